Background: an optimization exercise with open tools, aiming at small area. Do not read the settings as production practice. RTL that was checked went through simulation tests only; none was proved equivalent to the original. Runs are listed by start time; runs that overlapped did not see each other's results, and the first one shown may already differ from the original design. The series may have gaps, and a smaller design here may also do less where the tests do not look. Function not checked in run 8: the RTL went through the layout flow alone. The clock cells of runs 9 to 12 come from the design's own scripts or RTL, not from TritonCTS. No driver is modelled on the clock port, so clock power and skew are understated where the tree is cut down; a real chip needs a root buffer or a tree.

--- design.v ---
module VGA_Sync_Count #(
    parameter TOTAL_COLS = 800,
    parameter TOTAL_ROWS = 525
) (
    input clk_i,
    input rst_i,
    input Hsync_i,
    input Vsync_i,
    output reg Hsync_o,
    output reg Vsync_o,
    output reg [9:0] col_count_o,
    output reg [9:0] row_count_o
);
    wire frame_start_w;
    always@(posedge clk_i)
    begin
        if (rst_i)
        begin
            Vsync_o <= 1'b0;
            Hsync_o <= 1'b0;
        end
        else
        begin
            Vsync_o <= Vsync_i;
            Hsync_o <= Hsync_i;
        end
    end
    always @(posedge clk_i) 
    begin
        if (rst_i || frame_start_w == 1'b1)
        begin
            col_count_o <= 0;
            row_count_o <= 0;
        end
        else
        begin
            if (col_count_o == TOTAL_COLS - 1)
            begin
                if (row_count_o == TOTAL_ROWS - 1)
                begin
                    row_count_o <= 0;
                end
                else
                begin
                    row_count_o <= row_count_o + 1;
                end
                col_count_o <= 0;
            end
            else
            begin
                col_count_o <= col_count_o + 1;                
            end
        end
    end
    assign frame_start_w = (~Vsync_o & Vsync_i);
endmodule
module VGA_Sync_Pulse #(
    parameter TOTAL_COLS = 800, 
    parameter TOTAL_ROWS = 525, 
    parameter ACTIVE_COLS = 640, 
    parameter ACTIVE_ROWS = 480
) (
    input clk_i,
    input rst_i,
    output Hsync_o,
    output Vsync_o,
    output reg [9:0] col_count_o,
    output reg [9:0] row_count_o
);
    always@(posedge clk_i)
    begin
        if (rst_i)
        begin
            col_count_o <= 0;
            row_count_o <= 0;
        end
        else if (col_count_o == TOTAL_COLS - 1)
        begin
            col_count_o <= 0;
            if (row_count_o == TOTAL_ROWS - 1)
                row_count_o <= 0;
            else
                row_count_o <= row_count_o + 1;
        end
        else
            col_count_o <= col_count_o + 1;
    end
    assign Hsync_o = col_count_o < ACTIVE_COLS - 1 ? 1'b1 : 1'b0;
    assign Vsync_o = row_count_o < ACTIVE_ROWS - 1 ? 1'b1 : 1'b0;
endmodule 
module VGA_Sync_Porch #(
    parameter VIDEO_WIDTH = 3,
    parameter TOTAL_COLS = 3,
    parameter TOTAL_ROWS = 3,
    parameter ACTIVE_COLS = 2,
    parameter ACTIVE_ROWS = 2
) (
    input clk_i,
    input rst_i,
    input Hsync_i,
    input Vsync_i,
    input [VIDEO_WIDTH-1:0] red_video_i,
    input [VIDEO_WIDTH-1:0] grn_video_i,
    input [VIDEO_WIDTH-1:0] blu_video_i,
    output reg Hsync_o,
    output reg Vsync_o,
    output reg [VIDEO_WIDTH-1:0] red_video_o,
    output reg [VIDEO_WIDTH-1:0] grn_video_o,
    output reg [VIDEO_WIDTH-1:0] blu_video_o
);
    parameter FRONT_PORCH_HORIZ = 18;
    parameter BACK_PORCH_HORIZ = 50;
    parameter FRONT_PORCH_VERT = 10;
    parameter BACK_PORCH_VERT = 33;
    wire Hsync_w;
    wire Vsync_w;
    wire [9:0] col_count_w;
    wire [9:0] row_count_w;
    reg [VIDEO_WIDTH-1:0] red_video_r;
    reg [VIDEO_WIDTH-1:0] grn_video_r;
    reg [VIDEO_WIDTH-1:0] blu_video_r;
    VGA_Sync_Count #(.TOTAL_COLS(TOTAL_COLS),
                  .TOTAL_ROWS(TOTAL_ROWS)) VGA_Sync_Count_Inst 
    (
        .clk_i(clk_i),
        .rst_i(rst_i),
        .Hsync_i(Hsync_i),
        .Vsync_i(Vsync_i),
        .Hsync_o(Hsync_w),
        .Vsync_o(Vsync_w),
        .col_count_o(col_count_w),
        .row_count_o(row_count_w)
    );
    always @(posedge clk_i) 
    begin
        if (rst_i)
        begin
            Hsync_o <= 1'b0;
            Vsync_o <= 1'b0;
        end
        else
        begin
        if ((col_count_w < FRONT_PORCH_HORIZ + ACTIVE_COLS) || (col_count_w > TOTAL_COLS - BACK_PORCH_HORIZ - 1))
            Hsync_o <= 1'b1;
        else
            Hsync_o <= Hsync_w;
        if ((row_count_w < FRONT_PORCH_VERT + ACTIVE_ROWS) || (row_count_w > TOTAL_ROWS - BACK_PORCH_VERT - 1))
            Vsync_o <= 1'b1;
        else
            Vsync_o <= Vsync_w;
        end
    end
    always @(posedge clk_i) 
    begin
        if (rst_i)
        begin
            red_video_r <= 0;
            grn_video_r <= 0;
            blu_video_r <= 0;
            red_video_o <= 0;
            grn_video_o <= 0;
            blu_video_o <= 0;
        end
        else
        begin
        red_video_r <= red_video_i;
        grn_video_r <= grn_video_i;
        blu_video_r <= blu_video_i;
        red_video_o <= red_video_r;
        grn_video_o <= grn_video_r;
        blu_video_o <= blu_video_r;
        end
    end
endmodule
module Debounced_Switch #(parameter DEBOUNCE_LIMIT = 250000) (
    input clk_i,
    input rst_i, 
    input sw_i, 
    output sw_o 
);
    reg state_r;
    reg [$clog2(DEBOUNCE_LIMIT)-1:0] count_r;
    always @(posedge clk_i)
    begin
        if (rst_i)
            begin
                count_r <= 0;
                state_r <= 1'b0;
            end
        else if (sw_i != state_r && count_r < DEBOUNCE_LIMIT)
            count_r <= count_r + 1;  
        else if(count_r == DEBOUNCE_LIMIT)
            begin
                count_r <= 0;
                state_r <= sw_i;
            end
        else
            count_r <= 0;
   	end
    assign sw_o = state_r;
endmodule
module UART_RX #(parameter CLKS_PER_BIT = 217) (
    input clk_i,
    input rst_i,
    input rx_serial_i,
    output rx_dv_o,
    output [7:0] rx_byte_o
);
    parameter IDLE = 3'b000;
    parameter RX_START_BIT = 3'b001;
    parameter RX_DATA_BITS = 3'b010;
    parameter RX_STOP_BITS = 3'b011;
    parameter CLEANUP = 3'b100;
    reg [7:0] clk_count_r;
    reg [2:0] bit_index_r;
    reg [7:0] rx_byte_r;
    reg rx_dv_r;
    reg [2:0] state_r;
    always @(posedge clk_i) 
    begin
        if (rst_i)
        begin
            state_r <= IDLE;
            rx_dv_r <= 1'b0;
            clk_count_r <= 0;
            bit_index_r <= 0;
        end
        else
        case (state_r)
            IDLE : 
                begin
                    rx_dv_r <= 1'b0;
                    clk_count_r <= 0;
                    bit_index_r <= 0;
                    if (rx_serial_i == 1'b0)
                        state_r <= RX_START_BIT;
                    else
                        state_r <= IDLE;
                end
            RX_START_BIT :
                begin
                    if (clk_count_r == (CLKS_PER_BIT - 1) / 2)
                    begin
                        if (rx_serial_i == 1'b0)
                        begin
                            clk_count_r <= 0;
                            state_r <= RX_DATA_BITS;
                        end
                        else
                            state_r <= IDLE;
                    end
                    else
                    begin
                        clk_count_r <= clk_count_r + 1;
                        state_r <= RX_START_BIT;
                    end
                end
            RX_DATA_BITS :
                begin
                    if (clk_count_r < CLKS_PER_BIT - 1)
                    begin
                        clk_count_r <= clk_count_r + 1;
                        state_r <= RX_DATA_BITS;
                    end
                    else
                    begin
                        clk_count_r <= 0;
                        rx_byte_r[bit_index_r] <= rx_serial_i;
                        if (bit_index_r < 7)
                        begin
                            bit_index_r <= bit_index_r + 1;
                            state_r <= RX_DATA_BITS;
                        end
                        else
                        begin
                            bit_index_r <= 0;
                            state_r <= RX_STOP_BITS;
                        end
                    end
                end
            RX_STOP_BITS :
                begin
                    if (clk_count_r < CLKS_PER_BIT - 1)
                    begin
                        clk_count_r <= clk_count_r + 1;
                        state_r <= RX_STOP_BITS;
                    end           
                    else
                    begin
                        rx_dv_r <= 1'b1;
                        clk_count_r <= 0;
                        state_r <= CLEANUP;
                    end
                end
            CLEANUP :
                begin
                    state_r <= IDLE;
                    rx_dv_r <= 1'b0;
                end
            default: 
                state_r <= IDLE;
        endcase
    end
    assign rx_dv_o = rx_dv_r;
    assign rx_byte_o = rx_byte_r;
endmodule
module Pong_Paddle_Ctl #(
    parameter PLAYER_PADDLE_X = 0,
    parameter PADDLE_HEIGHT = 6,
    parameter GAME_HEIGHT = 30 
) (
        input clk_i,
        input rst_i,
        input [5:0] col_count_div_i,
        input [5:0] row_count_div_i,
        input Paddle_Up_i,
        input Paddle_Down_i,
        output reg Draw_Paddle_o,
        output reg [5:0] Paddle_Y_o 
);
    parameter PADDLE_SPEED = 1250000;  
    reg [31:0] Paddle_Count_r;
    wire Paddle_Count_en;
    assign Paddle_Count_en = Paddle_Up_i ^ Paddle_Down_i;
    always @(posedge clk_i) 
    begin
        if (rst_i)
        begin
            Paddle_Count_r <= 0;
            Paddle_Y_o <= (GAME_HEIGHT - PADDLE_HEIGHT) / 2;
        end
        else
        begin
        if (Paddle_Count_en == 1'b1)
        begin
            if (Paddle_Count_r == PADDLE_SPEED)
                Paddle_Count_r <= 0;
            else
                Paddle_Count_r <= Paddle_Count_r + 1;
        end
        if (Paddle_Up_i == 1'b1 && Paddle_Count_r == PADDLE_SPEED && Paddle_Y_o !== 0)
            Paddle_Y_o <= Paddle_Y_o - 1;
        else if (Paddle_Down_i == 1'b1 && Paddle_Count_r == PADDLE_SPEED && Paddle_Y_o !== GAME_HEIGHT - PADDLE_HEIGHT - 1)
            Paddle_Y_o <= Paddle_Y_o + 1;
        end
    end
    always @(posedge clk_i) 
    begin
        if (rst_i)
            Draw_Paddle_o <= 1'b0;
        else if (col_count_div_i == PLAYER_PADDLE_X && row_count_div_i >= Paddle_Y_o && row_count_div_i <= Paddle_Y_o + PADDLE_HEIGHT)
            Draw_Paddle_o <= 1'b1;
        else
            Draw_Paddle_o <= 1'b0;
    end
endmodule
module Pong_Ball_Ctl #(
    parameter GAME_WIDTH = 40,
    parameter GAME_HEIGHT = 30 
) (
    input clk_i,
    input rst_i,
    input Game_Active_i,
    input [5:0] col_count_div_i,
    input [5:0] row_count_div_i,
    output reg Draw_Ball_o,
    output reg [5:0] Ball_X_o,
    output reg [5:0] Ball_Y_o 
);
    parameter BALL_SPEED = 1250000;
    reg [5:0] Ball_X_prev_r;
    reg [5:0] Ball_Y_prev_r;
    reg [31:0] Ball_Count_r;
    always @(posedge clk_i) 
    begin
        if (rst_i)
        begin
            Ball_X_o <= GAME_WIDTH / 2;
            Ball_Y_o <= GAME_HEIGHT / 2;
            Ball_X_prev_r <= (GAME_WIDTH / 2) + 1;
            Ball_Y_prev_r <= (GAME_HEIGHT / 2) + 1;
            Ball_Count_r <= 0;
        end
        else if (Game_Active_i == 1'b0)
        begin
            Ball_X_o <= GAME_WIDTH / 2;
            Ball_Y_o <= GAME_HEIGHT / 2;
            Ball_X_prev_r <= (GAME_WIDTH / 2) + 1;
            Ball_Y_prev_r <= (GAME_HEIGHT / 2) + 1;
        end
        else
        begin
            if (Ball_Count_r < BALL_SPEED)
                Ball_Count_r <= Ball_Count_r + 1;
            else
            begin
                Ball_Count_r <= 0;
                Ball_X_prev_r <= Ball_X_o;
                Ball_Y_prev_r <= Ball_Y_o;
                if ((Ball_X_prev_r < Ball_X_o && Ball_X_o == GAME_WIDTH-1) || (Ball_X_prev_r > Ball_X_o && Ball_X_o != 0))
                    Ball_X_o <= Ball_X_o - 1;  
                else 
                    Ball_X_o <= Ball_X_o + 1;  
                if ((Ball_Y_prev_r < Ball_Y_o && Ball_Y_o == GAME_HEIGHT-1) || (Ball_Y_prev_r > Ball_Y_o && Ball_Y_o != 0))
                    Ball_Y_o <= Ball_Y_o - 1;  
                else 
                    Ball_Y_o <= Ball_Y_o + 1;  
            end
        end
    end
    always @(posedge clk_i) 
    begin
        if (rst_i)
            Draw_Ball_o <= 1'b0;
        else if (col_count_div_i == Ball_X_o && row_count_div_i == Ball_Y_o)
            Draw_Ball_o <= 1'b1;
        else
            Draw_Ball_o <= 1'b0;
    end
endmodule
module Pong_Top #(
    parameter TOTAL_COLS = 800, 
    parameter TOTAL_ROWS = 525, 
    parameter ACTIVE_COLS = 640, 
    parameter ACTIVE_ROWS = 480
) (
    input clk_i,
    input rst_i,
    input Hsync_i,
    input Vsync_i,
    input Game_Start_i, 
    input Paddle_Up_P1_i,
    input Paddle_Down_P1_i,
    input Paddle_Up_P2_i,
    input Paddle_Down_P2_i,
    output reg Hsync_o,
    output reg Vsync_o,
    output [2:0] Red_Video_o,
    output [2:0] Grn_Video_o,
    output [2:0] Blu_Video_o
);
    parameter GAME_WIDTH = 40;
    parameter GAME_HEIGHT = 30;
    parameter SCORE_LIMIT = 9;
    parameter PADDLE_HEIGHT = 6;
    parameter PADDLE_COL_P1 = 0;
    parameter PADDLE_COL_P2 = GAME_WIDTH - 1;  
    parameter IDLE = 3'b000;
    parameter RUNNING = 3'b001;
    parameter P1_Wins = 3'b010;
    parameter P2_Wins = 3'b011;
    parameter CLEANUP = 3'b100;
    reg [2:0] state_r;
    wire Hsync_w, Vsync_w;
    wire [9:0] col_count_w, row_count_w;
    wire Draw_Paddle_P1_w, Draw_Paddle_P2_w; 
    wire [5:0] Paddle_Y_P1_w, Paddle_Y_P2_w;
    wire Draw_Ball_w, Draw_Any_w;
    wire [5:0] Ball_X_w, Ball_Y_w;
    reg [3:0] P1_Score_r;
    reg [3:0] P2_Score_r;
    wire [5:0] col_count_div_w, row_count_div_w;
    VGA_Sync_Count #(.TOTAL_COLS(TOTAL_COLS),
                  .TOTAL_ROWS(TOTAL_ROWS)) VGA_Sync_Count_Inst 
    (
        .clk_i(clk_i),
        .rst_i(rst_i),
        .Hsync_i(Hsync_i),
        .Vsync_i(Vsync_i),
        .Hsync_o(Hsync_w),
        .Vsync_o(Vsync_w),
        .col_count_o(col_count_w),
        .row_count_o(row_count_w)
    );
    always @(posedge clk_i) 
    begin
        if (rst_i)
        begin
            Hsync_o <= 1'b0;
            Vsync_o <= 1'b0;
        end
        else
        begin
            Hsync_o <= Hsync_w;
            Vsync_o <= Vsync_w;
        end
    end
    assign col_count_div_w = col_count_w[9:4];
    assign row_count_div_w = row_count_w[9:4];
    Pong_Paddle_Ctl #(
        .PLAYER_PADDLE_X(PADDLE_COL_P1),
        .GAME_HEIGHT(GAME_HEIGHT)
    ) P1_Inst (
        .clk_i(clk_i),
        .rst_i(rst_i),
        .col_count_div_i(col_count_div_w),
        .row_count_div_i(row_count_div_w),
        .Paddle_Up_i(Paddle_Up_P1_i),
        .Paddle_Down_i(Paddle_Down_P1_i),
        .Draw_Paddle_o(Draw_Paddle_P1_w),
        .Paddle_Y_o(Paddle_Y_P1_w) 
    );
    Pong_Paddle_Ctl #(
        .PLAYER_PADDLE_X(PADDLE_COL_P2),
        .GAME_HEIGHT(GAME_HEIGHT)
        ) P2_Inst (
        .clk_i(clk_i),
        .rst_i(rst_i),
        .col_count_div_i(col_count_div_w),
        .row_count_div_i(row_count_div_w),
        .Paddle_Up_i(Paddle_Up_P2_i),
        .Paddle_Down_i(Paddle_Down_P2_i),
        .Draw_Paddle_o(Draw_Paddle_P2_w),
        .Paddle_Y_o(Paddle_Y_P2_w) 
    );
    wire Game_Active_w;
    Pong_Ball_Ctl Ball_Inst (
        .clk_i(clk_i),
        .rst_i(rst_i),
        .Game_Active_i(Game_Active_w),
        .col_count_div_i(col_count_div_w),
        .row_count_div_i(row_count_div_w),
        .Draw_Ball_o(Draw_Ball_w),
        .Ball_X_o(Ball_X_w),
        .Ball_Y_o(Ball_Y_w) 
    );
    always @(posedge clk_i) 
    begin
        if (rst_i)
        begin
            state_r <= IDLE;
            P1_Score_r <= 0;
            P2_Score_r <= 0;
        end
        else
        case (state_r)
            IDLE : 
            begin
                if (Game_Start_i == 1'b1)
                    state_r <= RUNNING;
            end
            RUNNING : 
            begin
                if (Ball_X_w == 0 && (Ball_Y_w < Paddle_Y_P1_w || Ball_Y_w > Paddle_Y_P1_w + PADDLE_HEIGHT))
                    state_r <= P2_Wins;
                else if (Ball_X_w == GAME_WIDTH-1 && (Ball_Y_w < Paddle_Y_P2_w || Ball_Y_w > Paddle_Y_P2_w + PADDLE_HEIGHT))
                    state_r <= P1_Wins;
            end
            P1_Wins : 
            begin
                if (P1_Score_r == SCORE_LIMIT - 1)
                    P1_Score_r <= 0;
                else
                begin
                    P1_Score_r <= P1_Score_r + 1;
                    state_r <= CLEANUP;
                end
            end
            P2_Wins : 
            begin
                if (P2_Score_r == SCORE_LIMIT - 1)
                    P2_Score_r <= 0;
                else
                begin
                    P2_Score_r <= P2_Score_r + 1;
                    state_r <= CLEANUP;
                end
            end
            CLEANUP :
                state_r <= IDLE;
        endcase
    end
    assign Game_Active_w = (state_r == RUNNING) ? 1'b1 : 1'b0;
    assign Draw_Any_w = Draw_Ball_w | Draw_Paddle_P1_w | Draw_Paddle_P2_w;
    assign Red_Video_o = Draw_Any_w ? 4'b1111 : 4'b0000;
    assign Grn_Video_o = Draw_Any_w ? 4'b1111 : 4'b0000;
    assign Blu_Video_o = Draw_Any_w ? 4'b1111 : 4'b0000;
endmodule
module Classic_Pong_Top (
    input clk_i,
    input rst_i,
    input UART_RX_i,
    input sw1_i,
    input sw2_i,
    input sw3_i,
    input sw4_i,
    output VGA_Hsync_o,
    output VGA_Vsync_o,
    output VGA_Red_0_o,
    output VGA_Red_1_o,
    output VGA_Red_2_o,
    output VGA_Grn_0_o,
    output VGA_Grn_1_o,
    output VGA_Grn_2_o,
    output VGA_Blu_0_o,
    output VGA_Blu_1_o,
    output VGA_Blu_2_o
);
    parameter CLKS_PER_BIT = 217;
    parameter VIDEO_WIDTH = 3;  
    parameter TOTAL_COLS = 800;
    parameter TOTAL_ROWS = 525;
    parameter ACTIVE_COLS = 640;
    parameter ACTIVE_ROWS = 480;
    wire [VIDEO_WIDTH-1:0] Red_Video_Pong_w, Red_Video_Porch_w;
    wire [VIDEO_WIDTH-1:0] Grn_Video_Pong_w, Grn_Video_Porch_w;
    wire [VIDEO_WIDTH-1:0] Blu_Video_Pong_w, Blu_Video_Porch_w;
    wire rx_dv_w;
    UART_RX #(.CLKS_PER_BIT(CLKS_PER_BIT)) UART_RX_Inst
    (
        .clk_i(clk_i),
        .rst_i(rst_i),
        .rx_serial_i(UART_RX_i),
        .rx_dv_o(rx_dv_w),
        .rx_byte_o()
    );
    wire Hsync_w, Vsync_w;
    VGA_Sync_Pulse #( 
        .TOTAL_COLS(TOTAL_COLS),
        .TOTAL_ROWS(TOTAL_ROWS),
        .ACTIVE_COLS(ACTIVE_COLS),
        .ACTIVE_ROWS(ACTIVE_ROWS) 
    ) VGA_Sync_Inst (
        .clk_i(clk_i),
        .rst_i(rst_i),
        .Hsync_o(Hsync_w),
        .Vsync_o(Vsync_w),
        .col_count_o(),
        .row_count_o()
    );
    wire sw1_w, sw2_w, sw3_w, sw4_w;
    Debounced_Switch sw_1 (
        .clk_i(clk_i),
        .rst_i(rst_i),
        .sw_i(sw1_i),
        .sw_o(sw1_w)
    );
    Debounced_Switch sw_2 (
        .clk_i(clk_i),
        .rst_i(rst_i),
        .sw_i(sw2_i),
        .sw_o(sw2_w)
    );
    Debounced_Switch sw_3 (
        .clk_i(clk_i),
        .rst_i(rst_i),
        .sw_i(sw3_i),
        .sw_o(sw3_w)
    );
    Debounced_Switch sw_4 (
        .clk_i(clk_i),
        .rst_i(rst_i),
        .sw_i(sw4_i),
        .sw_o(sw4_w)
    );
    wire Hsync_Pong_w, Vsync_Pong_w;
    Pong_Top #( 
        .TOTAL_COLS(TOTAL_COLS),
        .TOTAL_ROWS(TOTAL_ROWS),
        .ACTIVE_COLS(ACTIVE_COLS),
        .ACTIVE_ROWS(ACTIVE_ROWS) ) 
    Pong_Top_Inst (
        .clk_i(clk_i),
        .rst_i(rst_i),
        .Hsync_i(Hsync_w),
        .Vsync_i(Vsync_w),
        .Game_Start_i(rx_dv_w),
        .Paddle_Up_P1_i(sw1_w),
        .Paddle_Down_P1_i(sw2_w),
        .Paddle_Up_P2_i(sw3_w),
        .Paddle_Down_P2_i(sw4_w),
        .Hsync_o(Hsync_Pong_w),
        .Vsync_o(Vsync_Pong_w),
        .Red_Video_o(Red_Video_Pong_w),
        .Grn_Video_o(Grn_Video_Pong_w),
        .Blu_Video_o(Blu_Video_Pong_w)
    );
    wire Hsync_porch_w, Vsync_porch_w;
    VGA_Sync_Porch #(
        .VIDEO_WIDTH(VIDEO_WIDTH),   
        .TOTAL_COLS(TOTAL_COLS),
        .TOTAL_ROWS(TOTAL_ROWS),
        .ACTIVE_COLS(ACTIVE_COLS),
        .ACTIVE_ROWS(ACTIVE_ROWS)
    ) VGA_Sync_Porch_Inst (
        .clk_i(clk_i),
        .rst_i(rst_i),
        .Hsync_i(Hsync_Pong_w),
        .Vsync_i(Vsync_Pong_w),
        .red_video_i(Red_Video_Pong_w),
        .grn_video_i(Grn_Video_Pong_w),
        .blu_video_i(Blu_Video_Pong_w),
        .Hsync_o(Hsync_porch_w),
        .Vsync_o(Vsync_porch_w),
        .red_video_o(Red_Video_Porch_w),
        .grn_video_o(Grn_Video_Porch_w),
        .blu_video_o(Blu_Video_Porch_w)
    );
    assign VGA_Hsync_o = Hsync_porch_w;
    assign VGA_Vsync_o = Vsync_porch_w;
    assign { VGA_Red_2_o, VGA_Red_1_o, VGA_Red_0_o } = Red_Video_Porch_w; 
    assign { VGA_Grn_2_o, VGA_Grn_1_o, VGA_Grn_0_o } = Grn_Video_Porch_w; 
    assign { VGA_Blu_2_o, VGA_Blu_1_o, VGA_Blu_0_o } = Blu_Video_Porch_w; 
endmodule
--- config.mk ---
export PLATFORM = sky130hd
export DESIGN_NAME = Classic_Pong_Top
export DESIGN_NICKNAME = Classic_Pong_Top
export VERILOG_FILES = /design/flow/design.v
export SDC_FILE = /design/flow/constraint.sdc
export NUM_CORES = 4
export LEC_CHECK = 0
export CAP_MARGIN = 20
export CORE_MARGIN = 2
export CORE_UTILIZATION = 40
export PLACE_DENSITY = 0.6
export SLEW_MARGIN = 20
--- run.sh ---
#!/bin/bash
# synth_recipe.tcl (not shown) runs the flow's synth.tcl, then flattens the netlist and writes it again
# the make line also repeats each setting of config.mk as NAME=value (left out here)
make -C /OpenROAD-flow-scripts/flow DESIGN_CONFIG=/design/flow/config.mk WORK_HOME=/design/flow/orfs CLKGATE_MAP_FILE= SYNTH_SCRIPT=/design/flow/synth_recipe.tcl finish
--- constraint.sdc ---
create_clock -name core_clock -period 40.0 [get_ports {clk_i}]
set_input_delay 8.0000 -clock core_clock [delete_from_list [all_inputs] [get_ports {clk_i}]]
set_output_delay 8.0000 -clock core_clock [all_outputs]
set_load 0.01 [all_outputs]
==> impl_metrics.ini, run 1 <==
[detailed_routing]
via_count = 12300
routed_wl_mm = 31.6
drt_iter0_markers = 598
via_per_inst = 5.12
route.detailed.drc = 0
drt_pass1_iterations = 5
wl_per_cell_um = 13.2
drtAntennaViolNets = 0

[global_routing]
grt_pass1_wl_mm = 54.4
grt_max_degree = 54
top_usage_layer = met2
gr-usage-met1_pct = 20.7
met3_usage_pct = 3.05
grt.met2_usage_pct = 25.7
gr-total-overflow = 0
grtUsageTotal_pct = 15.6
grt_pass1_vias = 11600
antenna_found_initial = 0

[sta]
skew_ns = 0.0222
rsz0062_at_grt = no
slew_viol_final = 0
period_share_pct = 24.3
timing.slew.headroom_pct = 30.7
hold_viol = 0
tns_ns = 0
worst_slew_pin_slew_ns = 1.04
setup_violations = 0
layout_min_cycle_time_ns = 9.73
fmax_mhz = 103

[floorplan]
core_area_mm2 = 0.0387
start_util_pct = 40.5
ioPinCount = 18
die_w_um = 202
die_height_um = 202
rows = 72
dieArea_mm2 = 0.0409

[worst_setup_path]
path_class = input port to flip-flop
reg2reg_slack_ns = 36.19
end_kind = flip-flop
worstPathRequired_ns = 40.42
critPathLaunchType = input port
path_max_fanout = 53
arrival_ns = 10.14

[synthesis]
ys_async_sr_fraction_pct = 0
synth_compound_area_share_pct = 8.58
synth_area_mm2 = 0.0157
synthFlopType = dfxtp_1
synth_top_family_by_area = simple AND/OR/NAND/NOR gates
synthAdderAreaFrac_pct = 8.62
synth_area_leaders = dfxtp_1 (39%), ha_1 (8.0%), nor2_1 (7.9%)
synth_edf_count = 0
yosys.area.top_type = dfxtp_1
ys_types = 77
ys_seq_area_share_pct = 39.1
synth_xor_area_share_pct = 13.2
yosys.area_share.simple_pct = 25.9
syn_inst = 1845
syn_avg_cell_area_um2 = 8.51
ys_ff_latch = 307
synth_fp_nets = 1957
yosysWarnings = 9
synth_top_area_share_pct = 39.1
synth_mux_area_share_pct = 1.28

[place]
hpwl_mm = 21.6
gp_congestion = 0.821
port_buffers = 17

[final_layout]
final_common_cell = nor2_1
areaGrowthSynthToFinish_pct = 11.2
finish.utilization_pct = 45.1
diodes = 0
fin_nets = 1967
drive_above_1_share_pct = 4.31
final_cell_mix = nor2_1 (332), dfxtp_1 (307), xor2_1 (141)

[run]
cap_violations = 0

[clock_network]
cts_root_buf = clkbuf_16
hold_buffers = 0
clock-sinks = 307
cts_tree = yes
cts_setup_buffers = 0
clk-insertion-delay-late_ns = 0.56
h-tree-depth = 2
cts_buffer_depth = 3
clkTransAtPathRegs_ns = 0.06
cts_buffers = 36
postCtsResizedCells = 0

[hold_path]
hold_class = flip-flop to flip-flop

[run_status]
status = finished clean
==> metal layers <==
layer / share of wire, % / vias up
li1: - / 6373
met1: 49 / 5724
met2: 45 / 134
met3: 3.3 / 47
met4: 2.1 / 0
met5: 0 / -
==> logic make-up after synthesis <==
kind of cell | count (synthesis)
AND/OR/NAND/NOR | 833
flip-flops | 307
XOR/XNOR | 236
AO/OA/AOI/OAI | 211
buffers and inverters | 132
adder cells (fa/ha/maj) | 106
multiplexers | 20
==> worst max-delay path: stages <==
cell and delay, ns:
buf_2 0.07, buf_4 0.52, inv_2 0.44, o21ai_1 0.39
nor2_1 0.15, nor2_1 0.44, nor2_1 0.10
==> worst paths after layout <==
kind / from / end / cells after the start
worst min-delay path: VGA_Sync_Inst.col_count_o[0] / VGA_Sync_Inst.col_count_o[0] / 1
worst min register to register: VGA_Sync_Inst.col_count_o[0] / VGA_Sync_Inst.col_count_o[0] / 1
worst max register to register: Pong_Top_Inst.Ball_Inst.Ball_Y_o[3] / Pong_Top_Inst.Ball_Inst.Ball_Y_o[5] / 15
worst max-delay path: rst_i / flip-flop / 7
==> state kept, by name, indices dropped and copies added, names as in the netlist, 18 cells and up <==
signal	cells
sw_4.count_r	18
Pong_Top_Inst.Ball_Inst.Ball_Count_r	32
Pong_Top_Inst.P2_Inst.Paddle_Count_r	32
Pong_Top_Inst.P1_Inst.Paddle_Count_r	32
sw_3.count_r	18
sw_2.count_r	18
sw_1.count_r	18
==> through the flow <==
step | setup slack (ns) | cells | instance area, um^2 | hold slack, ns
after global placement | 29.76 | 2335 | 16400 | 0.428
after floorplan | 30.84 | 1845 | 15700 | 0.410
after CTS | 30.28 | 2396 | 17500 | 0.466
final | 30.27 | 2396 | 17500 | 0.459
after global routing | 30.03 | 2396 | 17500 | 0.479
after detailed placement | 29.66 | 2335 | 16400 | 0.453
==> cell usage after synthesis (4+ instances only) <==
cell type / instances
nor2_1: 332
dfxtp_1: 307
xor2_1: 141
nand2_1: 128
ha_1: 101
xnor2_1: 95
nand3_1: 89
inv_1: 78
a21oi_1: 69
nand4_1: 59
o21ai_0: 41
and3_1: 38
clkbuf_1: 35
nor3_1: 32
nor2b_1: 22
nor4_1: 21
or3_1: 20
mux2i_1: 19
o211ai_1: 19
nand2b_1: 15
and4_1: 14
a21o_1: 12
a31oi_1: 12
nor4b_1: 11
o31ai_1: 11
a211oi_1: 8
and2_1: 8
buf_1: 8
buf_4: 8
nand4b_1: 7
o21bai_1: 7
or2_2: 6
or4_1: 6
fa_1: 4
nor3b_1: 4
==> cell type report <==
type / instances / area (um^2)
Clock buffer: 53 / 1020
Clock inverter: 8 / 75.1
Fill cell: 3835 / 21300
Inverter: 79 / 297
Multi-Input combinational cell: 1406 / 9050
Sequential cell: 307 / 6150
Tap cell: 518 / 648
Timing Repair Buffer: 25 / 225
Power of run 1 is not shown: the default activity estimate is doubtful for this run.
==> run 2: changes to the inputs <==
==> design.v (replaced) <==
module VGA_Sync_Count (
    input  clk_i,
    input  rst_i,
    output reg [9:0] col_o,
    output reg [9:0] row_o
);
    always @(posedge clk_i) begin
        if (rst_i) begin
            col_o <= 10'd799;
            row_o <= 10'd524;
        end else if (col_o == 10'd799) begin
            col_o <= 10'd0;
            row_o <= (row_o == 10'd524) ? 10'd0 : row_o + 10'd1;
        end else
            col_o <= col_o + 10'd1;
    end
endmodule
module Debounced_Switch (
    input  clk_i,
    input  rst_i,
    input  sw_i,
    output reg sw_o
);
    localparam [17:0] SEED = 18'h00001;
    localparam [17:0] TERM = 18'h16385;
    reg [17:0] cnt_r;
    wire term_w = (cnt_r == TERM);
    wire diff_w = sw_i ^ sw_o;
    always @(posedge clk_i) begin
        if (rst_i) begin
            cnt_r <= SEED;
            sw_o  <= 1'b0;
        end else begin
            if (diff_w && !term_w)
                cnt_r <= {cnt_r[16:0], cnt_r[17] ^ cnt_r[10]};
            else
                cnt_r <= SEED;
            if (term_w)
                sw_o <= sw_i;
        end
    end
endmodule
module UART_RX (
    input  clk_i,
    input  rst_i,
    input  rx_serial_i,
    output rx_dv_o
);
    localparam [11:0] SEED  = 12'h001;
    localparam [11:0] P109  = 12'hee0;
    localparam [11:0] CLEAN = 12'hf96;
    reg [11:0] st_r;
    assign rx_dv_o = (st_r == CLEAN);
    always @(posedge clk_i) begin
        if (rst_i || rx_dv_o || (rx_serial_i && (st_r == SEED || st_r == P109)))
            st_r <= SEED;
        else
            st_r <= {st_r[10:0], st_r[11] ^ st_r[5] ^ st_r[3] ^ st_r[0]};
    end
endmodule
module Pong_Paddle_Ctl (
    input  clk_i,
    input  rst_i,
    input  up_i,
    input  dn_i,
    output reg [4:0] y_o
);
    localparam [20:0] SEED = 21'h0996ae;
    localparam [20:0] TERM = 21'h04cb57;
    reg [20:0] cnt_r;
    wire term_w = (cnt_r == TERM);
    always @(posedge clk_i) begin
        if (rst_i) begin
            cnt_r <= SEED;
            y_o   <= 5'd12;
        end else begin
            if (up_i ^ dn_i)
                cnt_r <= {cnt_r[19:0], cnt_r[20] ^ cnt_r[1] ^ term_w};
            if (term_w && up_i && y_o != 5'd0)
                y_o <= y_o - 5'd1;
            else if (term_w && dn_i && y_o != 5'd23)
                y_o <= y_o + 5'd1;
        end
    end
endmodule
module Pong_Ball_Ctl (
    input  clk_i,
    input  rst_i,
    input  active_i,
    output reg [5:0] x_o,
    output reg [4:0] y_o
);
    localparam [20:0] SEED = 21'h0996ae;
    localparam [20:0] TERM = 21'h04cb57;
    reg [20:0] cnt_r;
    reg left_r, up_r;
    wire term_w = (cnt_r == TERM);
    wire go_left_w = left_r ? (x_o != 6'd0) : (x_o == 6'd39);
    wire go_up_w   = up_r   ? (y_o != 5'd0) : (y_o == 5'd29);
    always @(posedge clk_i) begin
        if (rst_i)
            cnt_r <= SEED;
        else if (active_i)
            cnt_r <= {cnt_r[19:0], cnt_r[20] ^ cnt_r[1] ^ term_w};
    end
    always @(posedge clk_i) begin
        if (rst_i || !active_i) begin
            x_o    <= 6'd20;
            y_o    <= 5'd15;
            left_r <= 1'b1;
            up_r   <= 1'b1;
        end else if (term_w) begin
            x_o    <= go_left_w ? x_o - 6'd1 : x_o + 6'd1;
            y_o    <= go_up_w   ? y_o - 5'd1 : y_o + 5'd1;
            left_r <= go_left_w;
            up_r   <= go_up_w;
        end
    end
endmodule
module Classic_Pong_Top (
    input clk_i,
    input rst_i,
    input UART_RX_i,
    input sw1_i,
    input sw2_i,
    input sw3_i,
    input sw4_i,
    output VGA_Hsync_o,
    output VGA_Vsync_o,
    output VGA_Red_0_o,
    output VGA_Red_1_o,
    output VGA_Red_2_o,
    output VGA_Grn_0_o,
    output VGA_Grn_1_o,
    output VGA_Grn_2_o,
    output VGA_Blu_0_o,
    output VGA_Blu_1_o,
    output VGA_Blu_2_o
);
    localparam [2:0] IDLE = 3'd0, RUNNING = 3'd1, P1_WINS = 3'd2,
                     P2_WINS = 3'd3, CLEANUP = 3'd4;
    wire rx_dv_w;
    UART_RX uart_i (.clk_i(clk_i), .rst_i(rst_i), .rx_serial_i(UART_RX_i),
                    .rx_dv_o(rx_dv_w));
    wire sw1_w, sw2_w, sw3_w, sw4_w;
    Debounced_Switch sw_1 (.clk_i(clk_i), .rst_i(rst_i), .sw_i(sw1_i), .sw_o(sw1_w));
    Debounced_Switch sw_2 (.clk_i(clk_i), .rst_i(rst_i), .sw_i(sw2_i), .sw_o(sw2_w));
    Debounced_Switch sw_3 (.clk_i(clk_i), .rst_i(rst_i), .sw_i(sw3_i), .sw_o(sw3_w));
    Debounced_Switch sw_4 (.clk_i(clk_i), .rst_i(rst_i), .sw_i(sw4_i), .sw_o(sw4_w));
    wire [4:0] p1_y_w, p2_y_w;
    Pong_Paddle_Ctl p1_i (.clk_i(clk_i), .rst_i(rst_i), .up_i(sw1_w), .dn_i(sw2_w), .y_o(p1_y_w));
    Pong_Paddle_Ctl p2_i (.clk_i(clk_i), .rst_i(rst_i), .up_i(sw3_w), .dn_i(sw4_w), .y_o(p2_y_w));
    reg [2:0] state_r;
    reg [3:0] p1_score_r, p2_score_r;
    wire [5:0] ball_x_w;
    wire [4:0] ball_y_w;
    Pong_Ball_Ctl ball_i (.clk_i(clk_i), .rst_i(rst_i), .active_i(state_r == RUNNING),
                          .x_o(ball_x_w), .y_o(ball_y_w));
    function covers(input [5:0] r, input [4:0] y);
        covers = (r >= {1'b0, y}) && (r <= {1'b0, y} + 6'd6);
    endfunction
    always @(posedge clk_i) begin
        if (rst_i) begin
            state_r    <= IDLE;
            p1_score_r <= 4'd0;
            p2_score_r <= 4'd0;
        end else
            case (state_r)
                IDLE:
                    if (rx_dv_w) state_r <= RUNNING;
                RUNNING:
                    if (ball_x_w == 6'd0 && !covers({1'b0, ball_y_w}, p1_y_w))
                        state_r <= P2_WINS;
                    else if (ball_x_w == 6'd39 && !covers({1'b0, ball_y_w}, p2_y_w))
                        state_r <= P1_WINS;
                P1_WINS:
                    if (p1_score_r == 4'd8)
                        p1_score_r <= 4'd0;
                    else begin
                        p1_score_r <= p1_score_r + 4'd1;
                        state_r    <= CLEANUP;
                    end
                P2_WINS:
                    if (p2_score_r == 4'd8)
                        p2_score_r <= 4'd0;
                    else begin
                        p2_score_r <= p2_score_r + 4'd1;
                        state_r    <= CLEANUP;
                    end
                CLEANUP:
                    state_r <= IDLE;
                default: ;
            endcase
    end
    wire [9:0] col_w, row_w;
    VGA_Sync_Count vga_i (.clk_i(clk_i), .rst_i(rst_i), .col_o(col_w), .row_o(row_w));
    wire [5:0] cell_x_w = col_w[9:4];
    wire [5:0] cell_y_w = row_w[9:4];
    wire draw_w = (cell_x_w == ball_x_w && cell_y_w == {1'b0, ball_y_w})
                | (cell_x_w == 6'd0  && covers(cell_y_w, p1_y_w))
                | (cell_x_w == 6'd39 && covers(cell_y_w, p2_y_w));
    reg [2:0] video_r;
    always @(posedge clk_i) begin
        if (rst_i)
            video_r <= 3'b000;
        else
            video_r <= {video_r[1:0], draw_w};
    end
    assign VGA_Hsync_o = !(col_w >= 10'd661 && col_w <= 10'd752);
    assign VGA_Vsync_o = !((row_w == 10'd490 && col_w >= 10'd3) || row_w == 10'd491 ||
                           (row_w == 10'd492 && col_w < 10'd3));
    assign {VGA_Red_2_o, VGA_Red_1_o, VGA_Red_0_o} = {3{video_r[2]}};
    assign {VGA_Grn_2_o, VGA_Grn_1_o, VGA_Grn_0_o} = {3{video_r[2]}};
    assign {VGA_Blu_2_o, VGA_Blu_1_o, VGA_Blu_0_o} = {3{video_r[2]}};
endmodule
==> run 2 against run 1 <==
Worst hold slack worse by 0.011 ns. Register-to-register slack better by 0.72 ns. Final area is 39% lower. Die area is 39% lower. Still clean. Via count is 44% lower. Utilization is 0.81 points higher. First-iteration DRC count is 52% lower. Setup slack worse by 0.91 ns.
==> impl_metrics.ini, run 2 <==
[detailed_routing]
wl_per_cell_um = 12.9
routed_wl_mm = 18.0
drtAntennaViolNets = 0
drt_iter0_markers = 286
drt_pass1_iterations = 5
via_count = 6916
route.detailed.drc = 0
via_per_inst = 4.96

[sta]
timing.slew.headroom_pct = 43.6
fmax_mhz = 94.0
worst_slew_pin_slew_ns = 0.839
hold_viol = 0
rsz0062_at_grt = no
period_share_pct = 26.6
skew_ns = 0.00803
layout_min_cycle_time_ns = 10.64
tns_ns = 0
slew_viol_final = 0
setup_violations = 0

[floorplan]
start_util_pct = 40.7
die_height_um = 158
ioPinCount = 18
dieArea_mm2 = 0.0251
rows = 56
die_w_um = 158
core_area_mm2 = 0.0234

[global_routing]
grt_pass1_wl_mm = 30.8
grtUsageTotal_pct = 14.7
antenna_found_initial = 0
grt_pass1_vias = 6502
gr-total-overflow = 0
grt_max_degree = 60

[clock_network]
hold_buffers = 0
postCtsResizedCells = 0
cts_buffer_depth = 3
cts_buffers = 23
h-tree-depth = 1
clk-insertion-delay-late_ns = 0.52
cts_root_buf = clkbuf_16
cts_setup_buffers = 0
cts_tree = yes
clkTransAtPathRegs_ns = 0.06
clock-sinks = 208

[final_layout]
final_common_cell = dfxtp_1
diodes = 0
areaGrowthSynthToFinish_pct = 12.8
largestRegisters = ball_i.cnt_r x21, p1_i.cnt_r x21, p2_i.cnt_r x21
final_cell_mix = dfxtp_1 (208), nand2_1 (172), and2_1 (79)
fin_nets = 1131
nFillCells = 2315
drive_above_1_share_pct = 6.70

[worst_setup_path]
path_cells = nor3_2 > nand2_1 > or4_1 > a21oi_1 > o32ai_1 > nand2_1 > clkdlybuf4s50_1
critPathLaunchType = flip-flop
end_kind = output port
crit_top_cell = nand2_1
path_class = flip-flop to output port
reg2reg_depth = 10
arrival_ns = 2.64
worstPathRequired_ns = 32.00
timing.rr.end = video_r[0]
path_max_fanout = 8
reg2reg_slack_ns = 36.91
slowest_stage = clkdlybuf4s50_1
r2r_start = p1_i.y_o[1]
cpPeakStageDelay_ns = 0.54

[synthesis]
syn_avg_cell_area_um2 = 8.98
synth_top_area_share_pct = 43.7
ys_ff_latch = 208
ys_async_sr_fraction_pct = 0
yosysWarnings = 6
synth_edf_count = 0
yosysMostFrequentCell = dfxtp_1
synthFlopType = dfxtp_1
synth_area_leaders = dfxtp_1 (44%), ha_1 (7.9%), nand2_1 (6.8%)
synth_area_mm2 = 0.00952
synth_fp_nets = 1132
yosys.area.top_type = dfxtp_1
ys_seq_area_share_pct = 43.7
syn_inst = 1061
yosys-top-cells-count = dfxtp_1 (208), nand2_1 (172), and2_1 (79)
ys_types = 73

[place]
gp_congestion = 0.803
hpwl_mm = 11.8
port_buffers = 17

[hold_path]
holdPathEnd = sw_3.cnt_r[10]
whs_path_depth = 1
hold_start = sw_3.cnt_r[9]
hold_class = flip-flop to flip-flop

[run]
cap_violations = 0

[run_status]
status = finished clean
run 2: metrics by stage:
| step | setup WS [ns] | area (um^2) | util (%) | instances | hold WS (ns) |
|---|---|---|---|---|---|
| 2_1_floorplan | 30.49 | 9520 | - | 1061 | 0.414 |
| 3_3_place_gp | 29.90 | 9940 | 42.5 | 1354 | 0.432 |
| 3_5_place_dp | 29.90 | 9940 | 42.5 | 1354 | 0.438 |
| 4_1_cts | 29.33 | 10700 | 45.9 | 1393 | 0.456 |
| 5_1_grt | 29.21 | 10700 | 45.9 | 1393 | 0.469 |
| 6_report | 29.36 | 10700 | 45.9 | 1393 | 0.448 |
run 2: how the worst max path moves through the flow:
stage / to / cells past startpoint / start / slack [ns]
after global routing: VGA_Vsync_o / 7 / vga_i.col_o[5] / 29.21
after CTS: VGA_Vsync_o / 7 / vga_i.col_o[5] / 29.33
final: VGA_Vsync_o / 7 / vga_i.col_o[5] / 29.36
after detailed placement: VGA_Vsync_o / 7 / vga_i.col_o[5] / 29.90
after global placement: VGA_Vsync_o / 7 / vga_i.col_o[5] / 29.90
after floorplan: VGA_Vsync_o / 7 / vga_i.col_o[5] / 30.49
run 2: layout make-up:
type | instances | area (um^2) | area share (%)
tap | 319 | 399 | 3.72
clock buffer | 27 | 601 | 5.59
timing repair buffer | 29 | 255 | 2.38
sequential | 208 | 4160 | 38.8
multi-input combinational | 767 | 5000 | 46.6
clock inverter | 12 | 206 | 1.92
inverter | 31 | 116 | 1.08
run 2: per-layer routing:
metal | vias up | track usage, % | wire [um]
met1 | 3160 | 20.5 | 9180
met4 | 0 | 4.46 | 453
met5 | - | 0 | 0
met3 | 29 | 2.45 | 713
li1 | 3642 | - | -
met2 | 85 | 23.3 | 7620
run 2: worst max-delay path, delay by kind of cell (launching register included):
| kind | cells | cell delay (ns) |
|---|---|---|
| AO/OA/AOI/OAI | 2 | 0.25 |
| buffers and inverters | 1 | 0.54 |
| flip-flops | 1 | 0.39 |
| AND/OR/NAND/NOR | 4 | 0.94 |
run 2: kinds of logic after synthesis:
logic type | after synthesis | share of synthesized area, %
adders and majority gates | 66 | 8.93
DFF | 208 | 43.7
xor gates and xnor gates | 68 | 6.33
and+or+nand+nor | 470 | 25.8
muxes | 12 | 1.33
buffers and inverters | 86 | 3.82
AOI/OAI and AO/OA | 151 | 10.0
Power of run 2 is not shown: the default activity estimate is doubtful for this run.
==> run 3: changes to the inputs <==
--- a/design.v
+++ b/design.v
@@ -2,16 +2,35 @@
     input  clk_i,
     input  rst_i,
-    output reg [9:0] col_o,
-    output reg [9:0] row_o
-);
+    output reg [3:0] px_o,
+    output reg [5:0] cx_o,
+    output reg [3:0] py_o,
+    output reg [5:0] cy_o
+);
+    wire cell_end_w = (px_o == 4'd15);
+    wire line_end_w = cell_end_w && cx_o[5] && cx_o[4] && cx_o[0];    
+    wire row_end_w  = line_end_w && (py_o == 4'd15);
+    wire frame_end_w = line_end_w && cy_o[5] && py_o[3] && py_o[2];   
     always @(posedge clk_i) begin
         if (rst_i) begin
-            col_o <= 10'd799;
-            row_o <= 10'd524;
-        end else if (col_o == 10'd799) begin
-            col_o <= 10'd0;
-            row_o <= (row_o == 10'd524) ? 10'd0 : row_o + 10'd1;
-        end else
-            col_o <= col_o + 10'd1;
+            px_o <= 4'd15;
+            cx_o <= 6'd49;
+            py_o <= 4'd12;
+            cy_o <= 6'd32;
+        end else begin
+            px_o <= px_o + 4'd1;
+            if (line_end_w)
+                cx_o <= 6'd0;
+            else if (cell_end_w)
+                cx_o <= cx_o + 6'd1;
+            if (frame_end_w) begin
+                py_o <= 4'd0;
+                cy_o <= 6'd0;
+            end else begin
+                if (line_end_w)
+                    py_o <= py_o + 4'd1;
+                if (row_end_w)
+                    cy_o <= cy_o + 6'd1;
+            end
+        end
     end
 endmodule
@@ -24,19 +43,16 @@
     localparam [17:0] SEED = 18'h00001;
     localparam [17:0] TERM = 18'h16385;
-    reg [17:0] cnt_r;
-    wire term_w = (cnt_r == TERM);
-    wire diff_w = sw_i ^ sw_o;
-    always @(posedge clk_i) begin
-        if (rst_i) begin
-            cnt_r <= SEED;
-            sw_o  <= 1'b0;
-        end else begin
-            if (diff_w && !term_w)
-                cnt_r <= {cnt_r[16:0], cnt_r[17] ^ cnt_r[10]};
-            else
-                cnt_r <= SEED;
-            if (term_w)
-                sw_o <= sw_i;
-        end
+    localparam [17:0] POL  = 18'h2aaaa;
+    reg [17:0] q_r;
+    wire [17:0] s_w = q_r ^ POL;
+    wire term_w = (s_w == TERM);
+    wire go_w = (sw_i ^ sw_o) & ~term_w & ~rst_i;
+    wire [17:0] n_w = go_w ? {s_w[16:0], s_w[17] ^ s_w[10]} : SEED;
+    always @(posedge clk_i) begin
+        q_r <= n_w ^ POL;
+        if (rst_i)
+            sw_o <= 1'b0;
+        else if (term_w)
+            sw_o <= sw_i;
     end
 endmodule
@@ -68,18 +84,27 @@
     localparam [20:0] SEED = 21'h0996ae;
     localparam [20:0] TERM = 21'h04cb57;
-    reg [20:0] cnt_r;
-    wire term_w = (cnt_r == TERM);
-    always @(posedge clk_i) begin
-        if (rst_i) begin
-            cnt_r <= SEED;
-            y_o   <= 5'd12;
-        end else begin
-            if (up_i ^ dn_i)
-                cnt_r <= {cnt_r[19:0], cnt_r[20] ^ cnt_r[1] ^ term_w};
-            if (term_w && up_i && y_o != 5'd0)
-                y_o <= y_o - 5'd1;
-            else if (term_w && dn_i && y_o != 5'd23)
-                y_o <= y_o + 5'd1;
-        end
+    reg [20:0] q_r;
+    wire term_w = (q_r == TERM);
+    wire en_w = up_i ^ dn_i;
+    wire e0 = en_w & ~rst_i, h0 = ~en_w & ~rst_i;
+    wire e1 = ~en_w | rst_i, h1 = en_w | rst_i;
+    wire [20:0] sh = {q_r[19:0], q_r[20] ^ q_r[1] ^ term_w};
+    wire [20:0] n0 = (sh & {21{e0}}) | (q_r & {21{h0}});
+    wire [20:0] n1 = (sh | {21{e1}}) & (q_r | {21{h1}});
+    wire mv_up = term_w & up_i & (y_o != 5'd0);
+    wire mv_dn = term_w & dn_i & (y_o != 5'd23) & ~mv_up;
+    wire mv = mv_up | mv_dn;
+    wire [4:0] t;
+    assign t[0] = mv;
+    genvar i;
+    generate for (i = 1; i < 5; i = i + 1) begin : g
+        assign t[i] = t[i-1] & (y_o[i-1] ^ mv_up);
+    end endgenerate
+    always @(posedge clk_i) begin
+        q_r <= (n0 & ~SEED) | (n1 & SEED);
+        if (rst_i)
+            y_o <= 5'd12;
+        else
+            y_o <= y_o ^ t;
     end
 endmodule
@@ -93,26 +118,42 @@
     localparam [20:0] SEED = 21'h0996ae;
     localparam [20:0] TERM = 21'h04cb57;
-    reg [20:0] cnt_r;
+    reg [20:0] q_r;
     reg left_r, up_r;
-    wire term_w = (cnt_r == TERM);
+    wire term_w = (q_r == TERM);
+    wire e0 = active_i & ~rst_i, h0 = ~active_i & ~rst_i;
+    wire e1 = ~active_i | rst_i, h1 = active_i | rst_i;
+    wire [20:0] sh = {q_r[19:0], q_r[20] ^ q_r[1] ^ term_w};
+    wire [20:0] n0 = (sh & {21{e0}}) | (q_r & {21{h0}});
+    wire [20:0] n1 = (sh | {21{e1}}) & (q_r | {21{h1}});
+    wire ld_w = rst_i | ~active_i;
     wire go_left_w = left_r ? (x_o != 6'd0) : (x_o == 6'd39);
     wire go_up_w   = up_r   ? (y_o != 5'd0) : (y_o == 5'd29);
-    always @(posedge clk_i) begin
-        if (rst_i)
-            cnt_r <= SEED;
-        else if (active_i)
-            cnt_r <= {cnt_r[19:0], cnt_r[20] ^ cnt_r[1] ^ term_w};
-    end
-    always @(posedge clk_i) begin
-        if (rst_i || !active_i) begin
+    wire [5:0] tx_w;
+    wire [4:0] ty_w;
+    assign tx_w[0] = term_w;
+    assign ty_w[0] = term_w;
+    genvar i;
+    generate
+        for (i = 1; i < 6; i = i + 1) begin : gx
+            assign tx_w[i] = tx_w[i-1] & (x_o[i-1] ^ go_left_w);
+        end
+        for (i = 1; i < 5; i = i + 1) begin : gy
+            assign ty_w[i] = ty_w[i-1] & (y_o[i-1] ^ go_up_w);
+        end
+    endgenerate
+    always @(posedge clk_i) begin
+        q_r <= (n0 & ~SEED) | (n1 & SEED);
+        if (ld_w) begin
             x_o    <= 6'd20;
             y_o    <= 5'd15;
             left_r <= 1'b1;
             up_r   <= 1'b1;
-        end else if (term_w) begin
-            x_o    <= go_left_w ? x_o - 6'd1 : x_o + 6'd1;
-            y_o    <= go_up_w   ? y_o - 5'd1 : y_o + 5'd1;
-            left_r <= go_left_w;
-            up_r   <= go_up_w;
+        end else begin
+            x_o <= x_o ^ tx_w;
+            y_o <= y_o ^ ty_w;
+            if (term_w) begin
+                left_r <= go_left_w;
+                up_r   <= go_up_w;
+            end
         end
     end
@@ -160,4 +201,6 @@
         covers = (r >= {1'b0, y}) && (r <= {1'b0, y} + 6'd6);
     endfunction
+    wire ball_edge_w = (ball_x_w == 6'd0) || (ball_x_w == 6'd39);
+    wire ball_cov_w  = covers({1'b0, ball_y_w}, ball_x_w[5] ? p2_y_w : p1_y_w);
     always @(posedge clk_i) begin
         if (rst_i) begin
@@ -170,8 +213,6 @@
                     if (rx_dv_w) state_r <= RUNNING;
                 RUNNING:
-                    if (ball_x_w == 6'd0 && !covers({1'b0, ball_y_w}, p1_y_w))
-                        state_r <= P2_WINS;
-                    else if (ball_x_w == 6'd39 && !covers({1'b0, ball_y_w}, p2_y_w))
-                        state_r <= P1_WINS;
+                    if (ball_edge_w && !ball_cov_w)
+                        state_r <= ball_x_w[5] ? P1_WINS : P2_WINS;
                 P1_WINS:
                     if (p1_score_r == 4'd8)
@@ -193,11 +234,13 @@
             endcase
     end
-    wire [9:0] col_w, row_w;
-    VGA_Sync_Count vga_i (.clk_i(clk_i), .rst_i(rst_i), .col_o(col_w), .row_o(row_w));
-    wire [5:0] cell_x_w = col_w[9:4];
-    wire [5:0] cell_y_w = row_w[9:4];
+    wire [3:0] px_w, py_w;
+    wire [5:0] cell_x_w, cell_y_w;
+    VGA_Sync_Count vga_i (.clk_i(clk_i), .rst_i(rst_i), .px_o(px_w), .cx_o(cell_x_w),
+                          .py_o(py_w), .cy_o(cell_y_w));
+    wire [9:0] col_w = {cell_x_w, px_w};
+    wire [9:0] row_w = {cell_y_w, py_w};
     wire draw_w = (cell_x_w == ball_x_w && cell_y_w == {1'b0, ball_y_w})
-                | (cell_x_w == 6'd0  && covers(cell_y_w, p1_y_w))
-                | (cell_x_w == 6'd39 && covers(cell_y_w, p2_y_w));
+                | ((cell_x_w == 6'd0 || cell_x_w == 6'd39)
+                   && covers(cell_y_w, cell_x_w[5] ? p2_y_w : p1_y_w));
     reg [2:0] video_r;
     always @(posedge clk_i) begin
==> run 3 against run 2 <==
Still clean on timing, DRC and antenna. Utilization is 0.42 points lower. Setup slack gained 0.19 ns. Area after synthesis fell by 6.4%. Die area fell by 6.3%. Register-to-register slack got worse by 0.06 ns. Routed wire length decreased by 6.2%. Highest routed layer unchanged.
==> impl_metrics.ini, run 3 <==
[run_status]
status = finished clean

[floorplan]
die_height_um = 153
rows = 54
dieArea_mm2 = 0.0235
start_util_pct = 40.8
die_w_um = 153
ioPinCount = 18
core_area_mm2 = 0.0218

[synthesis]
synth_area_mm2 = 0.00891
ys_ff_latch = 208
synth_top_area_share_pct = 46.7
yosys-top-cells-count = dfxtp_1 (208), nand2_1 (134), nor2_1 (95)
synth_edf_count = 0
ys_async_sr_fraction_pct = 0
yosysMostFrequentCell = dfxtp_1
ys_types = 75
synth_area_leaders = dfxtp_1 (47%), nand2_1 (5.6%), ha_1 (5.2%)
syn_avg_cell_area_um2 = 9.08
syn_inst = 981
ys_seq_area_share_pct = 46.7
yosys.area.top_type = dfxtp_1
yosysWarnings = 6
synth_fp_nets = 1025
synthFlopType = dfxtp_1

[hold_path]
hold_class = flip-flop to flip-flop

[worst_setup_path]
path_max_fanout = 11
path_class = flip-flop to output port
worstPathRequired_ns = 32.00
cpPeakStageDelay_ns = 0.55
end_kind = output port
path_cells = nor4_1 > and2_1 > nand3b_1 > a21oi_1 > o22ai_1 > nand4_1 > clkdlybuf4s50_1
crit_buf_inv = 1
slowest_stage = clkdlybuf4s50_1
crit_family = simple AND/OR/NAND/NOR gates
critPathLaunchType = flip-flop
arrival_ns = 2.44

[clock_network]
cts_setup_buffers = 0
hold_buffers = 0
cts_buffer_depth = 3
cts_tree = yes
clkTransAtPathRegs_ns = 0.06
h-tree-depth = 1
postCtsResizedCells = 0
cts_root_buf = clkbuf_16
clock-sinks = 208
clk-insertion-delay-late_ns = 0.51
cts_buffers = 23

[final_layout]
final_cell_mix = dfxtp_1 (208), nand2_1 (134), nor2_1 (95)
nFillCells = 2108
multi_input_area_mm2 = 0.00437
drive_above_1_share_pct = 6.45
final_common_cell = dfxtp_1
areaGrowthSynthToFinish_pct = 11.4
fin_nets = 1004
diodes = 0
largestRegisters = ball_i.q_r x21, p1_i.q_r x21, p2_i.q_r x21
regArea_mm2 = 0.00416

[sta]
worst_slew_pin_slew_ns = 1.05
period_share_pct = 26.1
fmax_mhz = 95.8
slew_viol_final = 0
skew_ns = 0.0125
rsz0062_at_grt = no
holdWs_ns = 0.374
setup_violations = 0
layout_min_cycle_time_ns = 10.44
hold_viol = 0
timing.slew.headroom_pct = 29.3
tns_ns = 0

[global_routing]
gr-total-overflow = 0
antenna_found_initial = 0
grt_pass1_wl_mm = 29.5
grtUsageTotal_pct = 14.4
grt_pass1_vias = 6137
grt_max_degree = 60

[detailed_routing]
drtAntennaViolNets = 0
route.detailed.drc = 0
drt_iter0_markers = 420
drt_pass1_iterations = 4
routed_wl_mm = 16.9
wl_per_cell_um = 13.4
via_count = 6520
via_per_inst = 5.19

[place]
hpwl_mm = 11.0
port_buffers = 17
gp_congestion = 0.793

[run]
cap_violations = 0
[run 3: changes by cell type after synthesis, moves of 8 or more]
cell	before	now
a22o_1	0	18
clkbuf_1	35	44
nor2_1	47	95
nand3_1	54	36
nor4_1	2	12
xnor2_1	41	27
nand2_1	172	134
a21o_1	11	3
ha_1	60	37
and2_1	79	12
a21oi_1	58	44
o22a_1	0	19
[run 3: area by class of cell]
class	count	share of cell area, %
flip-flops and latches	208	41.9
clock inverters	12	1.46
clock buffers	30	6.37
inverters	23	0.870
multi-input cells	685	44.0
well taps	280	3.53
repair buffers	19	1.81
[run 3: layer usage]
| layer | vias to the layer above | wire [um] | track usage (%) |
|---|---|---|---|
| li1 | 3385 | - | - |
| met1 | 3050 | 8900 | 20.8 |
| met2 | 55 | 7090 | 22.3 |
| met3 | 30 | 484 | 2.32 |
| met4 | 0 | 387 | 4.23 |
| met5 | - | 0 | 0 |
[run 3: cell families (layout without fill, tap and decap cells)]
family                   count (synthesis)  count (layout)  share of synthesized area, %
AND/OR/NAND/NOR                        412             412                          23.4
flip-flops                             208             208                          46.7
AO/OA/AOI/OAI                          159             159                          12.4
buffers and inverters                   88              84                          4.37
XOR/XNOR                                58              58                          5.70
adder cells (fa/ha/maj)                 37              37                          5.19
multiplexers                            19              19                          2.18
[run 3: worst paths after layout]
kind	from	end	slack (ns)	depth (start not counted)
hold reg to reg	sw_3.q_r[6]	sw_3.q_r[7]	0.37	1
hold / removal	sw_3.q_r[6]	sw_3.q_r[7]	0.37	1
setup / recovery	vga_i.cx_o[5]	VGA_Vsync_o	29.56	7
setup reg to reg	ball_i.x_o[5]	state_r[0]	36.85	9
[run 3: stage by stage]
stage / instances / setup WS, ns / area [um^2] / utilization [%]
floorplan: 981 / 30.61 / 8910 / -
global placement: 1215 / 30.08 / 9140 / 41.9
detailed placement: 1215 / 30.08 / 9140 / 41.9
CTS: 1257 / 29.53 / 9920 / 45.4
global route: 1257 / 29.33 / 9930 / 45.5
finish: 1257 / 29.56 / 9930 / 45.5
Power of run 3 is not shown: the default activity estimate is doubtful for this run.
==> run 4: changes to the inputs <==
==> flow/run.sh (new file) <==
#!/bin/bash
# Layout flow: the standard synthesis, an area re-mapping of its
# combinational logic (flip-flops untouched), then the standard layout
# steps with a smaller clock tree and smaller port buffers.
set -euo pipefail
W=$PWD
F=$W/flow
R=$W/orfs/results/sky130hd/Classic_Pong_Top/base
LIB=$FLOW_HOME/platforms/sky130hd/lib/sky130_fd_sc_hd__tt_025C_1v80.lib

bash standard.sh synth > $W/log_1_synth.txt 2>&1

cp $R/1_2_yosys.v $W/std_synth.v
LIBFILE=$LIB NETIN=$W/std_synth.v NETOUT=$W/reopt.v TOP=$FLOW_TOP ABCSCRIPT=$F/area.abc \
  yosys -c $F/reopt.tcl > $W/log_2_reopt.txt 2>&1
cp $W/reopt.v $R/1_2_yosys.v
rm -f $R/1_synth.odb $R/1_synth.sdc

CTS="-sink_clustering_enable -repair_clock_nets -dont_use_dummy_load"
CTS="$CTS -buf_list sky130_fd_sc_hd__clkbuf_8 -root_buf sky130_fd_sc_hd__clkbuf_8"
CTS="$CTS -sink_clustering_size 14 -sink_clustering_max_diameter 60"
bash standard.sh "CTS_ARGS=$CTS" "BUFFER_PORTS_ARGS=-buffer_cell sky130_fd_sc_hd__buf_1" \
  RECOVER_POWER=100 finish > $W/log_3_layout.txt 2>&1
==> flow/area.abc (new file) <==
strash
&get -n
&deepsyn -T 180
&put
&get -n
&st
&dch -f
&nf -p -R 1000
&put
topo
==> flow/reopt.tcl (new file) <==
# Re-map the combinational logic of the standard synthesis netlist for area.
# Every flip-flop instance is kept as it is (same name, same cell); only the
# gates between them are re-mapped by ABC with an area-oriented script.
yosys -import
set lib $::env(LIBFILE)
read_liberty -ignore_miss_func -overwrite $lib
foreach c {sky130_fd_sc_hd__dfxtp_1 sky130_fd_sc_hd__dfxtp_2 sky130_fd_sc_hd__dfxtp_4} { blackbox $c }
read_verilog $::env(NETIN)
hierarchy -top $::env(TOP)
flatten
opt -purge
abc -liberty $lib -dont_use *probe* -dont_use *lpflow* -script $::env(ABCSCRIPT)
opt_clean -purge
hilomap -singleton -hicell sky130_fd_sc_hd__conb_1 HI -locell sky130_fd_sc_hd__conb_1 LO
insbuf -buf sky130_fd_sc_hd__buf_1 A X
opt_clean -purge
tee -o $::env(NETOUT).stat stat -liberty $lib
write_verilog -noattr -nohex -nodec -noexpr $::env(NETOUT)
==> standard.sh (new file) <==
#!/bin/bash
# synth_recipe.tcl (not shown) runs the flow's synth.tcl, then flattens the netlist and writes it again
# the make line also repeats each setting of config.mk as NAME=value (left out here)
make -C /OpenROAD-flow-scripts/flow DESIGN_CONFIG=/design/flow/config.mk WORK_HOME=/design/flow/orfs CLKGATE_MAP_FILE= SYNTH_SCRIPT=/design/flow/synth_recipe.tcl "${@:-finish}"
removed: run.sh
==> run 4 against run 3 <==
The layout now fails its checks (max-capacitance violations, max-slew violations). Clock-buffer cell count fell by 11. Setup slack worse by 0.65 ns. Routed wire length decreased by 18%. Sequential share of layout area grew 9.4 points. Via count is 16% lower. Non-clock buffer count is the same. First-iteration DRC count down 30%. Synthesized cell count shrank 21%. Clock skew grew 0.032 ns. Die area is 15% lower. Critical path depth is the same. Largest cell class is now registers.
==> impl_metrics.ini, run 4 <==
[run_status]
status = complete, but fails checks
so.violations = max-capacitance violations, max-slew violations

[place]
hpwl_mm = 9.42
placed_cells = 1016
gp_congestion = 0.817
port_buffers = 17

[final_layout]
largestRegisters = ball_i.q_r x21, p1_i.q_r x21, p2_i.q_r x21
fin_nets = 810
final_common_cell = dfxtp_1
layoutNonFillerInstCount = 1035
drive_above_1_share_pct = 2.50
final_cell_mix = dfxtp_1 (208), nand2_1 (92), nor2_1 (75)
finish.utilization_pct = 43.6
areaGrowthSynthToFinish_pct = 7.95
diodes = 0

[worst_setup_path]
reg2reg_slack_ns = 37.08
reg2reg_depth = 11
timing.rr.end = vga_i.cy_o[5]
worstPathRequired_ns = 40.42
slowest_stage = clkbuf_1
end_kind = flip-flop
crit_start = rst_i
cpPeakStageDelay_ns = 1.17
path_class = input port to flip-flop
path_cells = clkbuf_2 > clkbuf_1 > clkinv_1 > a31oi_1 > nand3_1 > nand2_1 > o22a_1
path_max_fanout = 37
r2r_start = vga_i.px_o[0]
critPathLaunchType = input port
arrival_ns = 11.51

[sta]
setup_violations = 0
fmax_mhz = 90.2
slew_viol_final = 38
hold_viol = 0
period_share_pct = 27.7
rsz0062_at_grt = no
skew_ns = 0.0443
worst_slew_pin_slew_ns = 1.65
layout_min_cycle_time_ns = 11.09
tns_ns = 0
timing.slew.headroom_pct = -9.75

[clock_network]
cts_setup_buffers = 0
postCtsResizedCells = 0
cts_buffer_depth = 3
cts_tree = yes
hold_buffers = 0
cts_buffers = 19
h-tree-depth = 1
clkTransAtPathRegs_ns = 0.08
cts_root_buf = clkbuf_8
clk-insertion-delay-late_ns = 0.50
clock-sinks = 208

[hold_path]
hold_class = flip-flop to flip-flop
holdPathEnd = sw_1.q_r[9]
whs_path_depth = 1
hold_start = sw_1.q_r[8]

[floorplan]
start_util_pct = 40.4
ioPinCount = 18
core_area_mm2 = 0.0186
rows = 50
dieArea_mm2 = 0.0199
die_w_um = 141
die_height_um = 141

[synthesis]
yosysWarnings = 6
synth_fp_nets = 778
syn_avg_cell_area_um2 = 9.74
syn_inst = 771
synth_area_mm2 = 0.00751

[detailed_routing]
route.detailed.drc = 0
drt_iter0_markers = 292
drt_pass1_iterations = 5
drtAntennaViolNets = 0
wl_per_cell_um = 13.4
via_per_inst = 5.29
routed_wl_mm = 13.9
via_count = 5474

[global_routing]
grtUsageTotal_pct = 14.4
grt_max_degree = 38
antenna_found_initial = 0
grt_pass1_wl_mm = 24.3
gr-total-overflow = 0
grt_pass1_vias = 5102

[run]
cap_violations = 1
[run 4: layer usage]
layer	wire length (um)	track usage (%)	vias up
met5	0	0	-
met3	489	2.68	20
li1	-	-	2837
met2	6080	23.2	65
met4	260	3.47	0
met1	7050	20.0	2552
[run 4: stage by stage]
stage,worst slack (ns),instance area [um^2],hold slack [ns]
after floorplan,30.34,7510,0.353
after global placement,29.59,7850,0.363
after detailed placement,29.58,7850,0.366
after CTS,29.78,8110,0.375
after global routing,28.51,8100,0.388
final,28.91,8100,0.381
[run 4: critical path, delay by kind of cell]
kind	cells	cell delay, ns
AO/OA/AOI/OAI	2	0.60
buffers and inverters	3	1.75
AND/OR/NAND/NOR	2	1.13
[run 4: area by class of cell]
class | instances | area [um^2]
fillers | 1815 | 10500
flip-flops and latches | 208 | 4160
multi-input cells | 538 | 3250
well taps | 234 | 293
clock buffers | 19 | 262
repair buffers | 19 | 72.6
inverters | 17 | 63.8
[run 4: worst max-delay path by stage]
stage,depth (start not counted),slack (ns),to
finish,7,28.91,ball_i.q_r[5]
global route,7,28.51,ball_i.q_r[15]
CTS,6,29.78,VGA_Vsync_o
detailed placement,7,29.58,ball_i.q_r[9]
global placement,7,29.59,ball_i.q_r[2]
floorplan,5,30.34,ball_i.q_r[10]
Power of run 4 is not shown: the default activity estimate is doubtful for this run.
==> run 5: changes to the inputs <==
--- a/flow/run.sh
+++ b/flow/run.sh
@@ -18,6 +18,6 @@
 
 CTS="-sink_clustering_enable -repair_clock_nets -dont_use_dummy_load"
-CTS="$CTS -buf_list sky130_fd_sc_hd__clkbuf_8 -root_buf sky130_fd_sc_hd__clkbuf_8"
-CTS="$CTS -sink_clustering_size 14 -sink_clustering_max_diameter 60"
+CTS="$CTS -buf_list sky130_fd_sc_hd__clkbuf_16 -root_buf sky130_fd_sc_hd__clkbuf_16"
+CTS="$CTS -sink_clustering_size 20 -sink_clustering_max_diameter 80"
 bash standard.sh "CTS_ARGS=$CTS" "BUFFER_PORTS_ARGS=-buffer_cell sky130_fd_sc_hd__buf_1" \
-  RECOVER_POWER=100 finish > $W/log_3_layout.txt 2>&1
+  finish > $W/log_3_layout.txt 2>&1
==> run 5 against run 4 <==
Now clean on timing, DRC and antenna. Worst hold slack worse by 0.015 ns. Register-to-register slack about the same. Routed wire length decreased by 0.53%. Sequential cell count did not move. Largest cell class unchanged.
==> impl_metrics.ini, run 5 <==
[detailed_routing]
drt_iter0_markers = 344
routed_wl_mm = 13.8
drt_pass1_iterations = 5
route.detailed.drc = 0
via_count = 5419
drtAntennaViolNets = 0
wl_per_cell_um = 13.4
via_per_inst = 5.26

[global_routing]
gr-total-overflow = 0
antenna_found_initial = 0
grt_pass1_wl_mm = 24.3
grt_pass1_vias = 5114
grt_max_degree = 38
grtUsageTotal_pct = 14.4

[final_layout]
final_cell_mix = dfxtp_1 (208), nand2_1 (92), nor2_1 (75)
fin_nets = 805
diodes = 0
regArea_mm2 = 0.00416
areaGrowthSynthToFinish_pct = 9.43
final_common_cell = dfxtp_1
largestRegisters = ball_i.q_r x21, p1_i.q_r x21, p2_i.q_r x21
drive_above_1_share_pct = 2.51
nFillCells = 1799
multi_input_area_mm2 = 0.00326

[floorplan]
core_area_mm2 = 0.0186
dieArea_mm2 = 0.0199
die_w_um = 141
rows = 50
start_util_pct = 40.4
die_height_um = 141
ioPinCount = 18

[run]
cap_violations = 0

[sta]
hold_viol = 0
worst_slew_pin_slew_ns = 0.922
skew_ns = 0.0406
period_share_pct = 25.3
fmax_mhz = 99.0
setup_violations = 0
slew_viol_final = 0
rsz0062_at_grt = no
timing.slew.headroom_pct = 38.1
tns_ns = 0
layout_min_cycle_time_ns = 10.10

[clock_network]
cts_buffers = 14
clk-insertion-delay-late_ns = 0.48
h-tree-depth = 1
cts_setup_buffers = 0
clock-sinks = 208
postCtsResizedCells = 0
hold_buffers = 0
clkTransAtPathRegs_ns = 0.08
cts_tree = yes
cts_buffer_depth = 3
cts_root_buf = clkbuf_16

[worst_setup_path]
worstPathRequired_ns = 32.00
crit_buf_inv = 1
cpPeakStageDelay_ns = 0.64
path_cells = nor2_1 > nor3_1 > nand3_1 > a21oi_1 > nand4b_1 > buf_1
critPathLaunchType = flip-flop
slowest_stage = dfxtp_1
path_max_fanout = 11
path_class = flip-flop to output port
arrival_ns = 2.10
crit_family = simple AND/OR/NAND/NOR gates
end_kind = output port

[run_status]
status = finished clean

[place]
hpwl_mm = 9.42
port_buffers = 17
gp_congestion = 0.817

[synthesis]
syn_avg_cell_area_um2 = 9.74
syn_inst = 771
synth_area_mm2 = 0.00751
synth_fp_nets = 778
yosysWarnings = 6

[hold_path]
hold_class = flip-flop to flip-flop
[run 5: cell types whose count changed in the layout (fill, tap and decap cells not counted), sizes merged]
cell,delta
buf,+2
clkbuf,-7
[run 5: path summary, 6_finish.rpt]
kind,startpoint,to,slack [ns],cells after the start
hold / removal,sw_1.q_r[8],sw_1.q_r[9],0.37,1
setup reg to reg,vga_i.px_o[0],vga_i.cy_o[5],37.09,11
setup / recovery,vga_i.cx_o[5],VGA_Vsync_o,29.90,6
hold reg to reg,sw_1.q_r[8],sw_1.q_r[9],0.37,1
[run 5: per-stage QoR]
step | instances | hold slack [ns] | cell area (um^2) | worst slack [ns] | utilization (%)
2_1_floorplan | 771 | 0.353 | 7510 | 30.34 | -
3_5_place_dp | 1016 | 0.366 | 7850 | 29.58 | 42.2
4_1_cts | 1030 | 0.361 | 8200 | 29.82 | 44.1
3_3_place_gp | 1016 | 0.363 | 7850 | 29.59 | 42.2
6_report | 1030 | 0.366 | 8210 | 29.90 | 44.2
5_1_grt | 1030 | 0.371 | 8210 | 29.71 | 44.2
[run 5: per-layer routing]
layer | global-route usage, % | vias to the layer above | wire, um
met5 | 0 | - | 0
met4 | 4.63 | 0 | 363
met3 | 2.17 | 21 | 321
met2 | 23.3 | 54 | 6080
met1 | 19.8 | 2507 | 7050
li1 | - | 2837 | -
[run 5: cell type report]
type,instances,share of cell area (%)
Timing Repair Buffer,19,0.975
Inverter,17,0.777
Sequential cell,208,50.7
Clock buffer,14,4.27
Tap cell,234,3.56
Multi-Input combinational cell,538,39.7
Power of run 5 is not shown: the default activity estimate is doubtful for this run.
==> run 6: changes to the inputs <==
--- a/flow/run.sh
+++ b/flow/run.sh
@@ -18,6 +18,6 @@
 
 CTS="-sink_clustering_enable -repair_clock_nets -dont_use_dummy_load"
-CTS="$CTS -buf_list sky130_fd_sc_hd__clkbuf_16 -root_buf sky130_fd_sc_hd__clkbuf_16"
-CTS="$CTS -sink_clustering_size 20 -sink_clustering_max_diameter 80"
+CTS="$CTS -buf_list sky130_fd_sc_hd__clkbuf_8 -root_buf sky130_fd_sc_hd__clkbuf_8"
+CTS="$CTS -sink_clustering_size 14 -sink_clustering_max_diameter 60"
 bash standard.sh "CTS_ARGS=$CTS" "BUFFER_PORTS_ARGS=-buffer_cell sky130_fd_sc_hd__buf_1" \
   finish > $W/log_3_layout.txt 2>&1
==> run 6 against run 5 <==
Sequential share of layout area increased by 0.55 points. Still clean on timing, DRC and antenna. Largest cell class unchanged. Routed wire length up 0.71%. Maximum frequency down 0.28%. Utilization shrank 0.48 points.
==> impl_metrics.ini, run 6 <==
[clock_network]
clkTransAtPathRegs_ns = 0.08
cts_root_buf = clkbuf_8
cts_buffers = 19
cts_tree = yes
hold_buffers = 0
h-tree-depth = 1
cts_setup_buffers = 0
clk-insertion-delay-late_ns = 0.50
cts_buffer_depth = 3
postCtsResizedCells = 0
clock-sinks = 208

[synthesis]
synth_area_mm2 = 0.00751
yosysWarnings = 6
synth_fp_nets = 778
syn_avg_cell_area_um2 = 9.74
syn_inst = 771

[global_routing]
gr-total-overflow = 0
grt_pass1_wl_mm = 24.3
antenna_found_initial = 0
grtUsageTotal_pct = 14.4
grt_max_degree = 38
grt_pass1_vias = 5102

[sta]
tns_ns = 0
slew_viol_final = 0
timing.slew.headroom_pct = 37.8
period_share_pct = 25.3
skew_ns = 0.0447
rsz0062_at_grt = no
hold_viol = 0
setup_violations = 0
fmax_mhz = 98.7
worst_slew_pin_slew_ns = 0.926
holdWs_ns = 0.380
layout_min_cycle_time_ns = 10.13

[final_layout]
design_area_mm2 = 0.00813
areaGrowthSynthToFinish_pct = 8.25
largestRegisters = ball_i.q_r x21, p1_i.q_r x21, p2_i.q_r x21
final_common_cell = dfxtp_1
drive_above_1_share_pct = 3.12
fin_nets = 810
diodes = 0
final_cell_mix = dfxtp_1 (208), nand2_1 (92), nor2_1 (75)

[detailed_routing]
drt_pass1_iterations = 5
drt_iter0_markers = 333
route.detailed.drc = 0
via_per_inst = 5.27
via_count = 5458
drtAntennaViolNets = 0
routed_wl_mm = 13.9
wl_per_cell_um = 13.4

[place]
port_buffers = 17
hpwl_mm = 9.42
placed_area_mm2 = 0.00785
gp_congestion = 0.817

[worst_setup_path]
crit_buf_inv = 1
end_kind = output port
slowest_stage = dfxtp_1
path_max_fanout = 11
critPathLaunchType = flip-flop
cpPeakStageDelay_ns = 0.65
arrival_ns = 2.13
crit_family = simple AND/OR/NAND/NOR gates
worstPathRequired_ns = 32.00
path_cells = nor2_1 > nor3_1 > nand3_1 > a21oi_1 > nand4b_1 > buf_1
path_class = flip-flop to output port

[floorplan]
ioPinCount = 18
start_util_pct = 40.4
die_height_um = 141
core_area_mm2 = 0.0186
dieArea_mm2 = 0.0199
rows = 50
die_w_um = 141

[run]
cap_violations = 0

[run_status]
status = finished clean

[hold_path]
hold_class = flip-flop to flip-flop
-- run 6: per-stage QoR --
step | setup WS (ns) | util (%) | cells
finish | 29.87 | 43.7 | 1035
floorplan | 30.34 | - | 771
CTS | 29.78 | 43.6 | 1035
detailed placement | 29.58 | 42.2 | 1016
global route | 29.67 | 43.7 | 1035
global placement | 29.59 | 42.2 | 1016
-- run 6: per-layer routing --
metal / wire length, um / vias up / share of wire, % / track usage, %
met5: 0 / - / 0 / 0
met4: 260 / 0 / 1.9 / 3.47
met1: 7110 / 2531 / 51 / 20.0
met3: 466 / 20 / 3.3 / 2.68
li1: - / 2838 / - / -
met2: 6070 / 69 / 44 / 23.2
-- run 6: path summary, 6_finish.rpt --
kind,startpoint,to,slack (ns),depth (start not counted)
setup / recovery,vga_i.cx_o[5],VGA_Vsync_o,29.87,6
hold / removal,sw_1.q_r[8],sw_1.q_r[9],0.38,1
setup reg to reg,vga_i.px_o[0],vga_i.cy_o[5],37.08,11
hold reg to reg,sw_1.q_r[8],sw_1.q_r[9],0.38,1
-- run 6: cell type report --
| class | count | area [um^2] |
|---|---|---|
| Fill cell | 1812 | 10500 |
| Multi-Input combinational cell | 538 | 3260 |
| Sequential cell | 208 | 4160 |
| Clock buffer | 19 | 262 |
| Tap cell | 234 | 293 |
| Inverter | 17 | 63.8 |
| Timing Repair Buffer | 19 | 80.1 |
Power of run 6 is not shown: the default activity estimate is doubtful for this run.
==> run 7: changes to the inputs <==
==> flow/run.sh (replaced) <==
#!/bin/bash
# Layout flow: the standard synthesis, an area re-mapping of its
# combinational logic (flip-flops untouched), then the standard layout
# steps with a smaller clock tree and smaller port buffers.
set -euo pipefail
W=$PWD
F=$W/flow
R=$W/orfs/results/sky130hd/Classic_Pong_Top/base
LIB=$FLOW_HOME/platforms/sky130hd/lib/sky130_fd_sc_hd__tt_025C_1v80.lib

# 1. the standard synthesis
bash standard.sh synth > $W/log_1_synth.txt 2>&1
cp $R/1_2_yosys.v $W/std_synth.v

# 2. re-map the gates between the flip-flops with ABC (four random seeds in
#    parallel), keep the smallest netlist
for s in 1 2 3 4; do
  sed "s/@SEED@/$s/" $F/area.abc > $W/area_$s.abc
  LIBFILE=$LIB NETIN=$W/std_synth.v NETOUT=$W/reopt_$s.v TOP=$FLOW_TOP ABCSCRIPT=$W/area_$s.abc \
    yosys -c $F/reopt.tcl > $W/log_2_reopt_$s.txt 2>&1 &
done
wait
best=""; bestA=""
for s in 1 2 3 4; do
  a=$(sed -nE "s/.*Chip area for module .*: ([0-9.]+).*/\1/p" $W/reopt_$s.v.stat | head -1)
  echo "seed $s area $a" >> $W/log_2_reopt_pick.txt
  if [[ -n "$a" ]] && { [[ -z "$bestA" ]] || awk "BEGIN{exit !($a < $bestA)}"; }; then best=$s; bestA=$a; fi
done
echo "picked seed $best area $bestA" >> $W/log_2_reopt_pick.txt
cp $W/reopt_$best.v $R/1_2_yosys.v
rm -f $R/1_synth.odb $R/1_synth.sdc

# 3. the standard flow's layout steps; the clock tree uses clkbuf_8 with clusters of up
#    to 20 flip-flops and no dummy loads, the ports get buf_1 buffers
CTS="-sink_clustering_enable -repair_clock_nets -dont_use_dummy_load"
CTS="$CTS -buf_list sky130_fd_sc_hd__clkbuf_8 -root_buf sky130_fd_sc_hd__clkbuf_8"
CTS="$CTS -sink_clustering_size 20 -sink_clustering_max_diameter 60"
bash standard.sh "CTS_ARGS=$CTS" "BUFFER_PORTS_ARGS=-buffer_cell sky130_fd_sc_hd__buf_1" \
  finish > $W/log_3_layout.txt 2>&1
==> flow/area.abc (replaced) <==
strash
&get -n
&deepsyn -T 180 -S @SEED@
&put
&get -n
&st
&dch -f
&nf -p -R 1000
&put
topo
--- a/config.mk
+++ b/config.mk
@@ -8,5 +8,5 @@
 export CAP_MARGIN = 20
 export CORE_MARGIN = 2
-export CORE_UTILIZATION = 40
-export PLACE_DENSITY = 0.6
+export CORE_UTILIZATION = 70
+export PLACE_DENSITY = 0.85
 export SLEW_MARGIN = 20
==> run 7 against run 6 <==
Highest routed layer unchanged. Sequential cell count unchanged. First-iteration DRC count up 0.30%. Cell count down 10%. Worst hold slack better by 0.012 ns. Final area down 2.2%. Utilization up 33 points. Critical path type unchanged.
==> impl_metrics.ini, run 7 <==
[sta]
timing.slew.headroom_pct = 30.1
skew_ns = 0.0489
layout_min_cycle_time_ns = 10.23
slew_viol_final = 0
hold_viol = 0
tns_ns = 0
worst_slew_pin_slew_ns = 1.04
rsz0062_at_grt = no
setup_violations = 0
period_share_pct = 25.6
fmax_mhz = 97.7
holdWs_ns = 0.392

[detailed_routing]
routed_wl_mm = 14.4
route.detailed.drc = 0
dr_wl_met3_um = 580
drt_pass1_iterations = 7
top_layer_used = met4
drtAntennaViolNets = 0
via_count = 5703
dr_wl_met2_mm = 6.84
wl_met1_mm = 6.65
wl_per_cell_um = 15.5
drt_iter0_markers = 334
via_per_inst = 6.14

[final_layout]
final_cell_mix = dfxtp_1 (208), nand2_1 (85), nor2_1 (82)
finish.utilization_pct = 76.6
fin_nets = 802
areaGrowthSynthToFinish_pct = 5.59
final_common_cell = dfxtp_1
largestRegisters = ball_i.q_r x21, p1_i.q_r x21, p2_i.q_r x21
diodes = 0
layoutNonFillerInstCount = 929
drive_above_1_share_pct = 2.14

[synthesis]
synth_fp_nets = 775
synth_area_mm2 = 0.00753
yosysWarnings = 6
syn_inst = 768
syn_avg_cell_area_um2 = 9.80

[run]
cap_violations = 0

[place]
hpwl_mm = 10.0
port_buffers = 17
placed_cells = 914
gp_congestion = 0.816

[worst_setup_path]
worstPathRequired_ns = 32.00
path_class = flip-flop to output port
crit_buf_inv = 1
cpPeakStageDelay_ns = 0.40
arrival_ns = 2.23
timing.rr.end = vga_i.cy_o[4]
path_cells = nor3_1 > nor2_1 > nor2_1 > nand2_1 > nor4_1 > o21ai_0 > nand4b_1 > buf_1
path_max_fanout = 7
slowest_stage = dfxtp_1
reg2reg_depth = 10
critPathLaunchType = flip-flop
crit_family = simple AND/OR/NAND/NOR gates
crit_top_cell = nor2_1
reg2reg_slack_ns = 37.14
r2r_start = vga_i.px_o[0]
cp.depth = 8
end_kind = output port

[clock_network]
postCtsResizedCells = 0
cts_root_buf = clkbuf_8
cts_buffer_depth = 3
cts_buffers = 15
clkTransAtPathRegs_ns = 0.11
clock-sinks = 208
h-tree-depth = 1
cts_setup_buffers = 0
clk-insertion-delay-late_ns = 0.49
cts_tree = yes
hold_buffers = 0

[hold_path]
hold_class = flip-flop to flip-flop
whs_path_depth = 1
holdPathEnd = sw_1.q_r[15]
hold_start = sw_1.q_r[14]

[floorplan]
die_w_um = 108
ioPinCount = 18
dieArea_mm2 = 0.0116
rows = 37
start_util_pct = 72.6
die_height_um = 108
core_area_mm2 = 0.0104

[global_routing]
grt_pass1_vias = 5548
grt_max_degree = 44
grtUsageTotal_pct = 25.5
gr-total-overflow = 0
antenna_found_initial = 0
grt_pass1_wl_mm = 24.9

[run_status]
status = finished clean
==> run 7: how the worst max path moves through the flow <==
| stage | end | startpoint | slack, ns |
|---|---|---|---|
| global placement | ball_i.x_o[5] | rst_i | 29.89 |
| CTS | VGA_Vsync_o | vga_i.cx_o[1] | 29.77 |
| detailed placement | ball_i.x_o[5] | rst_i | 29.81 |
| finish | VGA_Vsync_o | vga_i.cx_o[1] | 29.77 |
| floorplan | VGA_Vsync_o | vga_i.cx_o[1] | 30.66 |
| global route | VGA_Vsync_o | vga_i.cx_o[1] | 29.51 |
==> run 7: worst register-to-register path: cells and delay by family (launching register included) <==
kind / cells / cell delay, ns
compound gates: 1 / 0.08
flops: 1 / 0.40
simple gates: 9 / 2.30
==> run 7: area by class of cell <==
cell class              instances  area (um^2)
inverters                      16         60.1
multi-input cells             536         3270
repair buffers                 18         72.6
fillers                       718         2420
flip-flops and latches        208         4160
clock buffers                  15          206
well taps                     136          170
==> run 7: layer usage <==
metal  GRT usage [%]  vias to the layer above
met2            42.6                      137
met4            7.97                        0
li1                -                     2824
met3            3.27                       34
met1            34.7                     2708
met5               0                        -
==> run 7: stage by stage <==
| stage | cell area, um^2 | worst slack (ns) |
|---|---|---|
| after floorplan | 7530 | 30.66 |
| after global placement | 7740 | 29.89 |
| after detailed placement | 7740 | 29.81 |
| after CTS | 7950 | 29.77 |
| after global routing | 7950 | 29.51 |
| final | 7950 | 29.77 |
Power of run 7 is not shown: the default activity estimate is doubtful for this run.
==> run 8: changes to the inputs <==
--- a/design.v
+++ b/design.v
@@ -126,5 +126,5 @@
     wire [20:0] n0 = (sh & {21{e0}}) | (q_r & {21{h0}});
     wire [20:0] n1 = (sh | {21{e1}}) & (q_r | {21{h1}});
-    wire ld_w = rst_i | ~active_i;
+    wire ld_w = ~active_i;
     wire go_left_w = left_r ? (x_o != 6'd0) : (x_o == 6'd39);
     wire go_up_w   = up_r   ? (y_o != 5'd0) : (y_o == 5'd29);
@@ -199,5 +199,9 @@
                           .x_o(ball_x_w), .y_o(ball_y_w));
     function covers(input [5:0] r, input [4:0] y);
-        covers = (r >= {1'b0, y}) && (r <= {1'b0, y} + 6'd6);
+        reg [4:0] d;
+        begin
+            d = r[4:0] - y;
+            covers = !r[5] && d[4:3] == 2'b00 && d[2:0] != 3'b111;
+        end
     endfunction
     wire ball_edge_w = (ball_x_w == 6'd0) || (ball_x_w == 6'd39);
@@ -246,7 +250,8 @@
     always @(posedge clk_i) begin
         if (rst_i)
-            video_r <= 3'b000;
+            video_r[1:0] <= 2'b00;
         else
-            video_r <= {video_r[1:0], draw_w};
+            video_r[1:0] <= {video_r[0], draw_w};
+        video_r[2] <= video_r[1];
     end
     assign VGA_Hsync_o = !(col_w >= 10'd661 && col_w <= 10'd752);
==> run 8 against run 7 <==
Still clean on timing, DRC and antenna. Clock skew fell by 0.0059 ns. Die area about the same. Worst hold slack got worse by 0.052 ns. Utilization is the same. Synthesized cell count grew 0.78%. Sequential share of layout area did not move. Critical path type unchanged.
==> impl_metrics.ini, run 8 <==
[run_status]
status = finished clean

[final_layout]
drive_above_1_share_pct = 2.25
final_common_cell = dfxtp_1
areaGrowthSynthToFinish_pct = 5.64
final_cell_mix = dfxtp_1 (208), nand2_1 (86), nor2_1 (84)
fin_nets = 810
largestRegisters = ball_i.q_r x21, p1_i.q_r x21, p2_i.q_r x21
diodes = 0
nFillCells = 720

[detailed_routing]
route.detailed.drc = 0
drtAntennaViolNets = 0
via_count = 5615
wl_per_cell_um = 15.0
routed_wl_mm = 14.1
drt_iter0_markers = 417
drt_pass1_iterations = 5
via_per_inst = 5.99

[clock_network]
clk-insertion-delay-late_ns = 0.49
clkTransAtPathRegs_ns = 0.11
cts_buffer_depth = 3
cts_setup_buffers = 0
clock-sinks = 208
postCtsResizedCells = 0
cts_root_buf = clkbuf_8
h-tree-depth = 1
hold_buffers = 0
cts_tree = yes
cts_buffers = 14

[place]
hpwl_mm = 9.90
gp_congestion = 0.831
port_buffers = 17

[hold_path]
hold_class = flip-flop to flip-flop

[sta]
worst_slew_pin_slew_ns = 1.02
timing.slew.headroom_pct = 31.2
rsz0062_at_grt = no
tns_ns = 0
hold_viol = 0
fmax_mhz = 100
skew_ns = 0.0430
period_share_pct = 24.9
setup_violations = 0
layout_min_cycle_time_ns = 9.96
slew_viol_final = 0

[worst_setup_path]
worstPathRequired_ns = 32.00
path_class = flip-flop to output port
slowest_stage = dfxtp_1
critPathLaunchType = flip-flop
arrival_ns = 1.96
end_kind = output port
path_cells = o21bai_1 > nor2_1 > nand4_1 > mux2i_1 > nand3_1 > buf_1
cpPeakStageDelay_ns = 0.62
path_max_fanout = 11

[global_routing]
grt_pass1_wl_mm = 24.1
grtUsageTotal_pct = 24.8
grt_pass1_vias = 5338
gr-total-overflow = 0
grt_max_degree = 33
antenna_found_initial = 0

[run]
cap_violations = 0

[synthesis]
yosysWarnings = 6
syn_avg_cell_area_um2 = 9.72
synth_area_mm2 = 0.00752
syn_inst = 774
synth_fp_nets = 781

[floorplan]
ioPinCount = 18
core_area_mm2 = 0.0104
die_height_um = 108
dieArea_mm2 = 0.0116
start_util_pct = 72.5
rows = 37
die_w_um = 108
run 8: worst max-delay path, delay by kind of cell (launching register included):
kind,cells,cell delay [ns]
AO/OA/AOI/OAI,1,0.17
buffers and inverters,1,0.15
flip-flops,1,0.62
multiplexers,1,0.16
AND/OR/NAND/NOR,3,0.40
run 8: cell type report:
type	instances	area [um^2]	share of cell area (%)
clock buffers	14	193	2.42
inverters	14	52.6	0.661
multi-input cells	544	3280	41.2
flip-flops and latches	208	4160	52.4
well taps	136	170	2.14
repair buffers	21	91.3	1.15
run 8: worst paths after layout:
| kind | start | slack, ns | cells past startpoint | endpoint |
|---|---|---|---|---|
| hold reg to reg | video_r[1] | 0.34 | 0 | video_r[2] |
| hold / removal | video_r[1] | 0.34 | 0 | video_r[2] |
| setup / recovery | vga_i.cx_o[5] | 30.04 | 6 | VGA_Vsync_o |
| setup reg to reg | vga_i.px_o[0] | 37.14 | 11 | vga_i.cy_o[4] |
run 8: metrics by stage:
step,cells,instance area (um^2),utilization (%),setup slack (ns),hold slack [ns]
global placement,922,7750,74.7,30.51,0.312
detailed placement,922,7750,74.7,30.44,0.313
finish,937,7950,76.6,30.04,0.340
CTS,936,7940,76.6,30.05,0.340
floorplan,774,7520,-,30.74,0.310
global route,937,7950,76.6,29.93,0.348
run 8: per-layer routing:
metal | part of all wire (%) | vias up | wire length, um | global-route usage [%]
li1 | - | 2838 | - | -
met1 | 46 | 2658 | 6550 | 33.7
met2 | 48 | 98 | 6740 | 42.2
met3 | 3.9 | 21 | 543 | 3.15
met4 | 1.9 | 0 | 261 | 6.14
met5 | 0 | - | 0 | 0
Power of run 8 is not shown: the default activity estimate is doubtful for this run.
==> run 9: changes to the inputs <==
--- a/design.v
+++ b/design.v
@@ -63,14 +63,16 @@
     output rx_dv_o
 );
-    localparam [11:0] SEED  = 12'h001;
-    localparam [11:0] P109  = 12'hee0;
-    localparam [11:0] CLEAN = 12'hf96;
+    localparam [11:0] SEED  = 12'h222, SEED_M  = 12'hcdd;
+    localparam [11:0] P109  = 12'h611, P109_M  = 12'h5f7;
+    localparam [11:0] CLEAN = 12'h9c1, CLEAN_M = 12'hbf6;
     reg [11:0] st_r;
-    assign rx_dv_o = (st_r == CLEAN);
-    always @(posedge clk_i) begin
-        if (rst_i || rx_dv_o || (rx_serial_i && (st_r == SEED || st_r == P109)))
+    wire idle_w  = ((st_r & SEED_M) == (SEED & SEED_M));
+    wire mid_w   = ((st_r & P109_M) == (P109 & P109_M));
+    assign rx_dv_o = ((st_r & CLEAN_M) == (CLEAN & CLEAN_M));
+    always @(posedge clk_i) begin
+        if (rst_i || rx_dv_o || (rx_serial_i && (idle_w || mid_w)))
             st_r <= SEED;
         else
-            st_r <= {st_r[10:0], st_r[11] ^ st_r[5] ^ st_r[3] ^ st_r[0]};
+            st_r <= {st_r[10:0], st_r[11] ^ st_r[0]};
     end
 endmodule
@@ -84,6 +86,7 @@
     localparam [20:0] SEED = 21'h0996ae;
     localparam [20:0] TERM = 21'h04cb57;
+    localparam [20:0] TERM_M = 21'h1ffff9;
     reg [20:0] q_r;
-    wire term_w = (q_r == TERM);
+    wire term_w = ((q_r & TERM_M) == (TERM & TERM_M));
     wire en_w = up_i ^ dn_i;
     wire e0 = en_w & ~rst_i, h0 = ~en_w & ~rst_i;
@@ -118,7 +121,8 @@
     localparam [20:0] SEED = 21'h0996ae;
     localparam [20:0] TERM = 21'h04cb57;
+    localparam [20:0] TERM_M = 21'h1ffff9;
     reg [20:0] q_r;
     reg left_r, up_r;
-    wire term_w = (q_r == TERM);
+    wire term_w = ((q_r & TERM_M) == (TERM & TERM_M));
     wire e0 = active_i & ~rst_i, h0 = ~active_i & ~rst_i;
     wire e1 = ~active_i | rst_i, h1 = active_i | rst_i;
--- a/flow/run.sh
+++ b/flow/run.sh
@@ -31,9 +31,16 @@
 rm -f $R/1_synth.odb $R/1_synth.sdc
 
-# 3. the standard flow's layout steps; the clock tree uses clkbuf_8 with clusters of up
-#    to 20 flip-flops and no dummy loads, the ports get buf_1 buffers
-CTS="-sink_clustering_enable -repair_clock_nets -dont_use_dummy_load"
-CTS="$CTS -buf_list sky130_fd_sc_hd__clkbuf_8 -root_buf sky130_fd_sc_hd__clkbuf_8"
-CTS="$CTS -sink_clustering_size 20 -sink_clustering_max_diameter 60"
-bash standard.sh "CTS_ARGS=$CTS" "BUFFER_PORTS_ARGS=-buffer_cell sky130_fd_sc_hd__buf_1" \
-  finish > $W/log_3_layout.txt 2>&1
+# 3. the standard flow's layout steps up to placement; the ports get buf_1 buffers
+PORTS="BUFFER_PORTS_ARGS=-buffer_cell sky130_fd_sc_hd__buf_1"
+bash standard.sh "$PORTS" place > $W/log_3_place.txt 2>&1
+
+# 4. clock tree (mycts.tcl): the clock port drives one clkbuf_8, which drives
+#    one clkbuf_8 per cluster of at most 20 flip-flops
+RESULTS_DIR=$R PLATFORM_DIR=$FLOW_HOME/platforms/sky130hd LIBFILE=$LIB \
+  CTS_K=11 CTS_CAP=20 CTS_LEAF=sky130_fd_sc_hd__clkbuf_8 CTS_ROOT=sky130_fd_sc_hd__clkbuf_8 \
+  openroad -no_init -exit $F/mycts.tcl > $W/log_4_cts.txt 2>&1
+cp $R/4_1_cts.odb $R/4_cts.odb
+touch $R/4_cts.sdc
+
+# 5. the rest of the standard flow's layout steps
+bash standard.sh "$PORTS" finish > $W/log_5_layout.txt 2>&1
==> flow/mycts.tcl (new file) <==
# Two-level clock tree: the clock port drives one root buffer, which drives
# one leaf buffer per cluster of flip-flops; the clusters come from k-means
# on the flip-flop positions with a cap on their size.
# Env: RESULTS_DIR PLATFORM_DIR LIBFILE TECH_LEF SC_LEF CTS_K CTS_CAP CTS_LEAF CTS_ROOT
read_liberty $::env(LIBFILE)
read_db $::env(RESULTS_DIR)/3_place.odb
read_sdc $::env(RESULTS_DIR)/3_place.sdc
source $::env(PLATFORM_DIR)/setRC.tcl

set db [ord::get_db]
set block [ord::get_db_block]
set clk [$block findNet clk_i]
set sinks {}
foreach it [$clk getITerms] {
  set inst [$it getInst]
  set bb [$inst getBBox]
  lappend sinks [list $it [expr {([$bb xMin]+[$bb xMax])/2.0}] [expr {([$bb yMin]+[$bb yMax])/2.0}]]
}
set n [llength $sinks]
set K $::env(CTS_K)
set cap $::env(CTS_CAP)
puts "mycts: $n sinks, $K clusters, cap $cap"

# k-means with capacity: initial centres spread along a space-filling order
set sorted [lsort -real -index 1 $sinks]
set cx {}; set cy {}
for {set k 0} {$k < $K} {incr k} {
  set s [lindex $sorted [expr {int(($k + 0.5) * $n / $K)}]]
  lappend cx [lindex $s 1]; lappend cy [lindex $s 2]
}
for {set iter 0} {$iter < 30} {incr iter} {
  # assign: each sink to nearest centre with room, sinks in order of their best distance
  set pairs {}
  set i 0
  foreach s $sinks {
    for {set k 0} {$k < $K} {incr k} {
      set d [expr {abs([lindex $s 1]-[lindex $cx $k]) + abs([lindex $s 2]-[lindex $cy $k])}]
      lappend pairs [list $d $i $k]
    }
    incr i
  }
  set pairs [lsort -real -index 0 $pairs]
  set asg [lrepeat $n -1]
  set cnt [lrepeat $K 0]
  foreach p $pairs {
    lassign $p d i k
    if {[lindex $asg $i] >= 0} continue
    if {[lindex $cnt $k] >= $cap} continue
    lset asg $i $k
    lset cnt $k [expr {[lindex $cnt $k] + 1}]
  }
  # update centres
  set sx [lrepeat $K 0.0]; set sy [lrepeat $K 0.0]
  set i 0
  foreach s $sinks {
    set k [lindex $asg $i]
    lset sx $k [expr {[lindex $sx $k] + [lindex $s 1]}]
    lset sy $k [expr {[lindex $sy $k] + [lindex $s 2]}]
    incr i
  }
  for {set k 0} {$k < $K} {incr k} {
    set c [lindex $cnt $k]
    if {$c > 0} {
      lset cx $k [expr {[lindex $sx $k] / $c}]
      lset cy $k [expr {[lindex $sy $k] / $c}]
    }
  }
}
puts "mycts: cluster sizes $cnt"

set leafm [$db findMaster $::env(CTS_LEAF)]
set rootm [$db findMaster $::env(CTS_ROOT)]
set rootnet [odb::dbNet_create $block clknet_root]
$rootnet setSigType CLOCK
set rx 0.0; set ry 0.0
for {set k 0} {$k < $K} {incr k} {
  set b [odb::dbInst_create $block $leafm clkbuf_leaf_$k]
  $b setLocation [expr {int([lindex $cx $k])}] [expr {int([lindex $cy $k])}]
  $b setPlacementStatus PLACED
  set net [odb::dbNet_create $block clknet_leaf_$k]
  $net setSigType CLOCK
  [$b findITerm A] connect $rootnet
  [$b findITerm X] connect $net
  set rx [expr {$rx + [lindex $cx $k]}]; set ry [expr {$ry + [lindex $cy $k]}]
  set leafnet($k) $net
}
set i 0
foreach s $sinks {
  set it [lindex $s 0]
  $it disconnect
  $it connect $leafnet([lindex $asg $i])
  incr i
}
set r [odb::dbInst_create $block $rootm clkbuf_root]
$r setLocation [expr {int($rx / $K)}] [expr {int($ry / $K)}]
$r setPlacementStatus PLACED
[$r findITerm A] connect $clk
[$r findITerm X] connect $rootnet
$clk setSigType CLOCK

detailed_placement
check_placement -verbose
set_propagated_clock [all_clocks]
estimate_parasitics -placement
set mx 0
foreach p [get_pins -hierarchical */CLK] { foreach k {slew_max_rise slew_max_fall} { set s [get_property $p $k]; if {$s > $mx} {set mx $s} } }
puts "mycts: max clock pin slew $mx"
report_clock_skew
repair_timing -hold -verbose
detailed_placement
check_placement -verbose
write_db $::env(RESULTS_DIR)/4_1_cts.odb
write_sdc -no_timestamp $::env(RESULTS_DIR)/4_cts.sdc
==> run 9 against run 8 <==
Still clean. Sequential cell count is the same. Area after synthesis grew 0.20%. Synthesized cell count grew 0.13%. Worst hold slack lost 0.0011 ns. Via count is essentially flat. Register-to-register slack lost 0.04 ns. Final area shrank 0.39%. Setup slack lost 0.75 ns. Utilization shrank 0.30 points. Critical endpoint unchanged.
==> impl_metrics.ini, run 9 <==
[place]
port_buffers = 17
gp_congestion = 0.862
pre_cts_slack_ns = 29.76
hpwl_mm = 9.71
placed_area_mm2 = 0.00775

[sta]
tns_ns = 0
rsz0062_at_grt = no
holdWs_ns = 0.339
layout_min_cycle_time_ns = 10.71
worst_slew_pin_slew_ns = 1.05
setup_violations = 0
slew_viol_final = 0
hold_viol = 0
skew_ns = 0.0245
timing.slew.headroom_pct = 29.3
fin_ws_ns = 29.29
fmax_mhz = 93.3
period_share_pct = 26.8

[global_routing]
gr-total-overflow = 0
grt_max_degree = 64
antenna_found_initial = 0
grt_pass1_wl_mm = 23.9
grtUsageTotal_pct = 24.0
grt_pass1_vias = 5269

[floorplan]
start_util_pct = 72.7
die_height_um = 108
ioPinCount = 18
dieArea_mm2 = 0.0116
die_w_um = 108
rows = 37
core_area_mm2 = 0.0104

[detailed_routing]
via_per_inst = 6.02
route.detailed.drc = 0
drt_pass1_iterations = 5
routed_wl_mm = 14.0
drtAntennaViolNets = 0
drt_iter0_markers = 362
via_count = 5613
wl_per_cell_um = 15.0

[worst_setup_path]
reg2reg_slack_ns = 37.10
reg2reg_depth = 10
path_cells = nor2_1 > a2111oi_0 > nand3_1 > a2111oi_0 > o21ai_0 > buf_1
end_kind = output port
crit_top_cell = a2111oi_0
path_max_fanout = 11
r2r_start = vga_i.px_o[0]
arrival_ns = 2.71
critPathLaunchType = flip-flop
worstPathRequired_ns = 32.00
slowest_stage = dfxtp_1
crit_start = vga_i.cx_o[5]
cpPeakStageDelay_ns = 0.62
timing.rr.end = vga_i.cy_o[4]
path_class = flip-flop to output port
crit_family = compound AO/OA/AOI/OAI gates
crit_buf_inv = 1

[final_layout]
fin_nets = 806
drive_above_1_share_pct = 1.76
final_cell_mix = dfxtp_1 (208), nor2_1 (88), nand2_1 (81)
largestRegisters = ball_i.q_r x21, p1_i.q_r x21, p2_i.q_r x21
areaGrowthSynthToFinish_pct = 5.01
diodes = 0
design_area_mm2 = 0.00792
final_common_cell = dfxtp_1

[synthesis]
syn_avg_cell_area_um2 = 9.73
syn_inst = 775
synth_fp_nets = 782
synth_area_mm2 = 0.00754
yosysWarnings = 6

[hold_path]
holdPathEnd = video_r[2]
whs_path_depth = 0
hold_start = video_r[1]
hold_class = flip-flop to flip-flop

[clock_network]
clkTransAtPathRegs_ns = 0.11
clk-insertion-delay-late_ns = 0.44

[run]
cap_violations = 0

[run_status]
status = finished clean
[run 9: changes by cell type in the layout (fill, tap and decap cells not counted), moves of 4 or more]
cell,before,now
and3_1,7,11
clkinv_1,14,8
o21ai_0,39,25
nand3_1,15,11
o21bai_1,1,8
nor2_1,84,88
nand2_1,86,81
nand2b_1,7,15
nor3_1,26,40
[run 9: metrics by stage]
stage / utilization, % / instances
floorplan: - / 775
global placement: 74.7 / 921
detailed placement: 74.7 / 921
global route: 76.3 / 933
finish: 76.3 / 933
[run 9: layout make-up]
class,instances,area (um^2)
Buffer,12,165
Fill cell,731,2450
Sequential cell,208,4160
Timing Repair Buffer,18,72.6
Multi-Input combinational cell,551,3310
Inverter,8,30.0
Tap cell,136,170
[run 9: layer usage]
layer,wire length [um],part of all wire [%],vias to the layer above,track usage (%)
met2,6680,48,100,41.5
met5,0,0,-,0
li1,-,-,2819,-
met4,264,1.9,0,4.85
met3,423,3.0,20,1.45
met1,6640,47,2674,33.6
[run 9: worst max path at each step]
stage               slack (ns)  cells past startpoint     endpoint
finish                   29.29                      6  VGA_Vsync_o
floorplan                30.25                      6  VGA_Vsync_o
detailed placement       29.76                      7  VGA_Vsync_o
global route             29.02                      6  VGA_Vsync_o
global placement         30.01                      6  VGA_Vsync_o
Power of run 9 is not shown: the default activity estimate is doubtful for this run.
==> run 10: changes to the inputs <==
--- a/flow/run.sh
+++ b/flow/run.sh
@@ -36,7 +36,7 @@
 
 # 4. clock tree (mycts.tcl): the clock port drives one clkbuf_8, which drives
-#    one clkbuf_8 per cluster of at most 20 flip-flops
+#    one clkbuf_8 per cluster of at most 18 flip-flops
 RESULTS_DIR=$R PLATFORM_DIR=$FLOW_HOME/platforms/sky130hd LIBFILE=$LIB \
-  CTS_K=11 CTS_CAP=20 CTS_LEAF=sky130_fd_sc_hd__clkbuf_8 CTS_ROOT=sky130_fd_sc_hd__clkbuf_8 \
+  CTS_K=12 CTS_CAP=18 CTS_LEAF=sky130_fd_sc_hd__clkbuf_8 CTS_ROOT=sky130_fd_sc_hd__clkbuf_8 \
   openroad -no_init -exit $F/mycts.tcl > $W/log_4_cts.txt 2>&1
 cp $R/4_1_cts.odb $R/4_cts.odb
==> run 10 against run 9 <==
Area after synthesis stayed put. Clock skew is 0.0083 ns lower. First-iteration DRC count is 5.2% higher. Worst hold slack worse by 0.0042 ns. Utilization is 0.13 points higher. Critical path depth is 1 higher. Register-to-register slack better by 0.02 ns. Highest routed layer unchanged.
==> impl_metrics.ini, run 10 <==
[final_layout]
drive_above_1_share_pct = 1.88
final_cell_mix = dfxtp_1 (208), nor2_1 (88), nand2_1 (81)
regArea_mm2 = 0.00416
areaGrowthSynthToFinish_pct = 5.20
layoutNonFillerInstCount = 934
nFillCells = 724
final_common_cell = dfxtp_1
diodes = 0
multi_input_area_mm2 = 0.00331
largestRegisters = ball_i.q_r x21, p1_i.q_r x21, p2_i.q_r x21
fin_nets = 807

[floorplan]
start_util_pct = 72.7
ioPinCount = 18
die_w_um = 108
rows = 37
die_height_um = 108
dieArea_mm2 = 0.0116
core_area_mm2 = 0.0104

[worst_setup_path]
path_class = flip-flop to output port
crit_family = compound AO/OA/AOI/OAI gates
crit_buf_inv = 1
reg2reg_slack_ns = 37.12
critPathLaunchType = flip-flop
cpPeakStageDelay_ns = 0.58
end_kind = output port
path_max_fanout = 6
crit_top_cell = a2111oi_0
worstPathRequired_ns = 32.00
arrival_ns = 2.73
path_cells = nor3_1 > nor2_1 > a2111oi_0 > nand3_1 > a2111oi_0 > o21ai_0 > buf_1
slowest_stage = a2111oi_0

[detailed_routing]
wl_per_cell_um = 14.8
drt_iter0_markers = 381
via_count = 5587
via_per_inst = 5.98
routed_wl_mm = 13.9
drt_pass1_iterations = 6
route.detailed.drc = 0
drtAntennaViolNets = 0

[place]
gp_congestion = 0.862
hpwl_mm = 9.71
port_buffers = 17
pre_cts_slack_ns = 29.76
placed_cells = 921

[synthesis]
synth_area_mm2 = 0.00754
yosysWarnings = 6
syn_avg_cell_area_um2 = 9.73
syn_inst = 775
synth_fp_nets = 782

[global_routing]
gr-total-overflow = 0
grtUsageTotal_pct = 23.8
grt_pass1_vias = 5242
grt_pass1_wl_mm = 23.7
antenna_found_initial = 0
grt_max_degree = 64

[sta]
layout_min_cycle_time_ns = 10.73
rsz0062_at_grt = no
hold_viol = 0
fmax_mhz = 93.2
fin_ws_ns = 29.27
worst_slew_pin_slew_ns = 1.05
timing.slew.headroom_pct = 29.2
tns_ns = 0
setup_violations = 0
skew_ns = 0.0161
slew_viol_final = 0
period_share_pct = 26.8

[run_status]
status = finished clean

[clock_network]
clkTransAtPathRegs_ns = 0.11
clk-insertion-delay-late_ns = 0.45

[run]
cap_violations = 0

[hold_path]
hold_class = flip-flop to flip-flop
[run 10: changes by cell type in the layout (fill, tap and decap cells not counted)]
cell,change
clkbuf_8,+1
[run 10: path summary, 6_finish.rpt]
kind	from	endpoint	cells past startpoint
worst max-delay path	vga_i.cx_o[2]	VGA_Vsync_o	7
worst min-delay path	video_r[1]	video_r[2]	0
worst max register to register	vga_i.px_o[0]	vga_i.cy_o[4]	10
worst min register to register	video_r[1]	video_r[2]	0
[run 10: layout make-up]
cell class | count | share of cell area (%)
multi-input combinational | 551 | 41.8
buffer | 13 | 2.26
sequential | 208 | 52.5
timing repair buffer | 18 | 0.915
tap | 136 | 2.15
inverter | 8 | 0.379
[run 10: per-layer routing]
| layer | vias to the layer above | share of wire (%) | GRT usage (%) |
|---|---|---|---|
| li1 | 2830 | - | - |
| met1 | 2642 | 47 | 32.9 |
| met2 | 99 | 48 | 41.9 |
| met3 | 16 | 3.7 | 1.94 |
| met4 | 0 | 1.2 | 3.30 |
| met5 | - | 0 | 0 |
[run 10: through the flow]
| stage | instance area, um^2 | hold slack (ns) | util (%) |
|---|---|---|---|
| detailed placement | 7750 | 0.314 | 74.7 |
| finish | 7930 | 0.335 | 76.5 |
| global placement | 7750 | 0.310 | 74.7 |
| global route | 7930 | 0.354 | 76.5 |
| floorplan | 7540 | 0.310 | - |
Power of run 10 is not shown: the default activity estimate is doubtful for this run.
==> run 11: changes to the inputs <==
--- a/flow/run.sh
+++ b/flow/run.sh
@@ -13,14 +13,16 @@
 cp $R/1_2_yosys.v $W/std_synth.v
 
-# 2. re-map the gates between the flip-flops with ABC (four random seeds in
-#    parallel), keep the smallest netlist
-for s in 1 2 3 4; do
-  sed "s/@SEED@/$s/" $F/area.abc > $W/area_$s.abc
-  LIBFILE=$LIB NETIN=$W/std_synth.v NETOUT=$W/reopt_$s.v TOP=$FLOW_TOP ABCSCRIPT=$W/area_$s.abc \
-    yosys -c $F/reopt.tcl > $W/log_2_reopt_$s.txt 2>&1 &
+# 2. re-map the gates between the flip-flops with ABC (eight random seeds,
+#    four at a time), keep the smallest netlist
+for batch in "1 2 3 4" "5 6 7 8"; do
+  for s in $batch; do
+    sed "s/@SEED@/$s/" $F/area.abc > $W/area_$s.abc
+    LIBFILE=$LIB NETIN=$W/std_synth.v NETOUT=$W/reopt_$s.v TOP=$FLOW_TOP ABCSCRIPT=$W/area_$s.abc \
+      yosys -c $F/reopt.tcl > $W/log_2_reopt_$s.txt 2>&1 &
+  done
+  wait
 done
-wait
 best=""; bestA=""
-for s in 1 2 3 4; do
+for s in 1 2 3 4 5 6 7 8; do
   a=$(sed -nE "s/.*Chip area for module .*: ([0-9.]+).*/\1/p" $W/reopt_$s.v.stat | head -1)
   echo "seed $s area $a" >> $W/log_2_reopt_pick.txt
@@ -35,8 +37,8 @@
 bash standard.sh "$PORTS" place > $W/log_3_place.txt 2>&1
 
-# 4. clock tree (mycts.tcl): the clock port drives one clkbuf_8, which drives
+# 4. clock tree (mycts.tcl): the clock port drives one clkbuf_4, which drives
 #    one clkbuf_8 per cluster of at most 18 flip-flops
 RESULTS_DIR=$R PLATFORM_DIR=$FLOW_HOME/platforms/sky130hd LIBFILE=$LIB \
-  CTS_K=12 CTS_CAP=18 CTS_LEAF=sky130_fd_sc_hd__clkbuf_8 CTS_ROOT=sky130_fd_sc_hd__clkbuf_8 \
+  CTS_K=12 CTS_CAP=18 CTS_LEAF=sky130_fd_sc_hd__clkbuf_8 CTS_ROOT=sky130_fd_sc_hd__clkbuf_4 \
   openroad -no_init -exit $F/mycts.tcl > $W/log_4_cts.txt 2>&1
 cp $R/4_1_cts.odb $R/4_cts.odb
==> run 11 against run 10 <==
Still clean. Final area about the same. Sequential cell count unchanged. Sequential share of layout area is essentially flat. Global-route usage increased by 0.22 points. Via count rose by 1.5%. Worst hold slack improved by 0.011 ns. Clock skew up 0.0028 ns. Synthesized cell count is 0.13% lower. First-iteration DRC count increased by 2.9%.
==> impl_metrics.ini, run 11 <==
[detailed_routing]
route.detailed.drc = 0
routed_wl_mm = 13.9
drt_pass1_iterations = 5
wl_per_cell_um = 14.9
drt_iter0_markers = 392
drtAntennaViolNets = 0
via_count = 5673
via_per_inst = 6.07

[global_routing]
gr-total-overflow = 0
antenna_found_initial = 0
grt_pass1_vias = 5344
grt_max_degree = 62
grt_pass1_wl_mm = 23.8
grtUsageTotal_pct = 24.0

[run_status]
status = finished clean

[final_layout]
fin_nets = 808
diodes = 0
drive_above_1_share_pct = 2.25
multi_input_area_mm2 = 0.00328
nFillCells = 722
areaGrowthSynthToFinish_pct = 5.39
regArea_mm2 = 0.00416
final_cell_mix = dfxtp_1 (208), nor2_1 (101), nand2_1 (78)
largestRegisters = ball_i.q_r x21, p1_i.q_r x21, p2_i.q_r x21
final_common_cell = dfxtp_1

[worst_setup_path]
path_cells = nor2_1 > a2111oi_0 > nand3_1 > a2111oi_0 > o21ai_0 > buf_1
slowest_stage = dfxtp_1
arrival_ns = 2.76
path_class = flip-flop to output port
worstPathRequired_ns = 32.00
cpPeakStageDelay_ns = 0.66
path_max_fanout = 13
critPathLaunchType = flip-flop
crit_buf_inv = 1
end_kind = output port
crit_family = compound AO/OA/AOI/OAI gates
crit_top_cell = a2111oi_0

[sta]
skew_ns = 0.0189
fmax_mhz = 93.0
rsz0062_at_grt = no
setup_violations = 0
layout_min_cycle_time_ns = 10.76
tns_ns = 0
worst_slew_pin_slew_ns = 1.08
hold_viol = 0
slew_viol_final = 0
period_share_pct = 26.9
timing.slew.headroom_pct = 27.4

[floorplan]
die_w_um = 108
core_area_mm2 = 0.0104
rows = 37
start_util_pct = 72.6
die_height_um = 108
ioPinCount = 18
dieArea_mm2 = 0.0116

[synthesis]
yosysWarnings = 6
synth_area_mm2 = 0.00752
synth_fp_nets = 781
syn_inst = 774
syn_avg_cell_area_um2 = 9.72

[clock_network]
clkTransAtPathRegs_ns = 0.10
clk-insertion-delay-late_ns = 0.56

[place]
port_buffers = 17
gp_congestion = 0.840
hpwl_mm = 9.73

[hold_path]
hold_class = flip-flop to flip-flop

[run]
cap_violations = 0
## run 11: cell count changes in the layout (fill, tap and decap cells not counted), moves of 5 or more
cell | previous run | this run
nor2_1 | 88 | 101
nor3_1 | 40 | 28
clkinv_1 | 8 | 14
o21ai_0 | 25 | 19
a21oi_1 | 38 | 33
o22ai_1 | 3 | 8
xor2_1 | 19 | 14
## run 11: metal layers
layer	track usage, %	wire length [um]	up-vias
li1	-	-	2842
met1	32.8	6560	2681
met2	41.8	6570	122
met3	2.12	491	28
met4	5.04	280	0
met5	0	0	-
## run 11: path summary, 6_finish.rpt
path                            slack [ns]            end  depth (start not counted)           from
worst max-delay path                 29.24    VGA_Vsync_o                          6  vga_i.cx_o[5]
worst min-delay path                  0.35     video_r[2]                          0     video_r[1]
worst max register to register       36.93  vga_i.cy_o[4]                         11  vga_i.px_o[2]
worst min register to register        0.35     video_r[2]                          0     video_r[1]
## run 11: worst register-to-register path, cell delays in order, from the launching register on
cell and delay, ns:
dfxtp_1 0.39, and3_1 0.27, nand2_1 0.12, nor2_1 0.21, and3_1 0.40, and3_1 0.28, nand2_1 0.12, nor3b_1 0.48
and3_1 0.28, and2_0 0.23, xnor2_1 0.14, nor2_1 0.05
## run 11: cell type report
type / count / area share [%]
flip-flops and latches: 208 / 52.5
well taps: 136 / 2.15
multi-input cells: 544 / 41.4
repair buffers: 20 / 1.10
plain buffers: 13 / 2.18
inverters: 14 / 0.663
## run 11: per-stage QoR
stage / instances / hold slack [ns] / utilization, % / worst slack (ns) / cell area (um^2)
finish: 935 / 0.346 / 76.5 / 29.24 / 7930
global route: 935 / 0.355 / 76.5 / 28.99 / 7930
detailed placement: 922 / 0.320 / 74.8 / 29.89 / 7750
global placement: 922 / 0.313 / 74.8 / 29.93 / 7750
floorplan: 774 / 0.310 / - / 30.20 / 7520
Power of run 11 is not shown: the default activity estimate is doubtful for this run.
==> run 12: changes to the inputs <==
--- a/flow/run.sh
+++ b/flow/run.sh
@@ -13,7 +13,7 @@
 cp $R/1_2_yosys.v $W/std_synth.v
 
-# 2. re-map the gates between the flip-flops with ABC (eight random seeds,
+# 2. re-map the gates between the flip-flops with ABC (sixteen random seeds,
 #    four at a time), keep the smallest netlist
-for batch in "1 2 3 4" "5 6 7 8"; do
+for batch in "1 2 3 4" "5 6 7 8" "9 10 11 12" "13 14 15 16"; do
   for s in $batch; do
     sed "s/@SEED@/$s/" $F/area.abc > $W/area_$s.abc
@@ -24,5 +24,5 @@
 done
 best=""; bestA=""
-for s in 1 2 3 4 5 6 7 8; do
+for s in $(seq 1 16); do
   a=$(sed -nE "s/.*Chip area for module .*: ([0-9.]+).*/\1/p" $W/reopt_$s.v.stat | head -1)
   echo "seed $s area $a" >> $W/log_2_reopt_pick.txt
==> run 12 against run 11 <==
Cell count is the same. Area after synthesis is the same. Final area is the same. Setup slack is the same. Routed wire length is the same. Sequential share of layout area is the same. Largest cell class unchanged. Utilization is the same. Critical path type unchanged. Synthesized cell count is the same. Global-route usage is the same. Highest routed layer unchanged.
==> impl_metrics.ini, run 12 <==
[run_status]
status = finished clean

[global_routing]
gr-total-overflow = 0
grt_pass1_vias = 5344
grt_max_degree = 62
grtUsageTotal_pct = 24.0
antenna_found_initial = 0
grt_pass1_wl_mm = 23.8

[floorplan]
rows = 37
die_height_um = 108
ioPinCount = 18
die_w_um = 108
core_area_mm2 = 0.0104
dieArea_mm2 = 0.0116
start_util_pct = 72.6

[run]
cap_violations = 0

[final_layout]
finish.utilization_pct = 76.5
areaGrowthSynthToFinish_pct = 5.39
largestRegisters = ball_i.q_r x21, p1_i.q_r x21, p2_i.q_r x21
final_cell_mix = dfxtp_1 (208), nor2_1 (101), nand2_1 (78)
final_common_cell = dfxtp_1
nFillCells = 722
drive_above_1_share_pct = 2.25
diodes = 0
design_area_mm2 = 0.00793
fin_nets = 808
layoutNonFillerInstCount = 935

[clock_network]
clk-insertion-delay-late_ns = 0.56
clkTransAtPathRegs_ns = 0.10

[sta]
skew_ns = 0.0189
hold_viol = 0
period_share_pct = 26.9
fmax_mhz = 93.0
layout_min_cycle_time_ns = 10.76
worst_slew_pin_slew_ns = 1.08
slew_viol_final = 0
timing.slew.headroom_pct = 27.4
tns_ns = 0
setup_violations = 0
rsz0062_at_grt = no

[detailed_routing]
drt_pass1_iterations = 5
routed_wl_mm = 13.9
via_count = 5673
via_per_inst = 6.07
drtAntennaViolNets = 0
drt_iter0_markers = 392
wl_per_cell_um = 14.9
route.detailed.drc = 0

[hold_path]
whs_path_depth = 0
hold_class = flip-flop to flip-flop

[worst_setup_path]
worstPathRequired_ns = 32.00
critPathLaunchType = flip-flop
crit_top_cell = a2111oi_0
reg2reg_depth = 11
path_cells = nor2_1 > a2111oi_0 > nand3_1 > a2111oi_0 > o21ai_0 > buf_1
path_max_fanout = 13
path_class = flip-flop to output port
cpPeakStageDelay_ns = 0.66
end_kind = output port
slowest_stage = dfxtp_1
arrival_ns = 2.76

[synthesis]
synth_area_mm2 = 0.00752
synth_fp_nets = 781
syn_inst = 774
syn_avg_cell_area_um2 = 9.72
yosysWarnings = 6

[place]
hpwl_mm = 9.73
gp_congestion = 0.840
port_buffers = 17
placed_area_mm2 = 0.00775
placed_cells = 922
run 12: cell type report:
cell class / count / area, um^2 / area share [%]
Tap cell: 136 / 170 / 2.15
Inverter: 14 / 52.6 / 0.663
Buffer: 13 / 173 / 2.18
Sequential cell: 208 / 4160 / 52.5
Timing Repair Buffer: 20 / 87.6 / 1.10
Multi-Input combinational cell: 544 / 3280 / 41.4
run 12: final timing paths:
kind	startpoint	endpoint	slack (ns)
worst max-delay path	vga_i.cx_o[5]	VGA_Vsync_o	29.24
worst min-delay path	video_r[1]	video_r[2]	0.35
worst max register to register	vga_i.px_o[2]	vga_i.cy_o[4]	36.93
worst min register to register	video_r[1]	video_r[2]	0.35
run 12: through the flow:
stage                     worst slack (ns)  hold WS, ns
after floorplan                      30.20        0.310
after global placement               29.93        0.313
after detailed placement             29.89        0.320
after global routing                 28.99        0.355
final                                29.24        0.346
run 12: worst max-delay path: cells and delay by family, from the launching register on:
kind	cells	cell delay [ns]
AOI/OAI and AO/OA	3	1.10
DFF	1	0.66
and+or+nand+nor	2	0.28
buffers and inverters	1	0.16
run 12: per-layer routing:
metal  part of all wire, %  vias up  wire (um)  global-route usage, %
li1                      -     2842          -                      -
met2                    47      122       6570                   41.8
met4                   2.0        0        280                   5.04
met3                   3.5       28        491                   2.12
met1                    47     2681       6560                   32.8
met5                     0        -          0                      0
Power of run 12 is not shown: the default activity estimate is doubtful for this run.

-- port drivers added, routing unchanged --
The flow's constraints put no driver on any port. The routed layouts listed below were extracted and timed again, unchanged, in two steps.
Step 1 sets driving cells, clkbuf_16 on the clock port and buf_2 on the other inputs (assumed; they add their load-dependent delay and slew).
Step 2 moves the port delays by t, midway between the first and last clock arrival at a register: inputs arrive t later, outputs are due t later. That takes back most of the time a late clock gives input paths.
a / b / c = no drivers / after step 1 / after step 2; a / b = the first two.
run	t (ns)	setup WS [ns]	worst data-port slew with drivers (ns)	cell pins on the clock port's net
run 1	0.595	30.272 / 30.304 / 29.709	0.06	1
run 2	0.560	29.365 / 29.319 / 29.880	0.04	1
run 3	0.553	29.558 / 29.508 / 30.061	0.04	1
run 4	0.516	28.911 / 28.927 / 28.411	0.05	1
run 5	0.502	29.897 / 29.855 / 29.570	0.05	1
run 6	0.516	29.869 / 29.830 / 29.560	0.05	1
run 7	0.502	29.767 / 29.731 / 29.749	0.03	1
run 8	0.503	30.040 / 30.003 / 30.401	0.04	1
run 9	0.465	29.286 / 29.253 / 29.718	0.04	1
run 10	0.477	29.270 / 29.237 / 29.714	0.04	1
run 11	0.587	29.244 / 29.213 / 29.800	0.03	1
run 12	0.587	29.244 / 29.213 / 29.800	0.03	1
For run 1, which loses most, drivers alone change the setup slack by +0.032 ns; drivers and shift together by -0.563 ns.
